From an optimization exercise on the open Yosys and OpenROAD flow, aimed at small area and a short achievable clock period; shortcuts taken in it are not production practice. Function was checked by simulation only, so behaviour that the tests miss may differ from the original. Runs are listed by start time; runs that overlapped did not see each other's results, and the first one shown may already differ from the original design. Some runs may be left out. An edit can pass the tests and still lose a function that they never use. Power and IR drop assume default switching activity.

==> design/flow/design.v <==
`timescale 1ns / 1ps
module LAB1(ans_ex,data_out,DM_data,flag_ex,data_in,op_dec,A,B,clk,reset);
output reg [15:0] ans_ex,DM_data,data_out;
output wire [1:0] flag_ex;
input [15:0] data_in,A,B;
input [5:0] op_dec;
input clk,reset;
wire [15:0] ans_tmp,data_out_buff;
reg [1:0] flag_prv;
wire[15:0] x;
wire c1,c2,v1;
wire [15:0] m;
wire [15:0] y;
assign m=(op_dec[0]==1'b0)?B:
		 (op_dec[0]==1'b1)?(~(B)+16'b0000000000000001):B;
assign {c1,x[14:0]}=A[14:0]+m[14:0];
assign {c2,x[15]}=A[15]+m[15]+c1;
assign v1=c1^c2;
assign y=(B[3:0]==4'b0000)?A:
		   (B[3:0]==4'b0001)?{A[15],A[15:1]}:
			(B[3:0]==4'b0010)?{{2{A[15]}},A[15:2]}:
			(B[3:0]==4'b0011)?{{3{A[15]}},A[15:3]}:
			(B[3:0]==4'b0100)?{{4{A[15]}},A[15:4]}:
			(B[3:0]==4'b0101)?{{5{A[15]}},A[15:5]}:
			(B[3:0]==4'b0110)?{{6{A[15]}},A[15:6]}:
			(B[3:0]==4'b0111)?{{7{A[15]}},A[15:7]}: 
			(B[3:0]==4'b1000)?{{8{A[15]}},A[15:8]}:
         (B[3:0]==4'b1001)?{{9{A[15]}},A[15:9]}:
         (B[3:0]==4'b1010)?{{10{A[15]}},A[15:10]}:
         (B[3:0]==4'b1011)?{{11{A[15]}},A[15:11]}:
         (B[3:0]==4'b1100)?{{12{A[15]}},A[15:12]}:
         (B[3:0]==4'b1101)?{{13{A[15]}},A[15:13]}:
         (B[3:0]==4'b1110)?{{14{A[15]}},A[15:14]}:
         (B[3:0]==4'b1111)?{{15{A[15]}},A[15]}:16'b0;
assign ans_tmp=(op_dec==6'b000000)?x:
					(op_dec==6'b000001)?x:
					(op_dec==6'b000010)?B:
					(op_dec==6'b000100)?A&B:
					(op_dec==6'b000101)?A|B:
					(op_dec==6'b000110)?A^B:
					(op_dec==6'b000111)?~(B):
					(op_dec==6'b001000)?x:
					(op_dec==6'b001001)?x:
					(op_dec==6'b001010)?B:
					(op_dec==6'b001100)?A&B:
					(op_dec==6'b001101)?A|B:
					(op_dec==6'b001110)?A^B:
					(op_dec==6'b001111)?~(B):
					(op_dec==6'b010000)?ans_ex:
					(op_dec==6'b010001)?ans_ex:
					(op_dec==6'b010100)?A:
					(op_dec==6'b010101)?A:
					(op_dec==6'b010110)?data_in:
					(op_dec==6'b010111)?ans_ex:
					(op_dec==6'b011000)?ans_ex:
					(op_dec==6'b011001)?A<<B[3:0]:
					(op_dec==6'b011010)?A>>B[3:0]:
					(op_dec==6'b011011)?y:
					(op_dec==6'b011100)?ans_ex:
					(op_dec==6'b011101)?ans_ex:
					(op_dec==6'b011110)?ans_ex:
					(op_dec==6'b011111)?ans_ex:16'b0000000000000000;
assign flag_ex[1]=(ans_tmp==0)?1'b1:(op_dec==6'b010000)||(op_dec==6'b010000)||(op_dec==6'b010000)||(op_dec==6'b010000)||(op_dec==6'b010000)||(op_dec==6'b010000)?1'b0:(op_dec==6'b011100)||(op_dec==6'b011101)||(op_dec==6'b011110)||(op_dec==6'b011111)?flag_prv[1]:1'b0;
assign flag_ex[0]=(op_dec==6'b000000)||(op_dec==6'b000001)||(op_dec==6'b001000)||(op_dec==6'b001001)?v1:(op_dec==6'b011100)||(op_dec==6'b011101)||(op_dec==6'b011110)||(op_dec==6'b011111)?flag_prv[0]:1'b0;
assign data_out_buff=(op_dec==6'b010111)?A:data_out;
always@(posedge clk)
begin
	if(reset==1'b0)
	begin
		data_out<=0;
		ans_ex<=0;
		DM_data<=0;
		flag_prv<=0;
	end	 
	else
	begin
		data_out<=data_out_buff;
		ans_ex<=ans_tmp;
		flag_prv<=flag_ex;
		DM_data<=B;
	end	
end						
endmodule
`timescale 1ns / 1ps
module register_bank(A,B,ans_ex,ans_dm,ans_wb,imm,RA,RB,RW_dm,mux_sel_A,mux_sel_B,imm_sel,clk);
output[15:0] A,B;
input[15:0] ans_ex,ans_dm,ans_wb,imm;
input[4:0] RA,RB,RW_dm;
input[1:0] mux_sel_A,mux_sel_B;
input imm_sel,clk;
reg [15:0] AR,BR;
wire [15:0] B1;
reg[15:0] register_bank[31:0];
assign A=(mux_sel_A==2'b00)?AR:(mux_sel_A==2'b01)?ans_ex:(mux_sel_A==2'b10)?ans_dm:(mux_sel_A==2'b11)?ans_wb:16'b0;
assign B1=(mux_sel_B==2'b00)?BR:(mux_sel_B==2'b01)?ans_ex:(mux_sel_B==2'b10)?ans_dm:(mux_sel_B==2'b11)?ans_wb:16'b0;
assign B=(imm_sel==1'b1)?imm:B1;
always@ (posedge clk)
begin
register_bank[RW_dm]<=ans_dm;
AR<=register_bank[RA];
BR<=register_bank[RB]; 
end
endmodule
`timescale 1ns / 1ps
module stall_control_block(stall,stall_pm,op,clk,reset);
output stall;
output reg stall_pm;
input[5:0] op;
input clk,reset;
wire hlt,ld,jump;
reg ld1,jp1,jp;
and a1(hlt,op[0],~(op[1]),~(op[2]),~(op[3]),op[4],~(op[5]));
and a2(ld,~(op[0]),~(op[1]),op[2],~(op[3]),op[4],~(op[5]),~(ld1));
and a3(jump,op[2],op[3],op[4],~(op[5]),~(jp1),op[4],~(op[5]));
or o1(stall,hlt,jump,ld);
always@(posedge clk)
begin
	if(reset==1'b0)
	begin 
		ld1<=0;
		stall_pm<=0;
		jp<=0;
		jp1<=0;
	end
	else
	begin
		ld1<=ld;
		jp<=jump;
		stall_pm<=stall;
		jp1<=jp;
	end
end
endmodule
`timescale 1ns / 1ps
module write_back_block(ans_wb,ans_dm,clk,reset);
output reg [15:0] ans_wb;
input[15:0] ans_dm;
input clk,reset;
always@(posedge clk)
begin
	if(reset==1'b0)
	begin
		ans_wb<=16'b0;
	end
	else
	begin
		ans_wb<=ans_dm;
	end
end
endmodule
`timescale 1ns / 1ps
module jump_control_block(jmp_loc,pc_mux_sel,jmp_address_pm,current_address,op,flag_ex,interrupt,clk,reset);
input[15:0] jmp_address_pm,current_address;
input[5:0] op;
input[1:0] flag_ex;
input interrupt,clk,reset;
output[15:0] jmp_loc;
output pc_mux_sel;
wire[15:0] next_address,jmp_1;
wire jv,jnv,jz,jnz,jmp,ret,jv1,jnv1,jz1,jnz1;
wire[1:0] flag_ex_1;
reg interrupt_1,interrupt_2;
reg[15:0] next_address_prv;
reg[1:0] flag_ex_2;
wire[1:0] flag_ex_final;
and a1(jv,~op[0],~op[1],op[2],op[3],op[4],~op[5]);
and a2(jnv,op[0],~op[1],op[2],op[3],op[4],~op[5]);
and a3(jz,~op[0],op[1],op[2],op[3],op[4],~op[5]);
and a4(jnz,op[0],op[1],op[2],op[3],op[4],~op[5]);
and a5(jmp,~op[0],~op[1],~op[2],op[3],op[4],~op[5]);
and a6(jv1,flag_ex_final[0],jv);
and a7(jnv1,~flag_ex_final[0],jnv);
and a8(jz1,flag_ex_final[1],jz);
and a9(jnz1,~flag_ex_final[1],jnz);
and a10(ret,~op[0],~op[1],~op[2],~op[3],op[4],~op[5]);
or o1(pc_mux_sel,jv1,jnv1,jz1,jnz1,jmp,interrupt_1);
assign next_address=(interrupt==1'b1)?current_address+16'h0001:next_address_prv; 
assign flag_ex_1=(interrupt_2==1'b1)?flag_ex:flag_ex_2;
assign flag_ex_final=(ret==1'b1)?flag_ex_2:flag_ex;
assign jmp_1=(interrupt_1==1'b0)?jmp_address_pm:16'hf000;
assign jmp_loc=(ret==1'b1)?next_address_prv:jmp_1;
always@(posedge clk)
begin
	if(reset==1'b0)
	begin
		flag_ex_2<=2'b0;
		interrupt_1<=1'b0;
		interrupt_2<=1'b0;
		next_address_prv<=16'b0;
	end
	else
	begin
		flag_ex_2<=flag_ex_1;
		interrupt_1<=interrupt;
		interrupt_2<=interrupt_1;
		next_address_prv<=next_address;
	end
end
endmodule
`timescale 1ns / 1ps
module data_memory(ans_dm,ans_ex,DM_data,mem_rw_ex,mem_en_ex,mem_mux_sel_dm,reset,clk,DM_out);
output[15:0] ans_dm;
input[15:0] ans_ex,DM_data,DM_out;
input mem_rw_ex,mem_en_ex,mem_mux_sel_dm,reset,clk;
reg[15:0] Ex_out;
assign ans_dm=(mem_mux_sel_dm==1'b1)?DM_out:Ex_out;
always@(posedge clk)
begin
	if(reset==1'b0)
	begin
		Ex_out<=16'b0;
	end
	else
	begin
		Ex_out<=ans_ex;
	end
end
endmodule
`timescale 1ns / 1ps
module program_memory1(ins,current_address,jmp_loc,pc_mux_sel,stall,stall_pm,reset,clk,PM_out);
input clk,reset,pc_mux_sel,stall,stall_pm;
input[31:0] PM_out;
input[15:0] jmp_loc;
output  [15:0] current_address;
output [31:0] ins;
reg[15:0] hold_address,next_address;
reg[31:0] ins_prv;
wire[31:0] ins_pm;
wire[15:0] CAJ,CAR,IA;
assign CAJ=(stall==1'b1)? hold_address:next_address;
assign CAR = (pc_mux_sel == 1'b1) ? jmp_loc : CAJ;
assign current_address=(reset==1'b1)?CAR:16'b0;
assign IA=current_address+16'b0000000000000001;
assign ins_pm=(stall_pm==1'b1)?ins_prv:PM_out;
assign ins=(reset==1'b1)?ins_pm:32'b0;
always@(posedge clk)
begin
if(reset==1'b0)
begin
next_address<=16'b0;
hold_address<=16'b0;
ins_prv<=32'b0;
end
else
begin
next_address<=IA;
hold_address<=current_address;
ins_prv<=ins;
end
end
endmodule
`timescale 1ns / 1ps
module dep_check_16bit(imm,op_dec,RW_dm,mux_sel_A,mux_sel_B,imm_sel,mem_en_ex,mem_rw_ex,mem_mux_sel_dm,ins,clk,reset);
output reg [15:0] imm;
output reg [5:0] op_dec;
output reg [4:0] RW_dm;
output reg [1:0] mux_sel_A,mux_sel_B;
output reg imm_sel,mem_en_ex,mem_rw_ex,mem_mux_sel_dm;
input [31:0] ins;
input clk,reset;
wire [5:0] op=ins[31:26];
wire [4:0] rd=ins[25:21];
wire [4:0] ra=ins[20:16];
wire [4:0] rb=ins[15:11];
wire is_ld=(op==6'b010100);
wire is_st=(op==6'b010101);
reg ld1;
wire ld_first=is_ld&~ld1;
wire writes=(op[5:4]==2'b00)||ld_first||(op==6'b010110)||
            (op==6'b011001)||(op==6'b011010)||(op==6'b011011);
wire [4:0] dest=writes?rd:5'b0;
reg [4:0] dest_ex;
reg ld_ex,st_ex;
reg [4:0] dest_mem;
reg ld_mem;
wire [1:0] fwd_a=(ra==dest_ex&&!ld_ex)?2'b01:(ra==dest_mem)?2'b10:(ra==RW_dm)?2'b11:2'b00;
wire [1:0] fwd_b=(rb==dest_ex&&!ld_ex)?2'b01:(rb==dest_mem)?2'b10:(rb==RW_dm)?2'b11:2'b00;
always@(posedge clk)
begin
	if(reset==1'b0)
	begin
		ld1<=1'b0;
		imm<=16'b0;
		op_dec<=6'b0;
		mux_sel_A<=2'b0;
		mux_sel_B<=2'b0;
		imm_sel<=1'b0;
		dest_ex<=5'b0;
		ld_ex<=1'b0;
		st_ex<=1'b0;
		dest_mem<=5'b0;
		ld_mem<=1'b0;
		mem_en_ex<=1'b0;
		mem_rw_ex<=1'b0;
		mem_mux_sel_dm<=1'b0;
		RW_dm<=5'b0;
	end
	else
	begin
		ld1<=ld_first;
		imm<=ins[15:0];
		op_dec<=op;
		mux_sel_A<=fwd_a;
		mux_sel_B<=fwd_b;
		imm_sel<=(op[5:3]==3'b001);
		dest_ex<=dest;
		ld_ex<=ld_first;
		st_ex<=is_st;
		dest_mem<=dest_ex;
		ld_mem<=ld_ex;
		mem_en_ex<=ld_ex|st_ex;
		mem_rw_ex<=st_ex;
		mem_mux_sel_dm<=ld_mem;
		RW_dm<=dest_mem;
	end
end
endmodule
`timescale 1ns / 1ps
module mips_16bit(ins,A,B,Current_Address,ans_ex,ans_dm,ans_wb,mux_sel_A,mux_sel_B,imm_sel,data_out,data_in,interrupt,clk,reset,
                  pm_data,dm_en,dm_we,dm_wdata,dm_rdata);
output wire[31:0] ins;
output [15:0] A,B,data_out,Current_Address,ans_ex,ans_dm,ans_wb;
output wire[1:0] mux_sel_A,mux_sel_B;
output wire imm_sel;
input[15:0] data_in;
input clk,interrupt,reset;
input[31:0] pm_data;
output dm_en,dm_we;
output[15:0] dm_wdata;
input[15:0] dm_rdata;
wire stall,stall_pm,pc_mux_sel;
wire[5:0] op_dec;
wire[15:0] jmp_loc,imm,DM_data;
wire[4:0] RW_dm;
wire mem_en_ex,mem_rw_ex,mem_mux_sel_dm;
wire[1:0] flag_ex;
stall_control_block s1(stall,stall_pm,ins[31:26],clk,reset);
program_memory1 p1(ins,Current_Address,jmp_loc,pc_mux_sel,stall,stall_pm,reset,clk,pm_data);
dep_check_16bit dep1(imm,op_dec,RW_dm,mux_sel_A,mux_sel_B,imm_sel,mem_en_ex,mem_rw_ex,mem_mux_sel_dm,ins,clk,reset);
register_bank r1(A,B,ans_ex,ans_dm,ans_wb,imm,ins[20:16],ins[15:11],RW_dm,mux_sel_A,mux_sel_B,imm_sel,clk);
LAB1 l1(ans_ex,data_out,DM_data,flag_ex,data_in,op_dec,A,B,clk,reset);
data_memory dm1(ans_dm,ans_ex,DM_data,mem_rw_ex,mem_en_ex,mem_mux_sel_dm,reset,clk,dm_rdata);
assign dm_en=mem_en_ex;
assign dm_we=mem_rw_ex;
assign dm_wdata=DM_data;
write_back_block b1(ans_wb,ans_dm,clk,reset);
jump_control_block j1(jmp_loc,pc_mux_sel,ins[15:0],Current_Address,ins[31:26],flag_ex,interrupt,clk,reset);
endmodule
==> design/flow/run.sh <==
#!/bin/bash
# synth_recipe.tcl (not shown) runs the flow's synth.tcl, then flattens the netlist and writes it again
# the make line also repeats each setting of config.mk as NAME=value (left out here)
make -C /OpenROAD-flow-scripts/flow DESIGN_CONFIG=/design/flow/config.mk WORK_HOME=/design/flow/orfs CLKGATE_MAP_FILE= SYNTH_SCRIPT=/design/flow/synth_recipe.tcl finish
==> design/flow/config.mk <==
export PLATFORM = sky130hd
export DESIGN_NAME = mips_16bit
export DESIGN_NICKNAME = mips_16bit
export VERILOG_FILES = /design/flow/design.v
export SDC_FILE = /design/flow/constraint.sdc
export NUM_CORES = 4
export LEC_CHECK = 0
export CAP_MARGIN = 20
export CORE_MARGIN = 2
export CORE_UTILIZATION = 40
export SLEW_MARGIN = 20
==> design/flow/constraint.sdc <==
create_clock -name core_clock -period 11.5 [get_ports {clk}]
set_input_delay 2.3000 -clock core_clock [delete_from_list [all_inputs] [get_ports {clk}]]
set_output_delay 2.3000 -clock core_clock [all_outputs]
set_load 0.01 [all_outputs]
==> results_dict.tcl, run 1 <==
set metrics [dict create \
    status "finished clean" \
    stdcell_area_mm2 0.05056 \
    drv_slew 0 \
    clockBufferDepth 3 \
    placed_area_mm2 0.04759 \
    dieArea_mm2 0.1087 \
    wl_mm 201.8 \
    grt_overflow_total 0 \
    grt_pass1_wl_mm 284.2 \
    cp_max_fo 10 \
    cts_inserted_buffers 85 \
    cts_tree "built" \
    num_rows 119 \
    muxShareOfSynthArea_pct 4.679 \
    worst_slack_ns 0.3415 \
    fillers 9862 \
    cpMostUsedCell "inv_1" \
    critical-path-slowest-cell "clkdlybuf4s50_1" \
    rsz0062_at_grt "no" \
    crit_path_max_incr_delay_ns 0.54 \
    ys.flop_type "edfxtp_1" \
    pwr-share-seq_pct 35.3 \
    fin_cells 6467 \
    seq_area_frac_synth_pct 46.93 \
    fin_skew_ns 0.03987 \
    min_period_ns 11.16 \
    required_ns 9.20 \
    worstSetupPathDepth 32 \
    drcViolationCount 0 \
    synthAdderAreaFrac_pct 1.627 \
    cts_hold_buf 0 \
    path_class "in -> out" \
    pwr-share-clk_pct 30.9 \
    synth-simple-area-share_pct 23.49 \
    avgSynthCellArea_um2 8.931 \
    power_mw 8.778 \
    routed_via_density 6.398 \
    internal-power_mw 5.540 \
    ir_worst_vdd_mv 0.1386 \
    maxCapViolations 0 \
    first_pass_iters 9 \
    clk_latency_ns 0.69 \
    leakage_nw 18.91 \
    synth_compound_area_share_pct 17.08 \
    dpl.hpwl_mm 135.5 \
    regArea_mm2 0.01992 \
    synth_xor_area_share_pct 1.321 \
    grt_usage_pct 36.15 \
    clkTransAtPathRegs_ns 0.06 \
    ys_async_sr_fraction_pct 0 \
    syn_to_final_growth_pct 19.12 \
    yosysWarnings 8 \
    synth_area_mm2 0.04244 \
    ant_nets 0 \
    multi_input_area_mm2 0.02074 \
    synth_cells 4752 \
    dp_slack_ns -0.09975 \
    r2r.worst_path.cells 40 \
    power_switching_mw 3.238 \
    critPathBufInv 9 \
    boundaryPins 234 \
    min_path_type "reg -> reg" \
    hold_path_depth 1 \
    place_congestion 1.092 \
    drive_gt1_share_pct 13.07 \
    die_w_um 329.7 \
    setup_viol 0 \
    vias 41376 \
    worstSetupEndpointType "primary output" \
    worst_pin_slew_ns 1.122 \
    core_area_mm2 0.1053 \
    grt_antenna_before_repair 3 \
    max_freq_mhz 89.62 \
    combPwrFrac_pct 33.8 \
    critPathLaunchType "primary input" \
    slew_headroom_pct 25.01 \
    grt_pass1_vias 38967 \
    critPathArrivalTime_ns 8.86 \
    nNetsFinal 5123 \
    fin_util_pct 48.03 \
    p_per_area_mw_per_mm2 173.6 \
    synth_top_family_by_area "simple AND/OR/NAND/NOR gates" \
    htree_levels 3 \
    wl_per_cell_um 31.20 \
    crit_family "compound AO/OA/AOI/OAI gates" \
    p_sw_share_pct 36.89 \
    synth.distinct_cells 102 \
    finalCritPeriodShare_pct 97.03 \
    cts_num_sinks 739 \
    initial_core_util_pct 40.32 \
    first_iter_violations 5634 \
    port_buffers 233 \
    ys_ff_latch 739 \
    grt_max_degree 76 \
    die_y_um 329.7 \
    synth_edf_count 512 \
    setup_tns_ns 0 \
    placed_cells 6303 \
    root_buffer "clkbuf_16" \
    hold_viol_final 0 \
    hold_slack_ns 0.4158 \
]
cells in the final DEF (no fill, tap or decap), types with 81 or more instances in the layout:
cell / instances
a311oi_1: 261
nor2_1: 254
clkdlybuf4s50_1: 217
edfxtp_1: 512
dfxtp_1: 224
a21oi_1: 138
buf_4: 324
inv_1: 81
nand2_1: 1201
and3_1: 146
o21ai_0: 137
nand3_1: 317
mux2i_1: 88
clkbuf_16: 86
timing repair:
action | 4_1_cts | 5_1_grt
gates resized for setup | 5 | 32
buffers inserted | 1 | 1
pin swaps | 1 | 3
gates cloned | 0 | 1
setup endpoints to repair | 10 | 16
routing by layer:
| metal | wire, µm | GRT usage, % | up-vias |
|---|---|---|---|
| met4 | 15070 | 23.10 | 2 |
| met3 | 20720 | 6.774 | 613 |
| met5 | 9 | 0 | - |
| met2 | 90090 | 56.47 | 2794 |
| met1 | 75890 | 46.10 | 20023 |
| li1 | - | - | 17944 |
final cells by class:
class / instances / area share [%]
Timing Repair Buffer: 562 / 9.701
Clock inverter: 48 / 0.9478
Antenna cell: 3 / 0.01485
Tap cell: 1391 / 3.442
Sequential cell: 739 / 39.41
Multi-Input combinational cell: 3502 / 41.02
Clock buffer: 110 / 4.591
Inverter: 112 / 0.8761
worst paths after layout:
| check | endpoint | slack, ns | from |
|---|---|---|---|
| hold reg to reg | s1.ld1$_SDFF_PN0_ | 0.42 | s1.ld1$_SDFF_PN0_ |
| setup reg to reg | j1.next_address_prv[12]$_SDFFE_PN0P_ | 3.06 | dep1.mem_mux_sel_dm$_SDFF_PN0_ |
| setup / recovery | Current_Address[14] | 0.34 | dm_rdata[4] |
| hold / removal | s1.ld1$_SDFF_PN0_ | 0.42 | s1.ld1$_SDFF_PN0_ |
cells in the mapped netlist (54+ instances only):
cell	instances	share of area, %
nand2_1	1209	11
edfxtp_1	512	36
nand3_1	318	3.7
nor2_1	289	2.6
clkbuf_1	273	2.4
a311oi_1	261	5.4
dfxtp_1	227	11
and3_1	146	2.2
o21ai_0	142	1.7
a21oi_1	141	1.7
mux2i_1	89	2.1
inv_1	84	0.74
buf_1	66	0.58
and2_1	57	0.84
or3_1	56	0.83
a211oi_1	54	0.96
state kept, by name, summed over array words and instances (netlist names), 5 cells and up:
| name | count |
|---|---|
| dep1.dest_mem | 5 |
| j1.next_address_prv | 16 |
| dm1.Ex_out | 16 |
| l1.DM_data | 16 |
| dep1.dest_ex | 5 |
| r1.BR | 16 |
| dep1.RW_dm | 5 |
| p1.ins_prv | 32 |
| r1.AR | 16 |
| b1.ans_wb | 16 |
| l1.data_out | 16 |
| p1.hold_address | 16 |
| p1.next_address | 16 |
| r1.register_bank | 512 |
| l1.ans_ex | 16 |
kinds of logic after synthesis:
kind of cell | count (synthesis)
simple gates | 2249
compound gates | 973
flops | 739
buf+inv | 511
mux | 162
xor+xnor | 64
fa+ha+maj | 54
power by group through the flow:
stage                     clock [mW]  combinational [mW]  sequential, mW
after CTS                       2.74                2.85            3.09
after detailed placement           0                2.83            3.15
final                           2.72                2.97            3.10
after floorplan                    0                1.50            3.09
after global placement             0                2.86            3.15
after global routing            2.85                3.08            3.10
==> run 2: changes to the inputs <==
==> design/flow/design.v (replaced) <==
module mips_16bit(ins,A,B,Current_Address,ans_ex,ans_dm,ans_wb,mux_sel_A,mux_sel_B,imm_sel,data_out,data_in,interrupt,clk,reset,
                  pm_data,dm_en,dm_we,dm_wdata,dm_rdata);
output [31:0] ins;
output [15:0] A,B,data_out,Current_Address,ans_ex,ans_dm,ans_wb;
output [1:0] mux_sel_A,mux_sel_B;
output imm_sel;
input [15:0] data_in;
input clk,interrupt,reset;
input [31:0] pm_data;
output dm_en,dm_we;
output [15:0] dm_wdata;
input [15:0] dm_rdata;
reg [15:0] hold;           
reg        rst1;           
reg [31:0] ins_prv;
reg        stall_pm;
reg        ld1,jp,jp1;
reg [5:0]  op_dec;
reg        imm_sel_r;
reg [1:0]  sel_a,sel_b;
reg [4:0]  dest_ex,dest_mem,rw_dm;
reg        ld_ex,st_ex,ld_mem,en_mem,we_mem,msel;
reg [15:0] AR,BR;          
reg [15:0] ans_ex_r,ex_out,ans_wb_r,data_out_r,dm_data;
reg [1:0]  flag_prv,flag2;
reg        int1,int2;
reg [15:0] nap_r;          
reg [15:0] rf [0:31];
wire [31:0] ins_w = reset ? (stall_pm ? ins_prv : pm_data) : 32'b0;
assign ins = ins_w;
wire [5:0] op = ins_w[31:26];
wire [4:0] rd = ins_w[25:21];
wire [4:0] ra = ins_w[20:16];
wire [4:0] rb = ins_w[15:11];
wire is_hlt  = (op==6'b010001);
wire is_ld   = (op==6'b010100);
wire is_st   = (op==6'b010101);
wire is_jc   = (op[5:2]==4'b0111);
wire is_jmp  = (op==6'b011000);
wire is_ret  = (op==6'b010000);
wire ld_first= is_ld & ~ld1;
wire jump    = is_jc & ~jp1;
wire stall   = is_hlt | jump | ld_first;
wire writes = (op[5:4]==2'b00) | ld_first | (op==6'b010110) |
              (op==6'b011001) | (op==6'b011010) | (op==6'b011011);
wire [4:0] dest = writes ? rd : 5'b0;
wire [1:0] fwd_a = (ra==dest_ex && !ld_ex) ? 2'b01 : (ra==dest_mem) ? 2'b10 : (ra==rw_dm) ? 2'b11 : 2'b00;
wire [1:0] fwd_b = (rb==dest_ex && !ld_ex) ? 2'b01 : (rb==dest_mem) ? 2'b10 : (rb==rw_dm) ? 2'b11 : 2'b00;
wire imm_sel_d = (op[5:3]==3'b001);
wire [31:0] ra_oh, rb_oh, rw_oh;
genvar gi;
generate for (gi=0; gi<32; gi=gi+1) begin : g_dec
  assign ra_oh[gi] = (ra==gi);
  assign rb_oh[gi] = (rb==gi);
  assign rw_oh[gi] = (rw_dm==gi);
end endgenerate
reg [15:0] rd_a, rd_b;
integer k;
always @* begin
  rd_a = 16'b0; rd_b = 16'b0;
  for (k=0; k<32; k=k+1) begin
    rd_a = rd_a | ({16{ra_oh[k]}} & rf[k]);
    rd_b = rd_b | ({16{rb_oh[k]}} & rf[k]);
  end
end
wire [15:0] ans_dm_w = msel ? dm_rdata : ex_out;
always @(posedge clk) begin
  for (k=0; k<32; k=k+1)
    if (rw_oh[k]) rf[k] <= ans_dm_w;
  AR <= rd_a;
  BR <= imm_sel_d ? ins_w[15:0] : rd_b;
end
wire a_dm = (sel_a==2'b10) & msel;
wire b_dm = (sel_b==2'b10) & msel & ~imm_sel_r;
wire [15:0] A_e = (sel_a==2'b00) ? AR : (sel_a==2'b01) ? ans_ex_r : (sel_a==2'b10) ? ex_out : ans_wb_r;
wire [15:0] B_e = (imm_sel_r | sel_b==2'b00) ? BR : (sel_b==2'b01) ? ans_ex_r : (sel_b==2'b10) ? ex_out : ans_wb_r;
wire [15:0] Aw = a_dm ? dm_rdata : A_e;
wire [15:0] Bw = b_dm ? dm_rdata : B_e;
assign A = Aw;
assign B = Bw;
wire c_add = (op_dec[5:4]==2'b00) & (op_dec[2:1]==2'b00);    
wire sub   = op_dec[0];
wire c_mov = (op_dec[5:4]==2'b00) & (op_dec[2:0]==3'b010);
wire c_and = (op_dec[5:4]==2'b00) & (op_dec[2:0]==3'b100);
wire c_or  = (op_dec[5:4]==2'b00) & (op_dec[2:0]==3'b101);
wire c_xor = (op_dec[5:4]==2'b00) & (op_dec[2:0]==3'b110);
wire c_not = (op_dec[5:4]==2'b00) & (op_dec[2:0]==3'b111);
wire c_ldst= (op_dec[5:1]==5'b01010);
wire c_in  = (op_dec==6'b010110);
wire c_jc  = (op_dec[5:2]==4'b0111);
wire c_hold= (op_dec[5:1]==5'b01000) | (op_dec==6'b010111) | (op_dec==6'b011000) | c_jc;
wire c_sll = (op_dec==6'b011001);
wire c_srx = (op_dec[5:1]==5'b01101);
wire c_sra = (op_dec==6'b011011);
wire [15:0] Bx = sub ? ~Bw : Bw;
wire [15:0] lo = {1'b0,Aw[14:0]} + {1'b0,Bx[14:0]} + {15'b0,sub};
wire c15 = lo[15];
wire [15:0] x = {Aw[15]^Bx[15]^c15, lo[14:0]};
wire b_lo0 = (Bw[14:0]==15'b0);
wire v1 = (sub & b_lo0) ? (Aw[15] & Bw[15]) : ((Aw[15] ~^ Bx[15]) & (c15 ^ Aw[15]));
function [15:0] rev16(input [15:0] v);
  integer j;
  begin for (j=0; j<16; j=j+1) rev16[j] = v[15-j]; end
endfunction
wire [15:0] sh_in = c_sll ? rev16(Aw) : Aw;
wire fill = c_sra & Aw[15];
wire [31:0] sh_ext = {{16{fill}}, sh_in};
wire [15:0] sh_out = sh_ext >> Bw[3:0];
wire [15:0] ans_tmp =
    ({16{c_add}} & x) |
    ({16{c_mov}} & Bw) |
    ({16{c_and}} & (Aw & Bw)) |
    ({16{c_or }} & (Aw | Bw)) |
    ({16{c_xor}} & (Aw ^ Bw)) |
    ({16{c_not}} & ~Bw) |
    ({16{c_ldst}} & Aw) |
    ({16{c_in}} & data_in) |
    ({16{c_hold}} & ans_ex_r) |
    ({16{c_sll}} & rev16(sh_out)) |
    ({16{c_srx}} & sh_out);
wire [15:0] axb = Aw ^ Bw;
wire [15:0] aob = Aw | Bw;
wire z_add = ~|(axb ^ {aob[14:0],1'b0});
wire z_eq  = ~|axb;
wire z_b   = ~|Bw;
wire z_a   = ~|Aw;
wire z_ab  = ~|(Aw & Bw);
wire z_nb  = &Bw;
wire z_sh  = ~|sh_out;
wire c_zero = ~(c_add|c_mov|c_and|c_or|c_xor|c_not|c_ldst|c_in|c_hold|c_sll|c_srx);
wire zf = (c_add & ~sub & z_add) | (c_add & sub & z_eq) | (c_mov & z_b) | (c_and & z_ab) |
          (c_or & z_a & z_b) | (c_xor & z_eq) | (c_not & z_nb) | (c_ldst & z_a) |
          (c_in & ~|data_in) | (c_hold & ~|ans_ex_r) | ((c_sll|c_srx) & z_sh) | c_zero;
wire [1:0] flag_ex;
assign flag_ex[1] = zf | (c_jc & flag_prv[1]);
assign flag_ex[0] = c_add ? v1 : (c_jc & flag_prv[0]);
wire [15:0] hold_inc = hold + 16'd1;
wire [15:0] caj = (stall | rst1) ? hold : hold_inc;
wire [15:0] nap_w = int1 ? hold_inc : nap_r;
wire [15:0] jmp_loc = is_ret ? nap_w : (int1 ? 16'hf000 : ins_w[15:0]);
wire [1:0] ffin = is_ret ? flag2 : flag_ex;
wire base_j = is_jmp | int1;
wire fsel = op[1] ? ffin[1] : ffin[0];
wire cond_j = is_jc & (fsel ^ op[0]);
wire [15:0] ca_t = reset ? jmp_loc : 16'b0;
wire [15:0] ca_n = reset ? (base_j ? jmp_loc : caj) : 16'b0;
assign Current_Address = cond_j ? ca_t : ca_n;
always @(posedge clk) begin
  ins_prv   <= ins_w;
  stall_pm  <= stall;
  ld1       <= ld_first;
  jp        <= jump;
  op_dec    <= op;
  imm_sel_r <= imm_sel_d;
  dest_ex   <= dest;
  ld_ex     <= ld_first;
  st_ex     <= is_st;
  dm_data   <= Bw;
  if (!reset) begin
    hold <= 16'b0; rst1 <= 1'b1; jp1 <= 1'b0;
    sel_a <= 2'b0; sel_b <= 2'b0;
    dest_mem <= 5'b0; rw_dm <= 5'b0;
    ld_mem <= 1'b0; en_mem <= 1'b0; we_mem <= 1'b0; msel <= 1'b0;
    ans_ex_r <= 16'b0; ex_out <= 16'b0; ans_wb_r <= 16'b0; data_out_r <= 16'b0;
    flag_prv <= 2'b0; flag2 <= 2'b0; int1 <= 1'b0; int2 <= 1'b0; nap_r <= 16'b0;
  end else begin
    hold <= Current_Address; rst1 <= 1'b0; jp1 <= jp;
    sel_a <= fwd_a; sel_b <= fwd_b;
    dest_mem <= dest_ex; rw_dm <= dest_mem;
    ld_mem <= ld_ex; en_mem <= ld_ex | st_ex; we_mem <= st_ex; msel <= ld_mem;
    ans_ex_r <= ans_tmp; ex_out <= ans_ex_r; ans_wb_r <= ans_dm_w;
    if (op_dec==6'b010111) data_out_r <= Aw;
    flag_prv <= flag_ex;
    if (int2) flag2 <= flag_ex;
    int1 <= interrupt; int2 <= int1;
    nap_r <= nap_w;
  end
end
assign mux_sel_A = sel_a;
assign mux_sel_B = sel_b;
assign imm_sel = imm_sel_r;
assign ans_ex = ans_ex_r;
assign ans_dm = ans_dm_w;
assign ans_wb = ans_wb_r;
assign data_out = data_out_r;
assign dm_en = en_mem;
assign dm_we = we_mem;
assign dm_wdata = dm_data;
endmodule
==> run 2 against run 1 <==
Against the previous run:
- core utilization is 0.28 points higher
- via count is 21% lower
- global-route usage is 3.2 points higher
- synthesized cell count is 37% lower
- non-clock buffer count is 210 lower
- clock power is 5% lower
- die area is 18% lower
- power is 8.3% lower
- first-iteration DRC count is 19% higher
- sequential share of layout area is 7.4 points higher
- critical path type unchanged
- largest cell class is now sequential cells
==> results_dict.tcl, run 2 <==
set metrics [dict create \
    status "finished clean" \
    synth_common_cells "edfxtp_1 (512), nor2_1 (248), a22oi_1 (246), dfxtp_1 (211), a221oi_1 (166)" \
    synth_edf_count 512 \
    placed_area_mm2 0.03913 \
    grt_pass1_wl_mm 246.8 \
    first_iter_violations 6701 \
    grt.met3_usage_pct 14.28 \
    grt_pass1_vias 30729 \
    maxCapViolations 0 \
    drv_slew 0 \
    drive_gt1_share_pct 11.45 \
    wl_mm 181.9 \
    vias 32570 \
    ys_async_sr_fraction_pct 0 \
    r2r-start "sel_b[1]$_SDFF_PP0_" \
    r2r-end "hold[1]$_SDFF_PN0_" \
    yosys.area.top_type "edfxtp_1" \
    hold_viol_final 0 \
    wl_per_cell_um 40.43 \
    worst_pin_slew_ns 1.267 \
    grt_antenna_before_repair 13 \
    cp_max_fo 15 \
    critPathLaunchType "primary input" \
    min_period_ns 10.55 \
    mostFrequentLayoutCells "edfxtp_1 (512), a22oi_1 (246), clkdlybuf4s50_1 (232), nor2_1 (214), dfxtp_1 (207)" \
    dieArea_mm2 0.08959 \
    finalCritPeriodShare_pct 91.78 \
    syn_to_final_growth_pct 19.94 \
    dpl.hpwl_mm 113.2 \
    ys_ff_latch 723 \
    worstSetupEndpointType "primary output" \
    met2_usage_pct 59.05 \
    fin_cells 4499 \
    drcViolationCount 0 \
    slew_headroom_pct 15.34 \
    muxShareOfSynthArea_pct 4.143 \
    clkTransAtPathRegs_ns 0.06 \
    rsz0062_at_grt "no" \
    num_rows 108 \
    critical-path-slowest-cell "clkdlybuf4s50_1" \
    synthAdderAreaFrac_pct 1.743 \
    cts_setup_buffers 0 \
    synth_top_family_by_area "compound AO/OA/AOI/OAI gates" \
    boundaryPins 234 \
    required_ns 9.20 \
    ir_worst_vdd_mv 0.1375 \
    hold_slack_ns 0.4155 \
    ys.flop_type "edfxtp_1" \
    die_w_um 299.3 \
    grt_usage_pct 39.30 \
    synth.distinct_cells 102 \
    synth-simple-area-share_pct 11.73 \
    die_y_um 299.3 \
    nNetsFinal 3388 \
    cts_tree "built" \
    initial_core_util_pct 40.27 \
    fillers 7746 \
    crit_path_start "dm_rdata[1]" \
    cts_num_sinks 723 \
    synth_area_mm2 0.03488 \
    setup_tns_ns 0 \
    min_path_type "reg -> reg" \
    critPathCapture "Current_Address[1]" \
    worstSetupPathDepth 19 \
    crit_family "compound AO/OA/AOI/OAI gates" \
    critPathBufInv 2 \
    htree_levels 3 \
    regMostFlops "rf" \
    grt-busiest-layer "met2" \
    critPathArrivalTime_ns 8.25 \
    cts_hold_buf 0 \
    largest_registers "rf x512, ins_prv x27" \
    fin_skew_ns 0.05306 \
    port_buffers 233 \
    first_pass_iters 10 \
    final_common_cell "edfxtp_1" \
    grt_overflow_total 0 \
    grt_max_degree 85 \
    core_area_mm2 0.08662 \
    multi_input_area_mm2 0.01459 \
    synth_top_area_share_pct 44.07 \
    r2r_slack_ns 4.84 \
    synth.most_common_cell "edfxtp_1" \
    leakage_nw 14.05 \
    path_class "in -> out" \
    synth_xor_area_share_pct 2.184 \
    place_congestion 1.006 \
    crit_path_max_incr_delay_ns 0.57 \
    synth_cells 3015 \
    clk_latency_ns 0.67 \
    regArea_mm2 0.01960 \
    grt.met1_usage_pct 47.33 \
    stdcell_area_mm2 0.04184 \
    r2r.worst_path.cells 17 \
    placed_cells 4347 \
    clockBufferDepth 3 \
    root_buffer "clkbuf_16" \
    yosysWarnings 2 \
    setup_viol 0 \
    avgSynthCellArea_um2 11.57 \
    seq_area_frac_synth_pct 56.18 \
    synth.area.top_cells "edfxtp_1 (44%), dfxtp_1 (12%), a22oi_1 (5.3%), a221oi_1 (4.2%), a22o_1 (3.4%)" \
    fin_util_pct 48.30 \
    ctsResizeCount 0 \
    p_per_area_mw_per_mm2 192.4 \
    crit_chain "clkdlybuf4s50_1 > mux2_2 > mux2i_1 > a21oi_1 > ha_1 > o21a_1 > o21ai_0 > a21oi_1 > o221ai_2 > nor4_1 > mux2i_1 > nor4b_1 > o32a_1 > a41oi_2 > mux2i_4 > nand2_1 > a211oi_1 > a211oi_1 > clkdlybuf4s50_1" \
    max_freq_mhz 94.74 \
    synth_compound_area_share_pct 21.14 \
    cts_inserted_buffers 77 \
    routed_via_density 7.239 \
    largest_reg_flops 512 \
    ant_nets 0 \
]
==> run 2: cell count changes after synthesis, sizes merged, moves of 42 or more <==
cell	delta
o21ai	-102
a221oi	+132
o31ai	-42
nand2	-1060
nand4	+46
a22oi	+223
buf	-92
clkbuf	-134
and3	-140
a311oi	-256
nand3	-211
a22o	+134
==> run 2: worst min path at each step <==
stage              startpoint         end  cells past startpoint
2_1_floorplan  jp1$_SDFF_PN0_  jp$_DFF_P_                      1
4_1_cts        jp1$_SDFF_PN0_  jp$_DFF_P_                      1
3_3_place_gp   jp1$_SDFF_PN0_  jp$_DFF_P_                      1
6_report       jp1$_SDFF_PN0_  jp$_DFF_P_                      1
3_5_place_dp   jp1$_SDFF_PN0_  jp$_DFF_P_                      1
5_1_grt        jp1$_SDFF_PN0_  jp$_DFF_P_                      1
==> run 2: routing by layer <==
layer | share of wire [%] | wire, µm | up-vias
li1 | - | - | 12654
met4 | 8.5 | 15490 | 6
met2 | 43 | 78070 | 3298
met1 | 34 | 62550 | 15635
met3 | 14 | 25680 | 977
met5 | 0.069 | 125 | -
==> run 2: final cells by class <==
class / instances / share of cell area [%]
clock buffer: 95 / 4.940
antenna: 8 / 0.04785
tap: 1155 / 3.454
timing repair buffer: 352 / 7.766
inverter: 77 / 0.6908
clock inverter: 47 / 1.367
sequential: 723 / 46.85
multi-input combinational: 2042 / 34.88
==> run 2: logic make-up after synthesis <==
logic type | Yosys count
buf+inv | 250
flops | 723
compound gates | 955
fa+ha+maj | 48
mux | 128
simple gates | 824
xor+xnor | 87
==> run 2: worst reg2reg max path, cell delays in order (launching register included) <==
cell,delay (ns)
dfxtp_1,0.31
buf_4,0.39
nand4bb_1,0.85
o221ai_1,1.16
inv_1,0.22
ha_1,0.44
nor4_1,0.65
nand4_1,0.27
o32ai_1,0.21
nand2_1,0.09
and3_1,0.19
nand3_1,0.08
o32a_1,0.17
a41oi_2,0.06
mux2i_4,0.39
nand2_1,0.45
a211oi_1,0.46
a211oi_1,0.10
==> run 2: power breakdown <==
group	internal [mW]	switching, mW
combinational	0.810	1.51
sequential	2.98	0.157
clock	1.48	1.11
total	5.27	2.78
==> run 2: per-stage QoR <==
| step | worst slack (ns) | total power, mW |
|---|---|---|
| final | 0.9452 | 8.052 |
| after global routing | 0.7462 | 8.253 |
| after CTS | 1.157 | 7.969 |
| after detailed placement | 1.152 | 5.416 |
| after global placement | 0.7377 | 5.428 |
| after floorplan | 2.631 | 4.344 |
==> run 3: changes to the inputs <==
--- a/design/flow/design.v
+++ b/design/flow/design.v
@@ -1,3 +1,125 @@
+module alu(A,B,op_dec,ans_ex,data_in,flag_prv,ans_tmp,flag_ex);
+input [15:0] A,B,ans_ex,data_in;
+input [5:0] op_dec;
+input [1:0] flag_prv;
+output [15:0] ans_tmp;
+output [1:0] flag_ex;
+wire alu_op = (op_dec[5:4]==2'b00);
+wire c_add = alu_op & (op_dec[2:1]==2'b00);           
+wire sub   = op_dec[0];
+wire c_ldst= (op_dec[5:1]==5'b01010);                  
+wire c_in  = (op_dec==6'b010110);
+wire c_jc  = (op_dec[5:2]==4'b0111);
+wire c_hold= (op_dec[5:1]==5'b01000) | (op_dec==6'b010111) | (op_dec==6'b011000) | c_jc;
+wire c_sll = (op_dec==6'b011001);
+wire c_srx = (op_dec[5:1]==5'b01101);
+wire c_sra = (op_dec==6'b011011);
+reg [3:0] t;
+always @* begin
+  t = 4'b0000;
+  if (alu_op)
+    case (op_dec[2:0])
+      3'b010: t = 4'b1010;    
+      3'b100: t = 4'b1000;    
+      3'b101: t = 4'b1110;    
+      3'b110: t = 4'b0110;    
+      3'b111: t = 4'b0101;    
+      default: t = 4'b0000;
+    endcase
+  else if (c_ldst) t = 4'b1100;  
+end
+wire [15:0] lu;
+genvar i;
+generate for (i=0; i<16; i=i+1) begin : g_lu
+  assign lu[i] = B[i] ? (A[i] ? t[3] : t[1]) : (A[i] ? t[2] : t[0]);
+end endgenerate
+wire [15:0] Bx = sub ? ~B : B;
+wire [15:0] lo = {1'b0,A[14:0]} + {1'b0,Bx[14:0]} + {15'b0,sub};
+wire [15:0] x = {A[15]^Bx[15]^lo[15], lo[14:0]};
+wire c15;
+ctree u_ct(.g({A[14:0] & Bx[14:0], sub}), .p({A[14:0] | Bx[14:0], 1'b0}), .c(c15));
+wire b_lo0 = (B[14:0]==15'b0);
+wire v1 = (sub & b_lo0) ? (A[15] & B[15]) : ((A[15] ~^ Bx[15]) & (c15 ^ A[15]));
+function [15:0] rev16(input [15:0] v);
+  integer j;
+  begin for (j=0; j<16; j=j+1) rev16[j] = v[15-j]; end
+endfunction
+wire [15:0] sh_in = c_sll ? rev16(A) : A;
+wire fill = c_sra & A[15];
+wire [31:0] sh_ext = {{16{fill}}, sh_in};
+wire [15:0] sh_out = sh_ext >> B[3:0];
+assign ans_tmp =
+    ({16{c_add}} & x) |
+    lu |
+    ({16{c_in}} & data_in) |
+    ({16{c_hold}} & ans_ex) |
+    ({16{c_sll}} & rev16(sh_out)) |
+    ({16{c_srx}} & sh_out);
+wire [15:0] axb = A ^ B;
+wire [15:0] aob = A | B;
+wire [15:0] ones = 16'hffff;
+wire [15:0] mask = c_sll ? (ones >> B[3:0]) : (ones << B[3:0]);
+wire [15:0] nz = ({16{c_add}} & (axb ^ ({aob[14:0],1'b0} & {16{~sub}}))) |
+                 lu |
+                 ({16{c_sll|c_srx}} & A & mask) |
+                 ({16{c_in}} & data_in) |
+                 ({16{c_hold}} & ans_ex);
+assign flag_ex[1] = ~|nz | (c_jc & flag_prv[1]);
+assign flag_ex[0] = c_add ? v1 : (c_jc & flag_prv[0]);
+endmodule
+module ctree(g,p,c);
+input [15:0] g,p;
+output c;
+wire [7:0] g1,p1;
+wire [3:0] g2,p2;
+wire [1:0] g3,p3;
+genvar i;
+generate for (i=0; i<8; i=i+1) begin : l1
+  assign g1[i] = g[2*i+1] | (p[2*i+1] & g[2*i]);
+  assign p1[i] = p[2*i+1] & p[2*i];
+end
+for (i=0; i<4; i=i+1) begin : l2
+  assign g2[i] = g1[2*i+1] | (p1[2*i+1] & g1[2*i]);
+  assign p2[i] = p1[2*i+1] & p1[2*i];
+end
+for (i=0; i<2; i=i+1) begin : l3
+  assign g3[i] = g2[2*i+1] | (p2[2*i+1] & g2[2*i]);
+  assign p3[i] = p2[2*i+1] & p2[2*i];
+end endgenerate
+assign c = g3[1] | (p3[1] & g3[0]);
+endmodule
+module rf_ao3(d,s,y);
+input [2:0] d,s;
+output y;
+assign y = ~|(d & s);
+endmodule
+module rf_read(d,s,y);
+input [511:0] d;
+input [31:0] s;
+output [15:0] y;
+genvar b,g;
+generate for (b=0; b<16; b=b+1) begin : g_bit
+  wire [10:0] t;
+  for (g=0; g<11; g=g+1) begin : g_grp
+    wire [2:0] dd, ss;
+    if (g<10) begin : g_3
+      assign dd = {d[16*(3*g+2)+b], d[16*(3*g+1)+b], d[16*(3*g)+b]};
+      assign ss = s[3*g+2:3*g];
+    end else begin : g_2
+      assign dd = {1'b0, d[16*31+b], d[16*30+b]};
+      assign ss = {1'b0, s[31:30]};
+    end
+    rf_ao3 u(.d(dd),.s(ss),.y(t[g]));
+  end
+  assign y[b] = ~&t;
+end endgenerate
+endmodule
+module rf_row(d,q,we,wen,y);
+input [15:0] d,q;
+input we,wen;
+output [15:0] y;
+assign y = ({16{we}} & d) | ({16{wen}} & q);
+endmodule
 module mips_16bit(ins,A,B,Current_Address,ans_ex,ans_dm,ans_wb,mux_sel_A,mux_sel_B,imm_sel,data_out,data_in,interrupt,clk,reset,
                   pm_data,dm_en,dm_we,dm_wdata,dm_rdata);
 output [31:0] ins;
@@ -54,19 +176,20 @@
   assign rb_oh[gi] = (rb==gi);
   assign rw_oh[gi] = (rw_dm==gi);
 end endgenerate
-reg [15:0] rd_a, rd_b;
+wire [511:0] rf_flat;
+wire [15:0] rf_nxt [0:31];
+wire [15:0] ans_dm_w = msel ? dm_rdata : ex_out;
+generate for (gi=0; gi<32; gi=gi+1) begin : g_row
+  assign rf_flat[16*gi +: 16] = rf[gi];
+  rf_row u_row(.d(ans_dm_w),.q(rf[gi]),.we(rw_oh[gi]),.wen(~rw_oh[gi]),.y(rf_nxt[gi]));
+end endgenerate
+wire [15:0] rd_a, rd_b;
+rf_read u_rda(.d(rf_flat),.s(ra_oh),.y(rd_a));
+rf_read u_rdb(.d(rf_flat),.s(rb_oh),.y(rd_b));
 integer k;
-always @* begin
-  rd_a = 16'b0; rd_b = 16'b0;
-  for (k=0; k<32; k=k+1) begin
-    rd_a = rd_a | ({16{ra_oh[k]}} & rf[k]);
-    rd_b = rd_b | ({16{rb_oh[k]}} & rf[k]);
-  end
-end
-wire [15:0] ans_dm_w = msel ? dm_rdata : ex_out;
 always @(posedge clk) begin
   for (k=0; k<32; k=k+1)
-    if (rw_oh[k]) rf[k] <= ans_dm_w;
+    rf[k] <= rf_nxt[k];
   AR <= rd_a;
   BR <= imm_sel_d ? ins_w[15:0] : rd_b;
 end
@@ -78,62 +201,9 @@
 wire [15:0] Bw = b_dm ? dm_rdata : B_e;
 assign A = Aw;
 assign B = Bw;
-wire c_add = (op_dec[5:4]==2'b00) & (op_dec[2:1]==2'b00);    
-wire sub   = op_dec[0];
-wire c_mov = (op_dec[5:4]==2'b00) & (op_dec[2:0]==3'b010);
-wire c_and = (op_dec[5:4]==2'b00) & (op_dec[2:0]==3'b100);
-wire c_or  = (op_dec[5:4]==2'b00) & (op_dec[2:0]==3'b101);
-wire c_xor = (op_dec[5:4]==2'b00) & (op_dec[2:0]==3'b110);
-wire c_not = (op_dec[5:4]==2'b00) & (op_dec[2:0]==3'b111);
-wire c_ldst= (op_dec[5:1]==5'b01010);
-wire c_in  = (op_dec==6'b010110);
-wire c_jc  = (op_dec[5:2]==4'b0111);
-wire c_hold= (op_dec[5:1]==5'b01000) | (op_dec==6'b010111) | (op_dec==6'b011000) | c_jc;
-wire c_sll = (op_dec==6'b011001);
-wire c_srx = (op_dec[5:1]==5'b01101);
-wire c_sra = (op_dec==6'b011011);
-wire [15:0] Bx = sub ? ~Bw : Bw;
-wire [15:0] lo = {1'b0,Aw[14:0]} + {1'b0,Bx[14:0]} + {15'b0,sub};
-wire c15 = lo[15];
-wire [15:0] x = {Aw[15]^Bx[15]^c15, lo[14:0]};
-wire b_lo0 = (Bw[14:0]==15'b0);
-wire v1 = (sub & b_lo0) ? (Aw[15] & Bw[15]) : ((Aw[15] ~^ Bx[15]) & (c15 ^ Aw[15]));
-function [15:0] rev16(input [15:0] v);
-  integer j;
-  begin for (j=0; j<16; j=j+1) rev16[j] = v[15-j]; end
-endfunction
-wire [15:0] sh_in = c_sll ? rev16(Aw) : Aw;
-wire fill = c_sra & Aw[15];
-wire [31:0] sh_ext = {{16{fill}}, sh_in};
-wire [15:0] sh_out = sh_ext >> Bw[3:0];
-wire [15:0] ans_tmp =
-    ({16{c_add}} & x) |
-    ({16{c_mov}} & Bw) |
-    ({16{c_and}} & (Aw & Bw)) |
-    ({16{c_or }} & (Aw | Bw)) |
-    ({16{c_xor}} & (Aw ^ Bw)) |
-    ({16{c_not}} & ~Bw) |
-    ({16{c_ldst}} & Aw) |
-    ({16{c_in}} & data_in) |
-    ({16{c_hold}} & ans_ex_r) |
-    ({16{c_sll}} & rev16(sh_out)) |
-    ({16{c_srx}} & sh_out);
-wire [15:0] axb = Aw ^ Bw;
-wire [15:0] aob = Aw | Bw;
-wire z_add = ~|(axb ^ {aob[14:0],1'b0});
-wire z_eq  = ~|axb;
-wire z_b   = ~|Bw;
-wire z_a   = ~|Aw;
-wire z_ab  = ~|(Aw & Bw);
-wire z_nb  = &Bw;
-wire z_sh  = ~|sh_out;
-wire c_zero = ~(c_add|c_mov|c_and|c_or|c_xor|c_not|c_ldst|c_in|c_hold|c_sll|c_srx);
-wire zf = (c_add & ~sub & z_add) | (c_add & sub & z_eq) | (c_mov & z_b) | (c_and & z_ab) |
-          (c_or & z_a & z_b) | (c_xor & z_eq) | (c_not & z_nb) | (c_ldst & z_a) |
-          (c_in & ~|data_in) | (c_hold & ~|ans_ex_r) | ((c_sll|c_srx) & z_sh) | c_zero;
+wire [15:0] ans_tmp;
 wire [1:0] flag_ex;
-assign flag_ex[1] = zf | (c_jc & flag_prv[1]);
-assign flag_ex[0] = c_add ? v1 : (c_jc & flag_prv[0]);
+alu u_alu(.A(Aw),.B(Bw),.op_dec(op_dec),.ans_ex(ans_ex_r),.data_in(data_in),.flag_prv(flag_prv),.ans_tmp(ans_tmp),.flag_ex(flag_ex));
 wire [15:0] hold_inc = hold + 16'd1;
 wire [15:0] caj = (stall | rst1) ? hold : hold_inc;
 wire [15:0] nap_w = int1 ? hold_inc : nap_r;
==> design/flow/flow/run.sh (new file) <==
#!/bin/bash
set -euo pipefail
echo 'export BUFFER_PORTS_ARGS = -buffer_cell sky130_fd_sc_hd__buf_1' >> config.mk
bash standard.sh > standard_flow.log 2>&1
==> design/flow/standard.sh (new file) <==
#!/bin/bash
# synth_recipe.tcl (not shown) runs the flow's synth.tcl, then flattens the netlist and writes it again
# the make line also repeats each setting of config.mk as NAME=value (left out here)
make -C /OpenROAD-flow-scripts/flow DESIGN_CONFIG=/design/flow/config.mk WORK_HOME=/design/flow/orfs CLKGATE_MAP_FILE= SYNTH_SCRIPT=/design/flow/synth_recipe.tcl "${@:-finish}"
--- a/design/flow/config.mk
+++ b/design/flow/config.mk
@@ -8,4 +8,9 @@
 export CAP_MARGIN = 20
 export CORE_MARGIN = 2
 export CORE_UTILIZATION = 40
+export CTS_CLUSTER_DIAMETER = 80
+export CTS_CLUSTER_SIZE = 20
+export SETUP_SLACK_MARGIN = 3.0
 export SLEW_MARGIN = 20
+export SYNTH_HIERARCHICAL = 1
+export BUFFER_PORTS_ARGS = -buffer_cell sky130_fd_sc_hd__buf_1
removed: design/flow/run.sh
==> run 3 against run 2 <==
Against the previous run:
- still clean on timing, DRC and antenna
- cell area is 7.1% lower
- global-route usage is 7.2 points lower
- via count is 1.1% higher
- setup slack better by 2.1 ns
- critical path type unchanged
- largest cell class is now multi-input gates
- highest routed layer unchanged
==> results_dict.tcl, run 3 <==
set metrics [dict create \
    crit_chain "buf_1 > mux2_2 > inv_1 > ha_1 > nor4bb_1 > a31oi_1 > o32a_1 > nor4_2 > o21ai_1 > a211oi_2 > a41o_1 > nor2_1 > a31oi_4 > xnor2_4 > o21ai_4 > buf_12 > mux2i_1 > buf_1" \
    status "finished clean" \
    cts_hold_buf 0 \
    largest_registers "rf x512, ins_prv x27" \
    grt_usage_pct 32.09 \
    die_y_um 301.0 \
    grt_pass1_wl_mm 216.7 \
    worstSetupEndpointType "primary output" \
    fillers 8394 \
    port_buffers 233 \
    crit_family "compound AO/OA/AOI/OAI gates" \
    final_common_cell "dfxtp_1" \
    regMostFlops "rf" \
    clkTransAtPathRegs_ns 0.08 \
    finalCritPeriodShare_pct 73.30 \
    setup_viol 0 \
    syn_to_final_growth_pct 10.15 \
    critPathLaunchType "primary input" \
    drcViolationCount 0 \
    largest_reg_flops 512 \
    clockBufferDepth 3 \
    dp_slack_ns 2.071 \
    root_buffer "clkbuf_16" \
    rsz0062_at_grt "no" \
    worst_pin_slew_ns 1.164 \
    first_pass_iters 13 \
    routed_via_density 6.875 \
    cts_inserted_buffers 47 \
    cts_num_sinks 723 \
    crit_path_max_incr_delay_ns 0.42 \
    grt_overflow_total 0 \
    ant_nets 0 \
    drv_slew 0 \
    min_period_ns 8.430 \
    dpl.hpwl_mm 101.5 \
    cp_max_fo 13 \
    first_iter_violations 7147 \
    min_path_type "reg -> reg" \
    critPathArrivalTime_ns 6.13 \
    maxCapViolations 0 \
    synth_cells 3349 \
    fin_skew_ns 0.02414 \
    ir_worst_vdd_mv 0.1382 \
    mostFrequentLayoutCells "dfxtp_1 (719), a222oi_1 (353), a22o_1 (321), buf_1 (225), a22o_2 (192)" \
    critical-path-slowest-cell "mux2_2" \
    avgSynthCellArea_um2 10.53 \
    boundaryPins 234 \
    vias 32925 \
    grt_pass1_vias 29910 \
    nNetsFinal 3729 \
    htree_levels 2 \
    wl_mm 152.5 \
    slew_headroom_pct 22.32 \
    yosysWarnings 10 \
    dieArea_mm2 0.09060 \
    cts_tree "built" \
    hold_viol_final 0 \
    setup_tns_ns 0 \
    critPathBufInv 4 \
    drive_gt1_share_pct 17.22 \
    max_freq_mhz 118.6 \
    grt_antenna_before_repair 12 \
    place_congestion 1.025 \
    grt_max_degree 79 \
    wl_per_cell_um 31.84 \
    synth_area_mm2 0.03528 \
    cpMostUsedCell "buf_1" \
    core_area_mm2 0.08702 \
    die_w_um 301.0 \
    clk_latency_ns 0.64 \
    worst_slack_ns 3.070 \
    leakage_nw 14.85 \
    num_rows 108 \
    required_ns 9.20 \
    path_class "in -> out" \
    initial_core_util_pct 40.54 \
    p_per_area_mw_per_mm2 149.1 \
]
[run 3: cell count changes in the layout (fill, tap and decap cells not counted), moves of 40 or more]
| cell | before | now |
|---|---|---|
| a22o_1 | 137 | 321 |
| a22o_2 | 0 | 192 |
| edfxtp_1 | 512 | 0 |
| a21oi_1 | 123 | 70 |
| conb_1 | 0 | 64 |
| buf_1 | 0 | 225 |
| a221oi_1 | 166 | 8 |
| a22oi_1 | 246 | 28 |
| inv_1 | 66 | 106 |
| a222oi_1 | 19 | 353 |
| clkdlybuf4s50_1 | 232 | 0 |
| dfxtp_1 | 207 | 719 |
| nor2_1 | 214 | 157 |
[run 3: final timing paths]
| path | startpoint | endpoint | slack, ns | cells past startpoint |
|---|---|---|---|---|
| max reg2reg | msel$_SDFF_PN0_ | hold[11]$_SDFF_PN0_ | 5.90 | 21 |
| min | jp1$_SDFF_PN0_ | jp$_DFF_P_ | 0.44 | 1 |
| max | dm_rdata[2] | Current_Address[8] | 3.07 | 18 |
| min reg2reg | jp1$_SDFF_PN0_ | jp$_DFF_P_ | 0.44 | 1 |
[run 3: power by group]
part	switching (mW)	internal [mW]
Combinational	0.814	0.445
Clock	0.964	0.866
Sequential	0.0979	2.61
[run 3: cell type report]
type / instances / area (µm²) / area share (%)
multi-input cells: 2335 / 18860 / 48.52
flip-flops and latches: 723 / 14480 / 37.26
repair buffers: 388 / 2133 / 5.489
well taps: 1155 / 1445 / 3.719
clock buffers: 53 / 1261 / 3.245
inverters: 118 / 460.4 / 1.185
clock inverters: 12 / 211.5 / 0.5441
diodes: 4 / 10.01 / 0.02576
repair inverters: 1 / 5.005 / 0.01288
[run 3: repair_timing]
item | 4_1_cts | 5_1_grt
gates cloned | 2 | 1
setup buffers | 8 | 25
endpoints found under the setup margin | 16 | 16
gates resized for setup | 33 | 40
pin swaps | 2 | 7
[run 3: metrics by stage]
step	utilization, %	std cells	hold WS [ns]	instance area [µm²]	power (mW)
floorplan	-	3411	0.4008	35510	3.450
global placement	42.30	4684	0.4127	36810	3.920
detailed placement	42.30	4684	0.4149	36810	3.910
CTS	44.20	4759	0.4394	38470	5.716
global route	44.65	4785	0.4648	38850	5.964
finish	44.66	4789	0.4397	38860	5.793
[run 3: per-layer routing]
| layer | track usage, % | part of all wire [%] | wire (µm) |
|---|---|---|---|
| met2 | 48.23 | 42 | 64770 |
| met1 | 42.96 | 39 | 59720 |
| met4 | 13.29 | 5.0 | 7659 |
| met3 | 9.293 | 13 | 20060 |
| met5 | 0 | 0.17 | 253 |
==> run 4: changes to the inputs <==
--- a/design/flow/design.v
+++ b/design/flow/design.v
@@ -35,9 +35,8 @@
 end endgenerate
 wire [15:0] Bx = sub ? ~B : B;
 wire [15:0] lo = {1'b0,A[14:0]} + {1'b0,Bx[14:0]} + {15'b0,sub};
-wire [15:0] x = {A[15]^Bx[15]^lo[15], lo[14:0]};
-wire c15;
-ctree u_ct(.g({A[14:0] & Bx[14:0], sub}), .p({A[14:0] | Bx[14:0], 1'b0}), .c(c15));
+wire c15 = lo[15];
+wire [15:0] x = {A[15]^Bx[15]^c15, lo[14:0]};
 wire b_lo0 = (B[14:0]==15'b0);
 wire v1 = (sub & b_lo0) ? (A[15] & B[15]) : ((A[15] ~^ Bx[15]) & (c15 ^ A[15]));
 function [15:0] rev16(input [15:0] v);
@@ -66,27 +65,6 @@
                  ({16{c_hold}} & ans_ex);
 assign flag_ex[1] = ~|nz | (c_jc & flag_prv[1]);
 assign flag_ex[0] = c_add ? v1 : (c_jc & flag_prv[0]);
-endmodule
-module ctree(g,p,c);
-input [15:0] g,p;
-output c;
-wire [7:0] g1,p1;
-wire [3:0] g2,p2;
-wire [1:0] g3,p3;
-genvar i;
-generate for (i=0; i<8; i=i+1) begin : l1
-  assign g1[i] = g[2*i+1] | (p[2*i+1] & g[2*i]);
-  assign p1[i] = p[2*i+1] & p[2*i];
-end
-for (i=0; i<4; i=i+1) begin : l2
-  assign g2[i] = g1[2*i+1] | (p1[2*i+1] & g1[2*i]);
-  assign p2[i] = p1[2*i+1] & p1[2*i];
-end
-for (i=0; i<2; i=i+1) begin : l3
-  assign g3[i] = g2[2*i+1] | (p2[2*i+1] & g2[2*i]);
-  assign p3[i] = p2[2*i+1] & p2[2*i];
-end endgenerate
-assign c = g3[1] | (p3[1] & g3[0]);
 endmodule
 module rf_ao3(d,s,y);
 input [2:0] d,s;
==> run 4 against run 3 <==
Against the previous run:
- sequential share of layout area is 0.51 points higher
- critical endpoint is now Current_Address[15]
- register-to-register slack better by 0.08 ns
- critical path depth is 3 higher
- via count is 2.5% lower
- still clean
- hold slack worse by 0.0076 ns
- clock-buffer cell count is 2 lower
- power is 0.77% lower
- non-clock buffer count is 3 lower
- sequential power hardly changed
- clock power hardly changed
==> results_dict.tcl, run 4 <==
set metrics [dict create \
    grt-busiest-layer "met2" \
    worstSetupEndpointType "primary output" \
    grt.met3_usage_pct 7.314 \
    synth_cells 3310 \
    synth_common_cells "dfxtp_1 (723), a222oi_1 (353), a22o_1 (326), nor2_1 (201), a22o_2 (192)" \
    grt.met1_usage_pct 43.33 \
    syn_to_final_growth_pct 10.13 \
    maxCapViolations 0 \
    boundaryPins 234 \
    die_y_um 299.0 \
    ant_nets 0 \
    p_sw_share_pct 32.47 \
    grt_pass1_wl_mm 209.6 \
    setup_viol 0 \
    grt_pass1_vias 29217 \
    cts_tree "built" \
    synth.area.top_cells "dfxtp_1 (42%), a222oi_1 (10%), a22o_1 (8.2%), a22o_2 (5.5%), buf_6 (3.3%)" \
    required_ns 9.20 \
    routed_via_density 6.771 \
    fin_util_pct 44.32 \
    ys_ff_latch 723 \
    slew_headroom_pct 19.87 \
    hp-start "jp1$_SDFF_PN0_" \
    nNetsFinal 3665 \
    clkTransAtPathRegs_ns 0.09 \
    grt_antenna_before_repair 8 \
    hold_slack_ns 0.4321 \
    ir_worst_vdd_mv 0.1160 \
    root_buffer "clkbuf_16" \
    avgSynthCellArea_um2 10.51 \
    drv_slew 0 \
    crit_chain "buf_8 > nand2_4 > o21ai_4 > buf_12 > xor2_1 > ha_1 > a21o_1 > a31o_4 > a21oi_4 > a211oi_4 > o41a_1 > o221ai_1 > a22o_1 > inv_2 > a31o_1 > a31oi_4 > xnor2_4 > o21ai_4 > buf_12 > mux2i_1 > buf_2" \
    pwr-share-clk_pct 31.2 \
    synth_edf_count 0 \
    num_rows 108 \
    wl_per_cell_um 30.94 \
    synth_top_area_share_pct 41.59 \
    min_period_ns 8.464 \
    drcViolationCount 0 \
    critical-path-slowest-cell "o41a_1" \
    hold_path_depth 1 \
    r2r-end "hold[13]$_SDFF_PN0_" \
    r2r-start "sel_b[1]$_SDFF_PP0_" \
    cp_max_fo 7 \
    path_class "in -> out" \
    met2_usage_pct 45.56 \
    clk_latency_ns 0.66 \
    cts_inserted_buffers 47 \
    grt_usage_pct 31.12 \
    place_congestion 1.067 \
    power_switching_mw 1.866 \
    synth.most_common_cell "dfxtp_1" \
    initial_core_util_pct 40.24 \
    leakage_nw 14.48 \
    p_per_area_mw_per_mm2 150.0 \
    first_pass_iters 11 \
    dpl.hpwl_mm 99.78 \
    wl_mm 146.7 \
    max_freq_mhz 118.1 \
    first_iter_violations 5822 \
    crit_path_max_incr_delay_ns 0.40 \
    grt_max_degree 61 \
    mostFrequentLayoutCells "dfxtp_1 (721), a222oi_1 (353), a22o_1 (326), buf_1 (218), a22o_2 (192)" \
    critPathLaunchType "primary input" \
    setup_tns_ns 0 \
    r2r_slack_ns 5.98 \
    placed_area_mm2 0.03632 \
    ys.flop_type "dfxtp_1" \
    fin_skew_ns 0.05516 \
    die_w_um 299.0 \
    synth.distinct_cells 88 \
    synth_area_mm2 0.03480 \
    ys_async_sr_fraction_pct 0 \
    final_common_cell "dfxtp_1" \
    internal-power_mw 3.882 \
    vias 32099 \
    finalCritPeriodShare_pct 73.60 \
    holdPathEnd "jp$_DFF_P_" \
    largest_registers "rf x512, ins_prv x27" \
    core_area_mm2 0.08648 \
    critPathBufInv 5 \
    combPwrFrac_pct 21.3 \
    cts_num_sinks 723 \
    status "finished clean" \
    critPathArrivalTime_ns 6.16 \
    r2r.worst_path.cells 23 \
    largest_reg_flops 512 \
    port_buffers 233 \
    rsz0062_at_grt "yes" \
    stdcell_area_mm2 0.03833 \
    yosys.area.top_type "dfxtp_1" \
    regMostFlops "rf" \
    drive_gt1_share_pct 16.66 \
    yosysWarnings 10 \
    grt_overflow_total 0 \
    worst_pin_slew_ns 1.198 \
    min_path_type "reg -> reg" \
    htree_levels 2 \
    pwr-share-seq_pct 47.5 \
    hold_viol_final 0 \
    seq_area_frac_synth_pct 41.59 \
    dieArea_mm2 0.08938 \
    crit_family "compound AO/OA/AOI/OAI gates" \
    fillers 8340 \
    clockBufferDepth 3 \
]
-- run 4: metrics by stage --
step	instances	setup WS, ns	total power, mW
6_report	4741	3.036	5.749
5_1_grt	4739	2.889	5.930
4_1_cts	4725	3.013	5.701
3_5_place_dp	4647	1.925	3.901
3_3_place_gp	4647	1.967	3.907
2_1_floorplan	3372	3.027	3.442
-- run 4: worst max path at each step --
stage	from	endpoint	slack, ns	depth (start not counted)
2_1_floorplan	dm_rdata[2]	Current_Address[0]	3.03	20
3_3_place_gp	dm_rdata[3]	Current_Address[10]	1.97	19
3_5_place_dp	dm_rdata[3]	Current_Address[6]	1.92	19
4_1_cts	dm_rdata[2]	Current_Address[6]	3.01	21
5_1_grt	dm_rdata[2]	Current_Address[8]	2.89	21
6_report	dm_rdata[2]	Current_Address[15]	3.04	21
-- run 4: worst reg2reg max path, stage by stage (launching register included) --
cell and delay (ns):
dfxtp_1 0.31, buf_4 0.31, nor2b_4 0.40, and3b_1 0.20, buf_4 0.39, o21ai_4 0.13, buf_12 0.14, xor2_1 0.13
ha_1 0.35, a21o_1 0.21, a31o_4 0.22, a21oi_4 0.19, a211oi_4 0.09, o41a_1 0.40, o221ai_1 0.19, a22o_1 0.22
inv_2 0.05, a31o_1 0.21, a31oi_4 0.24, xnor2_4 0.14, o21ai_4 0.30, buf_4 0.21, buf_4 0.20, mux2i_1 0.20
-- run 4: area by class of cell --
| cell class | instances | area, µm² | area share (%) |
|---|---|---|---|
| multi-input cells | 2324 | 18440 | 48.11 |
| inverters | 85 | 327.8 | 0.8553 |
| well taps | 1155 | 1445 | 3.770 |
| diodes | 3 | 7.507 | 0.01959 |
| flip-flops and latches | 723 | 14480 | 37.77 |
| clock inverters | 15 | 239.0 | 0.6235 |
| clock buffers | 51 | 1222 | 3.189 |
| repair buffers | 385 | 2172 | 5.667 |
-- run 4: cells by family after synthesis --
kind of cell,count (synthesis),share of synthesized area (%)
and+or+nand+nor,760,10.95
xor gates and xnor gates,88,2.215
buffers and inverters,326,6.845
other,2,0.02158
adders and majority gates,32,1.172
AOI/OAI and AO/OA,1181,29.90
muxes,198,7.305
DFF,723,41.59
-- run 4: per-module statistics from Yosys (local to each module, per instance) --
module,copies in the design,cell area [µm²],flops+latches,cells
rf_ao3,352,10.01,0,1
alu,1,3996,0,556
mips_16bit,1,20230,723,1632
rf_read,2,384.1,0,65
rf_row,32,196.4,0,20
-- run 4: what timing repair did --
item / in CTS / in global routing
gates cloned: 3 / 1
endpoints found under the setup margin: 16 / 16
pin swaps: 5 / 10
gates resized for setup: 33 / 48
hold buffers: 0 / 0
buffers inserted: 9 / 12
-- run 4: routing by layer --
layer  vias up  wire, µm
met3       293     17410
met1     15693     59820
met5         -        18
met2      2250     61800
met4         2      7619
li1      13861         -
-- run 4: power groups by stage --
stage	combinational [mW]	sequential (mW)	clock [mW]
after global placement	1.13	2.78	0
after global routing	1.28	2.74	1.91
after detailed placement	1.12	2.78	0
after CTS	1.16	2.72	1.82
final	1.22	2.73	1.80
after floorplan	0.699	2.74	0
==> run 5: changes to the inputs <==
--- a/design/flow/config.mk
+++ b/design/flow/config.mk
@@ -7,10 +7,10 @@
 export LEC_CHECK = 0
 export CAP_MARGIN = 20
 export CORE_MARGIN = 2
-export CORE_UTILIZATION = 40
+export CORE_UTILIZATION = 60
 export CTS_CLUSTER_DIAMETER = 80
 export CTS_CLUSTER_SIZE = 20
-export SETUP_SLACK_MARGIN = 3.0
+export SETUP_SLACK_MARGIN = 3.5
 export SLEW_MARGIN = 20
 export SYNTH_HIERARCHICAL = 1
 export BUFFER_PORTS_ARGS = -buffer_cell sky130_fd_sc_hd__buf_1
==> run 5 against run 4 <==
Against the previous run:
- critical path depth shrank 3
- sequential share of layout area shrank 0.14 points
- clock skew shrank 0.025 ns
- first-iteration DRC count grew 31%
- largest cell class unchanged
==> results_dict.tcl, run 5 <==
set metrics [dict create \
    status "finished clean" \
    clkTransAtPathRegs_ns 0.08 \
    combPwrFrac_pct 23.4 \
    core_area_mm2 0.05748 \
    internal-power_mw 3.875 \
    grt_usage_pct 47.42 \
    regMostFlops "rf" \
    die_y_um 244.8 \
    final_common_cell "dfxtp_1" \
    required_ns 9.20 \
    synth_xor_area_share_pct 2.215 \
    synth_compound_area_share_pct 29.90 \
    crit_family "compound AO/OA/AOI/OAI gates" \
    slew_headroom_pct 17.80 \
    path_class "in -> out" \
    min_period_ns 8.438 \
    hold_viol_final 0 \
    maxCapViolations 0 \
    cts_hold_buf 0 \
    yosysWarnings 10 \
    p_sw_share_pct 32.51 \
    power_switching_mw 1.867 \
    yosys.area.top_type "dfxtp_1" \
    ant_nets 0 \
    largest_registers "rf x512, ins_prv x27" \
    grt_antenna_before_repair 6 \
    cp_max_fo 10 \
    place_congestion 1.065 \
    fillers 4596 \
    seq_area_frac_synth_pct 41.59 \
    synth.area.top_cells "dfxtp_1 (42%), a222oi_1 (10%), a22o_1 (8.2%), a22o_2 (5.5%), buf_6 (3.3%)" \
    min_path_type "reg -> reg" \
    nNetsFinal 3683 \
    port_buffers 233 \
    synth_edf_count 0 \
    routed_via_density 7.812 \
    synth_area_mm2 0.03480 \
    finalCritPeriodShare_pct 73.38 \
    synth-simple-area-share_pct 10.95 \
    ys_async_sr_fraction_pct 0 \
    syn_to_final_growth_pct 10.57 \
    setup_tns_ns 0 \
    dieArea_mm2 0.05995 \
    stdcell_area_mm2 0.03848 \
    initial_core_util_pct 60.55 \
    critPathArrivalTime_ns 6.14 \
    critical-path-slowest-cell "mux2_2" \
    boundaryPins 234 \
    synth.most_common_cell "dfxtp_1" \
    dpl.hpwl_mm 101.5 \
    ys_ff_latch 723 \
    dp_slack_ns 1.718 \
    ir_worst_vdd_mv 0.1315 \
    wl_per_cell_um 34.22 \
    synthAdderAreaFrac_pct 1.172 \
    synth_cells 3310 \
    grt_max_degree 87 \
    die_w_um 244.8 \
    drcViolationCount 0 \
    regArea_mm2 0.01448 \
    grt_overflow_total 0 \
    wl_mm 149.5 \
    pwr-share-clk_pct 28.7 \
    root_buffer "clkbuf_16" \
    ys.flop_type "dfxtp_1" \
    cts_inserted_buffers 44 \
    placed_area_mm2 0.03591 \
    cts_tree "built" \
    first_pass_iters 14 \
    vias 34124 \
    clk_latency_ns 0.62 \
    critPathLaunchType "primary input" \
    worst_slack_ns 3.062 \
    critPathBufInv 5 \
    grt_pass1_wl_mm 213.3 \
    synth_common_cells "dfxtp_1 (723), a222oi_1 (353), a22o_1 (326), nor2_1 (201), a22o_2 (192)" \
    multi_input_area_mm2 0.01891 \
    p_per_area_mw_per_mm2 149.2 \
    grt_pass1_vias 31743 \
    synth_top_family_by_area "compound AO/OA/AOI/OAI gates" \
    drv_slew 0 \
    largest_reg_flops 512 \
    max_freq_mhz 118.5 \
    synth.distinct_cells 88 \
    first_iter_violations 7616 \
    hold_slack_ns 0.4404 \
    crit_path_max_incr_delay_ns 0.39 \
    num_rows 88 \
    mostFrequentLayoutCells "dfxtp_1 (718), a222oi_1 (353), a22o_1 (326), buf_1 (208), a22o_2 (192)" \
    fin_skew_ns 0.03011 \
    rsz0062_at_grt "yes" \
    worstSetupEndpointType "primary output" \
    synth_top_area_share_pct 41.59 \
    htree_levels 2 \
    muxShareOfSynthArea_pct 7.305 \
    cts_num_sinks 723 \
    setup_viol 0 \
    leakage_nw 14.67 \
    clockBufferDepth 3 \
    avgSynthCellArea_um2 10.51 \
    drive_gt1_share_pct 18.79 \
    pwr-share-seq_pct 47.8 \
    power_mw 5.742 \
    crit_chain "buf_2 > mux2_2 > mux2_2 > a31o_4 > a21oi_4 > a211oi_4 > o41a_1 > o221ai_4 > a22o_1 > inv_2 > a31o_1 > a31oi_1 > xnor2_1 > o21ai_4 > buf_6 > buf_12 > mux2i_4 > buf_2" \
    worst_pin_slew_ns 1.229 \
]
## run 5: final cells by class
cell class	count	area share (%)
Tap cell	765	2.487
Timing Repair Buffer	407	6.470
Multi-Input combinational cell	2323	49.14
Clock buffer	50	3.053
Sequential cell	723	37.63
Clock inverter	9	0.2926
Antenna cell	6	0.03902
Inverter	85	0.8876
## run 5: routing by layer
metal  share of wire, %  wire (µm)  global-route usage [%]  vias to the layer above
li1                   -          -                       -                    13886
met1                 35      52790                   60.12                    16397
met2                 41      61640                   68.84                     3188
met3                 16      23350                   16.37                      647
met4                7.8      11610                   29.70                        6
met5              0.039         59                   1.552                        -
## run 5: power groups by stage
stage	Sequential (mW)	Clock (mW)	Combinational, mW
after floorplan	2.74	0	0.716
after global placement	2.79	0	1.12
after detailed placement	2.79	0	1.12
after CTS	2.74	1.64	1.23
after global routing	2.75	1.72	1.39
final	2.75	1.65	1.35
## run 5: path summary, 6_finish.rpt
kind	from	endpoint	slack, ns	cells after the start
worst max-delay path	dm_rdata[0]	Current_Address[4]	3.06	18
worst min-delay path	jp$_DFF_P_	jp1$_SDFF_PN0_	0.44	1
worst max register to register	stall_pm$_DFF_P_	BR[9]$_DFF_P_	5.75	10
worst min register to register	jp$_DFF_P_	jp1$_SDFF_PN0_	0.44	1
## run 5: kinds of logic (layout without fill, tap and decap cells)
kind of cell | after synthesis | after routing
flops | 723 | 723
compound gates | 1181 | 1181
mux | 198 | 198
other cells | 2 | 70
simple gates | 760 | 760
xor+xnor | 88 | 88
fa+ha+maj | 32 | 32
buf+inv | 326 | 551
## run 5: repair_timing
item,CTS,global route
cloned,5,0
gates resized for setup,108,40
pin swaps,24,23
setup endpoints to repair,16,16
buffers inserted,45,20
## run 5: metrics by stage
stage,util (%),std cells
after floorplan,-,3372
after global placement,62.40,4230
final,66.96,4368
after global routing,66.93,4362
after CTS,66.26,4341
after detailed placement,62.48,4232
## run 5: modules after synthesis, one instance, submodules excluded
module / times used / cells inside / area, µm²
alu: 1 / 556 / 3996
rf_read: 2 / 65 / 384.1
rf_row: 32 / 20 / 196.4
mips_16bit: 1 / 1632 / 20230
rf_ao3: 352 / 1 / 10.01
==> run 6: changes to the inputs <==
--- a/design/flow/design.v
+++ b/design/flow/design.v
@@ -71,6 +71,11 @@
 output y;
 assign y = ~|(d & s);
 endmodule
+module rf_ao2(d,s,y);
+input [1:0] d,s;
+output y;
+assign y = ~|(d & s);
+endmodule
 module rf_read(d,s,y);
 input [511:0] d;
 input [31:0] s;
@@ -78,25 +83,18 @@
 genvar b,g;
 generate for (b=0; b<16; b=b+1) begin : g_bit
   wire [10:0] t;
-  for (g=0; g<11; g=g+1) begin : g_grp
-    wire [2:0] dd, ss;
-    if (g<10) begin : g_3
-      assign dd = {d[16*(3*g+2)+b], d[16*(3*g+1)+b], d[16*(3*g)+b]};
-      assign ss = s[3*g+2:3*g];
-    end else begin : g_2
-      assign dd = {1'b0, d[16*31+b], d[16*30+b]};
-      assign ss = {1'b0, s[31:30]};
-    end
-    rf_ao3 u(.d(dd),.s(ss),.y(t[g]));
+  for (g=0; g<10; g=g+1) begin : g_grp
+    rf_ao3 u(.d({d[16*(3*g+2)+b], d[16*(3*g+1)+b], d[16*(3*g)+b]}),
+             .s(s[3*g+2:3*g]),.y(t[g]));
   end
+  rf_ao2 u2(.d({d[16*31+b], d[16*30+b]}),.s(s[31:30]),.y(t[10]));
   assign y[b] = ~&t;
 end endgenerate
 endmodule
-module rf_row(d,q,we,wen,y);
-input [15:0] d,q;
-input we,wen;
-output [15:0] y;
-assign y = ({16{we}} & d) | ({16{wen}} & q);
+module rf_bit(d,q,we,wen,y);
+input d,q,we,wen;
+output y;
+assign y = (we & d) | (wen & q);
 endmodule
 module mips_16bit(ins,A,B,Current_Address,ans_ex,ans_dm,ans_wb,mux_sel_A,mux_sel_B,imm_sel,data_out,data_in,interrupt,clk,reset,
                   pm_data,dm_en,dm_we,dm_wdata,dm_rdata);
@@ -148,7 +146,7 @@
 wire [1:0] fwd_b = (rb==dest_ex && !ld_ex) ? 2'b01 : (rb==dest_mem) ? 2'b10 : (rb==rw_dm) ? 2'b11 : 2'b00;
 wire imm_sel_d = (op[5:3]==3'b001);
 wire [31:0] ra_oh, rb_oh, rw_oh;
-genvar gi;
+genvar gi, gb;
 generate for (gi=0; gi<32; gi=gi+1) begin : g_dec
   assign ra_oh[gi] = (ra==gi);
   assign rb_oh[gi] = (rb==gi);
@@ -159,7 +157,9 @@
 wire [15:0] ans_dm_w = msel ? dm_rdata : ex_out;
 generate for (gi=0; gi<32; gi=gi+1) begin : g_row
   assign rf_flat[16*gi +: 16] = rf[gi];
-  rf_row u_row(.d(ans_dm_w),.q(rf[gi]),.we(rw_oh[gi]),.wen(~rw_oh[gi]),.y(rf_nxt[gi]));
+  for (gb=0; gb<16; gb=gb+1) begin : g_b
+    rf_bit u_bit(.d(ans_dm_w[gb]),.q(rf[gi][gb]),.we(rw_oh[gi]),.wen(~rw_oh[gi]),.y(rf_nxt[gi][gb]));
+  end
 end endgenerate
 wire [15:0] rd_a, rd_b;
 rf_read u_rda(.d(rf_flat),.s(ra_oh),.y(rd_a));
--- a/design/flow/config.mk
+++ b/design/flow/config.mk
@@ -7,10 +7,10 @@
 export LEC_CHECK = 0
 export CAP_MARGIN = 20
 export CORE_MARGIN = 2
-export CORE_UTILIZATION = 60
+export CORE_UTILIZATION = 40
 export CTS_CLUSTER_DIAMETER = 80
 export CTS_CLUSTER_SIZE = 20
-export SETUP_SLACK_MARGIN = 3.5
+export SETUP_SLACK_MARGIN = 3.0
 export SLEW_MARGIN = 20
 export SYNTH_HIERARCHICAL = 1
 export BUFFER_PORTS_ARGS = -buffer_cell sky130_fd_sc_hd__buf_1
==> run 6 against run 5 <==
Against the previous run:
- clock-buffer cell count is 2 higher
- sequential power is 4% lower
- sequential cell count stayed put
- critical path depth is 2 higher
- non-clock buffer count is 21 lower
- power is 12% lower
- global-route usage is 15 points lower
- clock power is 4% higher
- synthesized cell count is 5.3% lower
- via count is 6.6% lower
==> results_dict.tcl, run 6 <==
set metrics [dict create \
    regMostFlops "rf" \
    grt_antenna_before_repair 9 \
    synth_top_area_share_pct 43.95 \
    ys_ff_latch 723 \
    worst_pin_slew_ns 1.191 \
    crit_path_start "dm_rdata[2]" \
    worst_slack_ns 2.790 \
    r2r-start "sel_a[1]$_SDFF_PP0_" \
    setup_viol 0 \
    syn_to_final_growth_pct 14.52 \
    critPathArrivalTime_ns 6.41 \
    grt_usage_pct 32.31 \
    placed_area_mm2 0.03567 \
    r2r.worst_path.cells 23 \
    synth.most_common_cell "dfxtp_1" \
    rsz0062_at_grt "yes" \
    clk_latency_ns 0.64 \
    avgSynthCellArea_um2 10.50 \
    worstSetupEndpointType "primary output" \
    min_period_ns 8.710 \
    synth_common_cells "dfxtp_1 (723), a22o_1 (512), a222oi_1 (326), nor2_1 (193), nand2_1 (188)" \
    fillers 7762 \
    seq_area_frac_synth_pct 43.95 \
    final_common_cell "dfxtp_1" \
    crit_chain "buf_8 > nand2_4 > o21ai_2 > buf_6 > xor2_1 > ha_1 > a21oi_2 > o211ai_1 > a2111oi_4 > o31ai_2 > a31o_2 > mux2_4 > o31ai_4 > o31ai_2 > a31oi_2 > xnor2_2 > o221ai_4 > buf_12 > mux2_4 > buf_6" \
    drive_gt1_share_pct 13.04 \
    setup_tns_ns 0 \
    num_rows 105 \
    stdcell_area_mm2 0.03772 \
    required_ns 9.20 \
    slew_headroom_pct 20.50 \
    cts_num_sinks 723 \
    place_congestion 1.015 \
    root_buffer "clkbuf_16" \
    dpl.hpwl_mm 96.99 \
    die_w_um 290.9 \
    hold_path_depth 1 \
    grt_pass1_vias 29392 \
    dieArea_mm2 0.08465 \
    fin_util_pct 46.08 \
    clkTransAtPathRegs_ns 0.08 \
    fin_skew_ns 0.03562 \
    vias 31874 \
    yosys.area.top_type "dfxtp_1" \
    synth_area_mm2 0.03294 \
    r2r_slack_ns 5.30 \
    ys.flop_type "dfxtp_1" \
    drcViolationCount 0 \
    clockBufferDepth 3 \
    crit_family "compound AO/OA/AOI/OAI gates" \
    wl_mm 144.1 \
    min_path_type "reg -> reg" \
    synth_cells 3136 \
    finalCritPeriodShare_pct 75.74 \
    wl_per_cell_um 31.65 \
    dp_slack_ns 1.980 \
    synth.area.top_cells "dfxtp_1 (44%), a22o_1 (14%), a222oi_1 (9.9%), mux4_2 (2.9%), mux2i_1 (2.7%)" \
    max_freq_mhz 114.8 \
    initial_core_util_pct 40.24 \
    crit_path_max_incr_delay_ns 0.45 \
    critPathBufInv 4 \
    grt_overflow_total 0 \
    leakage_nw 14.30 \
    die_y_um 290.9 \
    boundaryPins 234 \
    critPathLaunchType "primary input" \
    routed_via_density 7.002 \
    holdPathEnd "msel$_SDFF_PN0_" \
    maxCapViolations 0 \
    cp_max_fo 7 \
    yosysWarnings 10 \
    nNetsFinal 3564 \
    ant_nets 0 \
    hold_viol_final 0 \
    synth.distinct_cells 86 \
    largest_reg_flops 512 \
    first_iter_violations 5157 \
    hp-start "ld_mem$_SDFF_PN0_" \
    path_class "in -> out" \
    grt-busiest-layer "met2" \
    placed_cells 4448 \
    grt_max_degree 59 \
    first_pass_iters 17 \
    largest_registers "rf x512, ins_prv x27" \
    r2r-end "hold[5]$_SDFF_PN0_" \
    synth_edf_count 0 \
    grt_pass1_wl_mm 206.7 \
    core_area_mm2 0.08185 \
    grt.met1_usage_pct 42.38 \
    met2_usage_pct 49.15 \
    fin_cells 4552 \
    status "finished clean" \
    ys_async_sr_fraction_pct 0 \
    port_buffers 233 \
    grt.met3_usage_pct 8.048 \
    mostFrequentLayoutCells "dfxtp_1 (721), a22o_1 (512), a222oi_1 (326), buf_1 (215), nand2_1 (187)" \
    ir_worst_vdd_mv 0.1122 \
    cts_tree "built" \
    drv_slew 0 \
    cts_inserted_buffers 47 \
    critical-path-slowest-cell "a2111oi_4" \
    htree_levels 2 \
    p_per_area_mw_per_mm2 133.5 \
]
==> run 6: modules after synthesis, one instance, submodules excluded <==
| module | cells inside | area (µm²) |
|---|---|---|
| rf_bit | 1 | 8.758 |
| alu | 521 | 3899 |
| rf_ao3 | 1 | 10.01 |
| mips_16bit | 1623 | 20190 |
| rf_ao2 | 1 | 12.51 |
| rf_read | 64 | 380.4 |
==> run 6: per-layer routing <==
metal / share of wire [%] / routed length [µm] / vias to the layer above
met5: 0.028 / 41 / -
met2: 43 / 61680 / 2273
met3: 12 / 16620 / 424
met4: 6.3 / 9096 / 6
li1: - / - / 13606
met1: 39 / 56610 / 15565
==> run 6: worst max path at each step <==
stage,cells past startpoint,endpoint
2_1_floorplan,19,Current_Address[12]
3_3_place_gp,18,Current_Address[6]
3_5_place_dp,19,Current_Address[12]
4_1_cts,20,Current_Address[12]
5_1_grt,20,Current_Address[5]
6_report,20,Current_Address[12]
==> run 6: repair_timing <==
| item | CTS | global route |
|---|---|---|
| gates cloned | 2 | 2 |
| pin swaps | 11 | 11 |
| resized for setup | 32 | 56 |
| buffers inserted | 20 | 12 |
| hold buffers | 0 | 0 |
| endpoints found under the setup margin | 16 | 16 |
==> run 6: per-stage QoR <==
step	power, mW	hold WS [ns]
6_report	5.034	0.4420
5_1_grt	5.185	0.4564
4_1_cts	5.021	0.4414
3_5_place_dp	3.312	0.4217
3_3_place_gp	3.313	0.4137
2_1_floorplan	3.052	0.4119
==> run 6: area by class of cell <==
| class | count | area (µm²) | share of cell area [%] |
|---|---|---|---|
| multi-input cells | 2226 | 18020 | 47.77 |
| flip-flops and latches | 723 | 14480 | 38.38 |
| repair buffers | 386 | 2205 | 5.845 |
| well taps | 1070 | 1339 | 3.550 |
| clock buffers | 52 | 1205 | 3.195 |
| inverters | 81 | 311.5 | 0.8260 |
| clock inverters | 13 | 161.4 | 0.4279 |
| diodes | 1 | 2.502 | 0.006635 |
==> run 6: report_power, final <==
part           internal, mW  switching [mW]
Sequential             2.57          0.0632
Clock                 0.770           0.946
Combinational         0.245           0.445
Total                  3.58            1.45
==> run 6: cells by family after synthesis <==
kind of cell / synth area share, %
compound gates: 30.76
xor+xnor: 2.287
fa+ha+maj: 1.269
buf+inv: 2.276
flops: 43.95
mux: 8.206
simple gates: 11.25
==> run 7: changes to the inputs <==
--- a/design/flow/design.v
+++ b/design/flow/design.v
@@ -95,6 +95,12 @@
 input d,q,we,wen;
 output y;
 assign y = (we & d) | (wen & q);
+endmodule
+module opsel(dm,e,sel,y);
+input [15:0] dm,e;
+input sel;
+output [15:0] y;
+assign y = sel ? dm : e;
 endmodule
 module mips_16bit(ins,A,B,Current_Address,ans_ex,ans_dm,ans_wb,mux_sel_A,mux_sel_B,imm_sel,data_out,data_in,interrupt,clk,reset,
                   pm_data,dm_en,dm_we,dm_wdata,dm_rdata);
@@ -175,8 +181,9 @@
 wire b_dm = (sel_b==2'b10) & msel & ~imm_sel_r;
 wire [15:0] A_e = (sel_a==2'b00) ? AR : (sel_a==2'b01) ? ans_ex_r : (sel_a==2'b10) ? ex_out : ans_wb_r;
 wire [15:0] B_e = (imm_sel_r | sel_b==2'b00) ? BR : (sel_b==2'b01) ? ans_ex_r : (sel_b==2'b10) ? ex_out : ans_wb_r;
-wire [15:0] Aw = a_dm ? dm_rdata : A_e;
-wire [15:0] Bw = b_dm ? dm_rdata : B_e;
+wire [15:0] Aw, Bw;
+opsel u_opa(.dm(dm_rdata),.e(A_e),.sel(a_dm),.y(Aw));
+opsel u_opb(.dm(dm_rdata),.e(B_e),.sel(b_dm),.y(Bw));
 assign A = Aw;
 assign B = Bw;
 wire [15:0] ans_tmp;
==> run 7 against run 6 <==
Against the previous run:
- combinational power grew 8.7%
- cell count up 1.1%
- register-to-register slack improved by 0.74 ns
- fmax up 3.3%
- hold slack worse by 0.0012 ns
- cell area is 2.4% higher
- synthesized cell count grew 0.80%
- clock power barely moved
- non-clock buffer count grew 23
- area after synthesis increased by 2.0%
- critical path depth fell by 1
- sequential power about the same
- largest power group unchanged
==> results_dict.tcl, run 7 <==
set metrics [dict create \
    synthAdderAreaFrac_pct 1.244 \
    m1WireLength_mm 56.70 \
    placed_cells 4476 \
    grt_overflow_total 0 \
    first_pass_iters 11 \
    top_layer "met5" \
    core_area_mm2 0.08342 \
    die_w_um 293.8 \
    stdcell_area_mm2 0.03861 \
    fin_cells 4600 \
    status "finished clean" \
    place_congestion 1.009 \
    min_period_ns 8.430 \
    holdPathEnd "jp1$_SDFF_PN0_" \
    syn_to_final_growth_pct 14.93 \
    r2r.worst_path.cells 12 \
    rsz0062_at_grt "yes" \
    ys_ff_latch 723 \
    initial_core_util_pct 40.27 \
    cts_inserted_buffers 46 \
    seq_area_frac_synth_pct 43.09 \
    synth.most_common_cell "dfxtp_1" \
    cts_tree "built" \
    max_freq_mhz 118.6 \
    cts_num_sinks 723 \
    yosys.area.top_type "dfxtp_1" \
    path_class "in -> out" \
    critPathLaunchType "primary input" \
    drv_slew 0 \
    grt_pass1_vias 29463 \
    vias 31922 \
    synth.distinct_cells 98 \
    synth-simple-area-share_pct 11.17 \
    mostFrequentLayoutCells "dfxtp_1 (719), a22o_1 (512), a222oi_1 (326), buf_1 (212), buf_4 (168)" \
    final_common_cell "dfxtp_1" \
    avgSynthCellArea_um2 10.63 \
    drcViolationCount 0 \
    ys.flop_type "dfxtp_1" \
    cts_hold_buf 0 \
    routed_via_density 6.940 \
    die_y_um 293.8 \
    nNetsFinal 3602 \
    synth_compound_area_share_pct 30.81 \
    cp_max_fo 8 \
    power_mw 5.085 \
    first_iter_violations 5525 \
    dieArea_mm2 0.08631 \
    port_buffers 233 \
    synth_edf_count 0 \
    dr_wl_met2_mm 61.92 \
    fin_util_pct 46.28 \
    critPathArrivalTime_ns 6.13 \
    hold_viol_final 0 \
    grt_pass1_wl_mm 205.2 \
    root_buffer "clkbuf_16" \
    synth_common_cells "dfxtp_1 (723), a22o_1 (512), a222oi_1 (326), nand2_1 (132), nor2_1 (132)" \
    regArea_mm2 0.01448 \
    clkTransAtPathRegs_ns 0.08 \
    clk_latency_ns 0.64 \
    synth_top_area_share_pct 43.09 \
    synth_area_mm2 0.03359 \
    r2r_slack_ns 6.04 \
    slew_headroom_pct 24.25 \
    clockBufferDepth 3 \
    ant_nets 0 \
    worst_slack_ns 3.070 \
    ys_async_sr_fraction_pct 0 \
    synth_xor_area_share_pct 1.747 \
    grt_max_degree 74 \
    yosysWarnings 10 \
    synth.area.top_cells "dfxtp_1 (43%), a22o_1 (13%), a222oi_1 (9.7%), mux2i_1 (3.0%), mux4_2 (2.8%)" \
    wl_met3_mm 14.25 \
    synth_top_family_by_area "compound AO/OA/AOI/OAI gates" \
    hp-start "jp$_DFF_P_" \
    setup_tns_ns 0 \
    multi_input_area_mm2 0.01873 \
    dp_slack_ns 2.005 \
    htree_levels 2 \
    finalCritPeriodShare_pct 73.30 \
    worst_pin_slew_ns 1.133 \
    boundaryPins 234 \
    largest_reg_flops 512 \
    fin_skew_ns 0.04176 \
    synth_cells 3161 \
    ir_worst_vdd_mv 0.1108 \
    grt_antenna_before_repair 12 \
    muxShareOfSynthArea_pct 9.252 \
    dpl.hpwl_mm 97.49 \
    regMostFlops "rf" \
    maxCapViolations 0 \
    placed_area_mm2 0.03649 \
    worstSetupEndpointType "primary output" \
    setup_viol 0 \
    drive_gt1_share_pct 15.41 \
    hold_slack_ns 0.4408 \
    p_per_area_mw_per_mm2 131.7 \
    r2r-end "BR[11]$_DFF_P_" \
    wl_per_cell_um 30.71 \
    min_path_type "reg -> reg" \
    wl_mm 141.3 \
    fillers 7881 \
    required_ns 9.20 \
    num_rows 106 \
    r2r-start "stall_pm$_DFF_P_" \
    leakage_nw 14.34 \
    hold_path_depth 1 \
    largest_registers "rf x512, ins_prv x27" \
    grt_usage_pct 31.39 \
]
==> run 7: kinds of logic after synthesis <==
family	Yosys count
muxes	238
DFF	723
and+or+nand+nor	705
buffers and inverters	206
AOI/OAI and AO/OA	1189
xor gates and xnor gates	67
adders and majority gates	33
==> run 7: power breakdown <==
group / leakage [nW] / total, mW / internal, mW / switching (mW)
clock: 0.658 / 1.70 / 0.764 / 0.936
sequential: 5.85 / 2.63 / 2.57 / 0.0650
combinational: 7.84 / 0.750 / 0.272 / 0.478
==> run 7: critical path, stage by stage <==
cell	delay, ns
buf_8	0.10
mux2_4	0.30
xor2_2	0.17
ha_4	0.27
a21oi_4	0.15
o211ai_1	0.10
buf_4	0.16
a2111oi_4	0.39
o31ai_2	0.15
a31o_2	0.33
mux2_4	0.33
o31ai_4	0.26
o31ai_4	0.12
and4_4	0.19
nor3_4	0.15
buf_6	0.13
buf_12	0.14
mux2i_2	0.22
buf_2	0.16
==> run 7: modules after synthesis (local to each module, per instance) <==
module,area (µm²),cells inside
rf_read,380.4,64
rf_ao3,10.01,1
alu,3899,521
rf_bit,8.758,1
rf_ao2,12.51,1
mips_16bit,20350,1612
opsel,249.0,18
==> run 7: area by class of cell <==
class                   instances  area share (%)
clock inverters                12          0.3986
flip-flops and latches        723           37.50
inverters                      87          0.8751
well taps                    1080           3.500
repair buffers                409           6.074
diodes                          3         0.01945
clock buffers                  50           3.102
repair inverters                1         0.01296
multi-input cells            2235           48.51
==> run 7: worst max path at each step <==
stage | from | to | cells after the start
2_1_floorplan | dm_rdata[2] | Current_Address[10] | 17
3_3_place_gp | dm_rdata[3] | Current_Address[0] | 15
3_5_place_dp | dm_rdata[3] | Current_Address[9] | 15
4_1_cts | dm_rdata[2] | Current_Address[13] | 19
5_1_grt | dm_rdata[2] | Current_Address[13] | 19
6_report | dm_rdata[2] | Current_Address[13] | 19
==> run 7: repair_timing <==
item / 4_1_cts / 5_1_grt
pin swaps: 14 / 9
setup buffers: 22 / 30
gates cloned: 6 / 0
endpoints found under the setup margin: 16 / 16
gates resized for setup: 46 / 20
==> run 7: layer usage <==
| layer | global-route usage, % | vias to the layer above |
|---|---|---|
| li1 | - | 13843 |
| met1 | 41.96 | 15721 |
| met2 | 48.43 | 2017 |
| met3 | 5.612 | 333 |
| met4 | 16.18 | 8 |
| met5 | 0 | - |

-- static timing again, ports no longer ideal --
Ports are ideal in the flow. The routed layouts listed here were re-timed in OpenROAD.
Step 1, drivers: a clkbuf_16 drives clk and a buf_2 each remaining input, both assumed.
Step 2 also shifts input and output timing later by t, the mid clock arrival at the registers, as if the neighbouring blocks saw the same clock.
Three values: ideal ports, drivers, drivers and shift; two values: the first two.
run | shift t [ns] | setup slack, ns | latest minus earliest clock arrival (ns)
run 1 | 0.748 | 0.342 / 0.266 / 0.266 | 0.043 / 0.042
run 2 | 0.710 | 0.945 / 0.918 / 0.918 | 0.056 / 0.056
run 3 | 0.697 | 3.070 / 3.046 / 3.046 | 0.028 / 0.029
run 4 | 0.703 | 3.036 / 2.973 / 2.973 | 0.063 / 0.062
run 5 | 0.675 | 3.062 / 3.018 / 3.018 | 0.030 / 0.031
run 6 | 0.691 | 2.790 / 2.738 / 2.738 | 0.044 / 0.044
run 7 | 0.689 | 3.070 / 3.005 / 3.005 | 0.042 / 0.042
After both steps setup and hold are still met in every run listed. For run 1, which loses most, drivers alone change the setup slack by -0.076 ns; drivers and shift together by -0.076 ns.
